From an optimization exercise on the open Yosys and OpenROAD flow, aimed at small area, a short achievable clock period and few clock cycles; shortcuts taken in it are not production practice. The RTL was checked by simulation tests, not by an equivalence proof against the original design. Order is by start time. A run may have started before the one above it ended, and the first run may already hold edits. Some runs may be left out. An edit can pass the tests and still lose a function that they never use.

===== run.sh =====
#!/bin/bash
# synth_recipe.tcl (not shown) runs the flow's synth.tcl, then flattens the netlist and writes it again
# the make line also repeats each setting of config.mk as NAME=value (left out here)
make -C /OpenROAD-flow-scripts/flow DESIGN_CONFIG=/design/flow/config.mk WORK_HOME=/design/flow/orfs CLKGATE_MAP_FILE= SYNTH_SCRIPT=/design/flow/synth_recipe.tcl finish

===== config.mk =====
export PLATFORM = sky130hd
export DESIGN_NAME = mips
export DESIGN_NICKNAME = mips
export VERILOG_FILES = /design/flow/design.v
export SDC_FILE = /design/flow/constraint.sdc
export NUM_CORES = 4
export LEC_CHECK = 0
export CAP_MARGIN = 20
export CORE_MARGIN = 2
export CORE_UTILIZATION = 40
export SLEW_MARGIN = 20

===== constraint.sdc =====
create_clock -name core_clock -period 9.0 [get_ports {clk}]
set_input_delay 1.8000 -clock core_clock [delete_from_list [all_inputs] [get_ports {clk}]]
set_output_delay 1.8000 -clock core_clock [all_outputs]
set_load 0.01 [all_outputs]

===== design.v =====
`timescale 1ns / 1ps
module ALU(indata1,indata2,aluop,outdata);
	input [31:0] indata1;
	input [31:0] indata2;
	input [1:0] aluop;
	output [31:0] outdata;
	wire [31:0]addu,subu,ori;
	assign addu = indata1+indata2;
	assign subu = indata1-indata2;
	assign ori = indata1|indata2;
	assign outdata = (aluop==2'b00)?addu:
						  (aluop==2'b01)?subu:
						  (aluop==2'b10)?ori:0;
endmodule
`timescale 1ns / 1ps
module EXT(
    input [15:0] inputdata,
    input [1:0] extop,
    output [31:0] outputdata
    );
	 wire [31:0] signdata,highextend,lowextend;
	 assign signdata = {{16{inputdata[15]}},inputdata};
	 assign highextend = {{16{1'b0}},inputdata};
	 assign lowextend = {inputdata,{16{1'b0}}};
	 assign outputdata = (extop==2'b00)?highextend:
								(extop==2'b01)?lowextend:
								(extop==2'b10)?signdata:0;
endmodule
`timescale 1ns / 1ps
module NPC(pc,npc_sel,ra,npc,index,zero,xiao);
	input [31:0] pc;
	input [2:0] npc_sel;
	input zero;
	input xiao;
	input [25:0] index;
	input [31:0] ra;
	output [31:0] npc;
	wire [31:0] npc;
	wire [15:0] offset; 
	assign offset = index[15:0];
	assign npc = ((npc_sel==3'b100)&&xiao)? pc + {{14{offset[15]}},offset,2'b0}:
					 ((npc_sel==3'b100)&&!xiao)? pc + 4:
					 ((npc_sel==3'b001)&&zero)? pc + {{14{offset[15]}},offset,2'b0}:
					 ((npc_sel==3'b001)&&!zero)? pc + 4:
					 (npc_sel==3'b010)?{pc[31:28],index,2'b0}:
					 (npc_sel==3'b011)? ra:pc;
endmodule
`timescale 1ns / 1ps
module M1(A,B,sel,C);
	input [31:0] A;
	input [31:0] B;
	input sel;
	output [31:0] C;
	assign C = (sel==0)?A:B;
endmodule
`timescale 1ns / 1ps
module M2(
    input [31:0] A,
    input [31:0] B,
    input [31:0] C,
    input [1:0] sel,
    output [31:0] D
    );
	 assign D = (sel==0)?A:
					(sel==1)?B:C;
endmodule
`timescale 1ns / 1ps
module M3(
    input [4:0] A,
    input [4:0] B,
    input [4:0] C,
    input [1:0] sel,
    output [4:0] D
    );
	 assign D = (sel==0)?A:
					(sel==1)?B:C;
endmodule
`timescale 1ns / 1ps
module M4(
    input [31:0] A,
    input [31:0] B,
    input [31:0] C,
    input [31:0] D,
    input [1:0] op,
    output [31:0] out
    );
	 assign out = (op==0)?A:
					  (op==1)?B:
					  (op==2)?C:D;
endmodule
`timescale 1ns / 1ps
module MJR(
    input [31:0] A,
    input [31:0] B,
    input [31:0] C,
    input [31:0] D,
    input [31:0] E,
    input [2:0] op,
    output [31:0] out
    );
	 assign out = (op==0)?A:
					  (op==1)?B:
					  (op==2)?C:
					  (op==3)?D:E;
endmodule
`timescale 1ns / 1ps
module PC(clk,reset,inputadd,outputadd,en);
	input clk;
	input reset;
	input en;
	input [31:0]inputadd;
	output reg [31:0]outputadd;
	always @(posedge clk)begin
		if(reset==1)
			outputadd <= 32'h00003000;			
		else
			if(en==1)
				outputadd <= inputadd;
	end
endmodule
`timescale 1ns / 1ps
module add4(
    input [31:0] inputadd,
    output [31:0] outputadd
    );
	 assign outputadd = inputadd + 4;
endmodule
`timescale 1ns / 1ps
module reg1(clk,reset,ird,pc4d,ire,pc4e,pc8d,pc8e,en,pcd,pce);
	input clk;
	input reset;
	input en;
	input [31:0] pcd;
	input [31:0] ird;
	input [31:0] pc4d;
	input [31:0] pc8d;
	output [31:0] pc8e;
	output [31:0] ire;
	output [31:0] pc4e;
	output [31:0] pce;
	reg [31:0] ir;
	reg [31:0] pc4;
	reg [31:0] pc8;
	reg [31:0] pc;
	assign pc4e = pc4;
	assign ire = ir;
	assign pc8e = pc8;
	assign pce = pc;
	always @(posedge clk)begin
		if(reset)begin
			pc4 <= 0;
			ir <= 0;
			pc8 <= 0;
			pc <= 0;
		end
		else begin
			if(en) begin
				pc4 <= pc4d;
				pc8 <= pc8d;
				ir <= ird;
				pc <= pcd;
			end
		end
	end
endmodule
`timescale 1ns / 1ps
module reg2(clk,reset,ire,pc4e,rse,rte,exte,irm,pc4m,rsm,rtm,extm,pc8e,pc8m,pce,pcm);
	input clk,reset;
	input [31:0] ire;
	input [31:0] pce;
	input [31:0] pc4e;
	input [31:0] rse;
	input [31:0] rte;
	input [31:0] exte;
	input [31:0] pc8e;
	output [31:0] pc8m;
	output [31:0] irm;
	output [31:0] pc4m;
	output [31:0] rsm;
	output [31:0] rtm;
	output [31:0] extm;
	output [31:0] pcm;
	reg [31:0] ir,pc4,rs,rt,ext,pc8,pc;
	assign irm = ir;
	assign pc4m = pc4;
	assign pc8m = pc8;
	assign rsm = rs;
	assign rtm = rt;
	assign extm = ext;
	assign pcm = pc;
	always @(posedge clk)begin
		if(reset)begin
			ir <= 0;
			rt <= 0;
			rs <= 0;
			pc4 <= 0;
			pc8 <= 0;
			ext <= 0;
			pc <= 0;
		end
		else begin
			ir <= ire;
			rt <= rte;
			rs <= rse;
			pc4 <= pc4e;
			pc8 <= pc8e;
			ext <= exte;
			pc <= pce;
		end
	end
endmodule
`timescale 1ns / 1ps
module reg3(clk,reset,irm,pc4m,aom,rtm,irw,pc4w,aow,rtw,pc8m,pc8w,pcm,pcw);
	input clk;
	input reset;
	input [31:0] irm,pc4m,aom,rtm,pc8m,pcm;
   output [31:0] irw,pc4w,aow,rtw,pc8w,pcw;
	reg [31:0] ir,pc4,ao,rt,pc8,pc;
	assign irw = ir;
	assign pc4w = pc4;
	assign pc8w = pc8;
	assign aow = ao;
	assign rtw = rt;
	assign pcw = pc;
	always @(posedge clk)begin
		if(reset)begin
			ir <= 0;
			pc4 <= 0;
			ao <= 0;
			rt <= 0;
			pc8 <= 0;
			pc <= 0;
		end
		else begin
			ir <= irm;
			pc4 <= pc4m;
			pc8 <= pc8m;
			ao <= aom;
			pc <= pcm;
			rt <= rtm;
		end
	end
endmodule
`timescale 1ns / 1ps
module reg4(clk,reset,irw,ird,pc4w,pc4d,aow,aod,drw,drd,pc8w,pc8d,pcw,pcd);
	input clk,reset;
	input [31:0] irw,pc4w,aow,drw,pc8w,pcw;
	output [31:0] ird,pc4d,aod,drd,pc8d,pcd;
	reg [31:0] ir,pc4,ao,dr,pc8,pc;
	assign ird = ir;
	assign pc4d = pc4;
	assign pc8d = pc8;
	assign aod = ao;
	assign drd = dr;
	assign pcd = pc;
	always @(posedge clk)begin
		if(reset)begin
			ir <= 0;
			pc4 <= 0;
			pc8 <= 0;
			ao <= 0;
			dr <= 0;
			pc <= 0; 
		end
		else begin
			ir <= irw;
			pc4 <= pc4w;
			pc8 <= pc8w;
			ao <= aow;
			dr <= drw;
			pc <= pcw;
		end
	end
endmodule
`timescale 1ns / 1ps
module control0(op,fun,npc_sel,extop,mu);
	input [5:0] op;
	input [5:0] fun;
	output [2:0] npc_sel;
	output [1:0] extop;
	output mu;
	wire ori,blezals,lw,sw,beq,lui,jal,jr;
	assign blezals = (~op[5])&&op[4]&&op[3]&&(~op[2])&&(~op[1])&&(~op[0]);
	assign ori = (~op[5])&&(~op[4])&&op[3]&&op[2]&&(~op[1])&&op[0];
	assign lw = op[5]&&(~op[4])&&(~op[3])&&(~op[2])&&op[1]&&op[0];
	assign sw = op[5]&&(~op[4])&&op[3]&&(~op[2])&&op[1]&&op[0];
	assign beq = (~op[5])&&(~op[4])&&(~op[3])&&op[2]&&(~op[1])&&(~op[0]);
	assign lui = (~op[5])&&(~op[4])&&op[3]&&op[2]&&op[1]&&op[0];
	assign jal = (~op[5])&&(~op[4])&&(~op[3])&&(~op[2])&&op[1]&&op[0];
	assign j = (~op[5])&&(~op[4])&&(~op[3])&&(~op[2])&&op[1]&&(~op[0]);
	assign jr = (~op[5])&&(~op[4])&&(~op[3])&&(~op[2])&&(~op[1])&&(~op[0])&&(~fun[5])&&(~fun[4])&&fun[3]&&(~fun[2])&&(~fun[1])&&(~fun[0]);
	assign npc_sel = (beq==1)?3'b001:
						  (jal==1||j==1)?3'b010:
						  (jr==1)?3'b011:
						  (blezals==1)?3'b100:3'b000;
	assign extop = (lw||sw)?2'b10:
						(lui)?2'b01:
						(ori)?2'b00:2'b11;
	assign mu = (npc_sel==0)?0:1;
endmodule
`timescale 1ns / 1ps
module control1(
    input [5:0] op,
    input [5:0] fun,
	 output alusrc,
	 output [1:0]aluop
	 );
	 wire addu,subu,ori,lw,sw,lui;
	 assign addu = (~op[5])&&(~op[4])&&(~op[3])&&(~op[2])&&(~op[1])&&(~op[0])&&fun[5]&&(~fun[4])&&(~fun[3])&&(~fun[2])&&(~fun[1])&&fun[0];
	 assign subu = (~op[5])&&(~op[4])&&(~op[3])&&(~op[2])&&(~op[1])&&(~op[0])&&fun[5]&&(~fun[4])&&(~fun[3])&&(~fun[2])&&fun[1]&&fun[0];
	 assign ori = (~op[5])&&(~op[4])&&op[3]&&op[2]&&(~op[1])&&op[0];
	 assign lw = op[5]&&(~op[4])&&(~op[3])&&(~op[2])&&op[1]&&op[0];
	 assign sw = op[5]&&(~op[4])&&op[3]&&(~op[2])&&op[1]&&op[0];
	 assign lui = (~op[5])&&(~op[4])&&op[3]&&op[2]&&op[1]&&op[0];
	 assign alusrc = ori||lw||sw||lui;
	 assign aluop = (subu)?2'b01:
						 (ori)?2'b10:2'b00;
endmodule
`timescale 1ns / 1ps
module control2(
    input [5:0] op,
    input [5:0] fun,
	 output memwrite
	 );
	 wire sw;
	 assign sw = op[5]&&(~op[4])&&op[3]&&(~op[2])&&op[1]&&op[0];
	 assign memwrite = sw;
endmodule
`timescale 1ns / 1ps
module control3(
	input [5:0] op,
   input [5:0] fun,
	output regwrite,
	output [1:0]memtoreg,
	output [1:0]regdst
    );
	wire addu,subu,ori,lw,sw,lui,blezals;
	assign addu = (~op[5])&&(~op[4])&&(~op[3])&&(~op[2])&&(~op[1])&&(~op[0])&&fun[5]&&(~fun[4])&&(~fun[3])&&(~fun[2])&&(~fun[1])&&fun[0];
	assign subu = (~op[5])&&(~op[4])&&(~op[3])&&(~op[2])&&(~op[1])&&(~op[0])&&fun[5]&&(~fun[4])&&(~fun[3])&&(~fun[2])&&fun[1]&&fun[0];
	assign ori = (~op[5])&&(~op[4])&&op[3]&&op[2]&&(~op[1])&&op[0];
	assign lw = op[5]&&(~op[4])&&(~op[3])&&(~op[2])&&op[1]&&op[0];
	assign lui = (~op[5])&&(~op[4])&&op[3]&&op[2]&&op[1]&&op[0];
	assign blezals = (~op[5])&&op[4]&&op[3]&&(~op[2])&&(~op[1])&&(~op[0]);
   assign jal = (~op[5])&&(~op[4])&&(~op[3])&&(~op[2])&&op[1]&&op[0];
	assign regdst = (addu||subu)?2'b01:
						 (jal||blezals)?2'b10:2'b00;
   assign regwrite = addu||subu||ori||lw||lui||jal||blezals;
	assign memtoreg = (lw)?2'b01:
							(jal||blezals)?2'b10:2'b00;
endmodule
`timescale 1ns / 1ps
module GRF(inputadd1,address,inputadd2,outputdata1,outputdata2,regwrite,clk,reset,writeadd,writedata);
	input [4:0] inputadd1;
	input [4:0] inputadd2;
	input clk;
	input reset;
	input regwrite;
	input [4:0] writeadd;
	input [31:0] address;
	input [31:0] writedata;
	output [31:0] outputdata1;
	output [31:0] outputdata2;
	reg [31:0] regfile [31:0];
	integer i;
	always @(posedge clk)begin
		if(reset==1)
			for(i = 0;i<32;i = i+1)
				regfile[i] <= 0;
		else
			if(regwrite==1)begin
				regfile[writeadd] <= writedata;
			end
	end
	assign outputdata1 = (inputadd1==0)?0:
								(inputadd1==writeadd&&regwrite==1)?writedata:regfile[inputadd1];
	assign outputdata2 = (inputadd2==0)?0:
								(inputadd2==writeadd&&regwrite==1)?writedata:regfile[inputadd2];
endmodule
`timescale 1ns / 1ps
module hazard(ird,ire,irm,irw,pcen,irden,ireclr,FORWARDRSD,FORWARDRTD,FORWARDRSE,FORWARDRTE,FORWARDJR,FORWARDRTM,inadd);
	input signed [31:0] ird;
	input [31:0] ire;
	input [31:0] irm;
	input [31:0] irw;
	input [4:0] inadd;
	output pcen;
	output irden;
	output ireclr;
	output [2:0] FORWARDRSD,FORWARDRTD;
	output [1:0] FORWARDRSE,FORWARDRTE;
	output FORWARDRTM;
	output [2:0] FORWARDJR;
	wire [5:0] opd,fund,ope,fune,opm,funm,opw,funw;
	wire calrd,calid,ld,std,beqd,jrd,jald,jd,bld;
	wire calre,calie,le,ste,beqe,jre,jale,je,ble;
	wire calrm,calim,lm,stm,beqm,jrm,jalm,jm,blm;
	wire calrw,caliw,lw,stw,beqw,jrw,jalw,jw,blw;	
	wire stall,stallb,stallcalr,stallcali,stallld,stallsts,stalljr,stallbl;
	wire [1:0] FORWARDRSE,FORWARDRTE;
	wire FORWARDRTM;
	wire [2:0] FORWARDRSD,FORWARDRTD,FORWARDJR;
	assign opd = ird[31:26];
	assign fund = ird[5:0];
	assign ope = ire[31:26];
	assign fune = ire[5:0];
	assign opm = irm[31:26];
	assign funm = irm[5:0];
	assign opw = irw[31:26];
	assign funw = irw[5:0];
	assign calrd = (opd==0&&fund==33)||(opd==0&&fund==35);
	assign calid = (opd==13||opd==15);
	assign ld = opd==35;
 	assign std = opd==43;
	assign beqd = opd==4;
	assign bld = opd==24;
	assign jrd = opd==0&&fund==8;
	assign jald = opd==3;
	assign jd = opd==2;
	assign calre = (ope==0&&fune==33)||(ope==0&&fune==35);
	assign calie = (ope==13||ope==15);
	assign le = ope==35;
	assign ble = ope==24;
 	assign ste = ope==43;
	assign beqe = ope==4;
	assign jre = ope==0&&fune==8;
	assign jale = ope==3;
	assign je = ope==2;
   assign calrm = (opm==0&&funm==33)||(opm==0&&funm==35);
	assign calim = (opm==13||opm==15);
	assign lm = opm==35;
 	assign stm = opm==43;
	assign beqm = opm==4;
	assign blm = opm==24;
	assign jrm = opm==0&&funm==8;
	assign jalm = opm==3;
	assign jm = opm==2;
	assign calrw = (opw==0&&funw==33)||(opw==0&&funw==35);
	assign caliw = (opw==13||opw==15);
	assign lw = opw==35;
 	assign stw = opw==43;
	assign beqw = opw==4;
	assign blw = opw==24;
	assign jrw = opw==0&&funw==8;
	assign jalw = opw==3;
	assign jw = opw==2;
	assign stallb = (beqd&&calre&&((ird[25:21]==ire[15:11]&&ird[25:21]!=0)||(ird[20:16]==ire[15:11]&&ird[20:16]!=0)))||(beqd&&calie&&((ird[25:21]==ire[20:16]&&ird[25:21]!=0)||(ird[20:16]==ire[20:16]&&ird[20:16]!=0)))||(beqd&&le&&((ird[25:21]==ire[20:16]&&ird[25:21]!=0)||(ird[20:16]==ire[20:16]&&ird[20:16]!=0)))||(beqd&&lm&&((ird[25:21]==irm[20:16]&&ird[25:21]!=0)||(ird[20:16]==irm[20:16]&&ird[20:16]!=0)));
	assign stallcalr = calrd&&le&&((ird[25:21]==ire[20:16]&&ird[25:21]!=0)||(ird[20:16]==ire[20:16]&&ird[20:16]!=0));
	assign stallcali = calid&&le&&(ird[25:21]==ire[20:16]&&ird[25:21]!=0);		
	assign stallld = ld&&le&&(ird[25:21]==ire[20:16]&&ird[25:21]!=0);
	assign stallsts = std&&le&&(ird[25:21]==ire[20:16]&&ird[25:21]!=0);
	assign stallbl = (bld&&calre&&((ird[25:21]==ire[15:11]&&ird[25:21]!=0)||(ird[20:16]==ire[15:11]&&ird[20:16]!=0)))||(bld&&calie&&((ird[25:21]==ire[20:16]&&ird[25:21]!=0)||(ird[20:16]==ire[20:16]&&ird[20:16]!=0)))||(bld&&le&&((ird[25:21]==ire[20:16]&&ird[25:21]!=0)||(ird[20:16]==ire[20:16]&&ird[20:16]!=0)))||(bld&&lm&&((ird[25:21]==irm[20:16]&&ird[25:21]!=0)||(ird[20:16]==irm[20:16]&&ird[20:16]!=0)));
	assign stalljr = (jrd&&calre&&((ird[25:21]==ire[15:11]&&ird[25:21]!=0)||(ird[20:16]==ire[15:11]&&ird[20:16]!=0)))||(jrd&&calie&&((ird[25:21]==ire[20:16]&&ird[25:21]!=0)||(ird[20:16]==ire[20:16]&&ird[20:16]!=0)))||(jrd&&le&&((ird[25:21]==ire[20:16]&&ird[25:21]!=0)||(ird[20:16]==ire[20:16]&&ird[20:16]!=0)))||(jrd&&lm&&((ird[25:21]==irm[20:16]&&ird[25:21]!=0)||(ird[20:16]==irm[20:16]&&ird[20:16]!=0)));
	assign stall = stallb||stallcalr||stallcali||stallld||stallsts||stalljr||stallbl;
	assign pcen = ~stall;
	assign irden = ~stall;
	assign ireclr = stall;
	assign FORWARDRSD	= (opd==4||opd==24)&&(jale||ble)&&(ird[25:21]==31)?1:
							  (opd==4||opd==24)&&calrm&&(ird[25:21]==irm[15:11]&&ird[25:21]!=0)?2:
							  (opd==4||opd==24)&&calim&&(ird[25:21]==irm[20:16]&&ird[25:21]!=0)?2:	
							  (opd==4||opd==24)&&(jalm||blm)&&(ird[25:21]==31)?3:	
							  (opd==4||opd==24)&&calrw&&(ird[25:21]==inadd&&ird[25:21]!=0)?4:
							  (opd==4||opd==24)&&caliw&&(ird[25:21]==inadd&&ird[25:21]!=0)?4:
							  (opd==4||opd==24)&&lw&&(ird[25:21]==inadd&&ird[25:21]!=0)?4:
							  (opd==4||opd==24)&&(jalw||blw)&&(ird[25:21]==31)?4:0;
	assign FORWARDJR = jrd&&(jalm||blm)&&(ird[25:21]==31)?0:
							 jrd&&calrm&&(ird[25:21]==irm[15:11]&&ird[25:21]!=0)?1:
							 jrd&&calim&&(ird[25:21]==irm[20:16]&&ird[25:21]!=0)?1:	
							 jrd&&(jalw||blw)&&(ird[25:21]==31)?2:
							 jrd&&calrw&&(ird[25:21]==inadd&&ird[25:21]!=0)?3:
							 jrd&&caliw&&(ird[25:21]==inadd&&ird[25:21]!=0)?3:
							 jrd&&lw&&(ird[25:21]==inadd&&ird[25:21]!=0)?3:4;
	assign FORWARDRTD	= (opd==4)&&(jale||ble)&&(ird[20:16]==31)?1:
							  (opd==4)&&calrm&&(ird[20:16]==irm[15:11]&&ird[20:16]!=0)?2:
							  (opd==4)&&calim&&(ird[20:16]==irm[20:16]&&ird[20:16]!=0)?2:
							  (opd==4)&&(jalm||blm)&&(ird[20:16]==31)?3:	
							  (opd==4)&&calrw&&(ird[20:16]==inadd&&ird[20:16]!=0)?4:
							  (opd==4)&&caliw&&(ird[20:16]==inadd&&ird[20:16]!=0)?4:
							  (opd==4)&&lw&&(ird[20:16]==inadd&&ird[20:16]!=0)?4:
							  (opd==4)&&(jalw||blw)&&(ird[20:16]==31)?4:0;
	assign FORWARDRSE	= ((ope==0&&fune==33)||(ope==0&&fune==35)||(ope==13)||(ope==15)||(ope==35)||(ope==43))&&calrm&&(ire[25:21]==irm[15:11]&&ire[25:21]!=0)?1:
							  ((ope==0&&fune==33)||(ope==0&&fune==35)||(ope==13)||(ope==15)||(ope==35)||(ope==43))&&calim&&(ire[25:21]==irm[20:16]&&ire[25:21]!=0)?1:	
							  ((ope==0&&fune==33)||(ope==0&&fune==35)||(ope==13)||(ope==15)||(ope==35)||(ope==43))&&(jalm||blm)&&(ire[25:21]==31)?3:
							  ((ope==0&&fune==33)||(ope==0&&fune==35)||(ope==13)||(ope==15)||(ope==35)||(ope==43))&&calrw&&(ire[25:21]==irw[15:11]&&ire[25:21]!=0)?2:
							  ((ope==0&&fune==33)||(ope==0&&fune==35)||(ope==13)||(ope==15)||(ope==35)||(ope==43))&&caliw&&(ire[25:21]==irw[20:16]&&ire[25:21]!=0)?2:
							  ((ope==0&&fune==33)||(ope==0&&fune==35)||(ope==13)||(ope==15)||(ope==35)||(ope==43))&&lw&&(ire[25:21]==irw[20:16]&&ire[25:21]!=0)?2:
							  ((ope==0&&fune==33)||(ope==0&&fune==35)||(ope==13)||(ope==15)||(ope==35)||(ope==43))&&(jalw||blw)&&(ire[25:21]==31)?2:0;
	assign FORWARDRTE	= ((ope==0&&fune==33)||(ope==0&&fune==35)||(ope==43))&&calrm&&(ire[20:16]==irm[15:11]&&ire[20:16]!=0)?1:
							  ((ope==0&&fune==33)||(ope==0&&fune==35)||(ope==43))&&calim&&(ire[20:16]==irm[20:16]&&ire[20:16]!=0)?1:
							  ((ope==0&&fune==33)||(ope==0&&fune==35)||(ope==43))&&(jalm||blm)&&(ire[20:16]==31)?3:								  
							  ((ope==0&&fune==33)||(ope==0&&fune==35)||(ope==43))&&calrw&&(ire[20:16]==inadd&&ire[20:16]!=0)?2:
							  ((ope==0&&fune==33)||(ope==0&&fune==35)||(ope==43))&&caliw&&(ire[20:16]==inadd&&ire[20:16]!=0)?2:
							  ((ope==0&&fune==33)||(ope==0&&fune==35)||(ope==43))&&lw&&(ire[20:16]==inadd&&ire[20:16]!=0)?2:
							  ((ope==0&&fune==33)||(ope==0&&fune==35)||(ope==43))&&(jalw||blw)&&(ire[20:16]==31)?2:0;
	assign FORWARDRSM	= ((opm==43)||(ope==35))&&calrw&&(irm[25:21]==inadd&&irm[25:21]!=0)?1:
							  ((opm==43)||(ope==35))&&caliw&&(irm[25:21]==inadd&&irm[25:21]!=0)?1:
							  ((opm==43)||(ope==35))&&lw&&(irm[25:21]==inadd&&irm[25:21]!=0)?1:
							  ((opm==43)||(ope==35))&&(jalw||blw)&&(irm[25:21]==31)?1:0;
	assign FORWARDRTM	= (opm==43)&&calrw&&(irm[20:16]==inadd&&irm[20:16]!=0)?1:
							  (opm==43)&&caliw&&(irm[20:16]==inadd&&irm[20:16]!=0)?1:
							  (opm==43)&&lw&&(irm[20:16]==inadd&&irm[20:16]!=0)?1:
							  (opm==43)&&(jalw||blw)&&(irm[20:16]==31)?1:0;
endmodule
`timescale 1ns / 1ps
module mips(clk,reset,im_addr,im_data,dm_addr,dm_wdata,dm_we,dm_rdata,wb_we,wb_addr,wb_data);
	input clk;
	input reset;
	output [31:0] im_addr;
	input [31:0] im_data;
	output [31:0] dm_addr;
	output [31:0] dm_wdata;
	output dm_we;
	input [31:0] dm_rdata;
	output wb_we;
	output [4:0] wb_addr;
	output [31:0] wb_data;
	wire clk,reset;
	wire [31:0] p1,p2,p3,p4,p5,p6;
	wire d1;
	wire [31:0] r1,r2,r3,r4;
	wire [31:0] re1,re2;
	wire [31:0] se1,se2,se3,se4;
	wire [31:0] t1,t2,t3,t4,t5;
	wire [31:0] ts1;
	wire [4:0] a1;
	wire [31:0] a2;
	wire [31:0] u1,u2,u3,u4,u5;
	wire [31:0] s1,s2,s3,s4;
	wire [31:0] m1,m2,m3,m4;
	wire zero,xiao;
	wire en,en2,clr;
	wire [1:0] h3,h4;
	wire h5;
	wire [2:0] h1,h2,h6,npc_sel;
	wire [31:0] b1,b2,b3,b4,b5,b6;
	wire [1:0]regdst,aluop,extop,memtoreg;
	wire alusrc,regwrite,memwrite;
	assign zero = (b1==b2)?1:0;
	assign xiao = ($signed(b1)<=0)?1:0;
	PC QPC(.clk(clk),.reset(reset),.inputadd(p6),.outputadd(p1),.en(en));
	assign im_addr = p1;
	assign p3 = im_data;
	add4 qadd4(.inputadd(p1),.outputadd(p4));
	add4 qqadd4(.inputadd(p4),.outputadd(p5));
	reg1 qreg1(.clk(clk),.reset(reset),.pcd(p1),.pce(m1),.ird(p3),.pc4d(p4),.ire(r1),.pc4e(r2),.pc8d(p5),.pc8e(r3),.en(en2));
	GRF QGRF(.inputadd1(r1[25:21]),.address(m4),.inputadd2(r1[20:16]),.outputdata1(re1),.outputdata2(re2),.regwrite(regwrite),.clk(clk),.reset(reset),.writeadd(a1),.writedata(a2));
	EXT QEXT(.inputdata(r1[15:0]),.extop(extop),.outputdata(r4));
	NPC QNPC(.pc(r2),.npc_sel(npc_sel),.ra(b6),.npc(p2),.index(r1[25:0]),.zero(zero),.xiao(xiao));
	reg2 qreg2(.clk(clk),.reset(reset||clr),.pce(m1),.pcm(m2),.ire(r1),.pc4e(r2),.rse(re1),.rte(re2),.exte(r4),.irm(s1),.pc4m(s2),.rsm(se1),.rtm(se2),.extm(s4),.pc8e(r3),.pc8m(s3));
	M1 QM1(.A(b4),.B(s4),.sel(alusrc),.C(se3));
	ALU QALU(.indata1(b3),.indata2(se3),.aluop(aluop),.outdata(se4));
	reg3 qreg3(.clk(clk),.reset(reset),.pcm(m2),.pcw(m3),.irm(s1),.pc4m(s2),.aom(se4),.rtm(b4),.irw(t3),.pc4w(t4),.aow(t1),.rtw(t2),.pc8m(s3),.pc8w(t5));
	assign dm_addr = t1;
	assign dm_wdata = b5;
	assign dm_we = memwrite;
	assign ts1 = dm_rdata;
	reg4 qreg4(.clk(clk),.reset(reset),.pcw(m3),.pcd(m4),.irw(t3),.ird(u3),.pc4w(t4),.pc4d(u4),.aow(t1),.aod(u1),.drw(ts1),.drd(u2),.pc8w(t5),.pc8d(u5));
	M2 QM2(.A(u1),.B(u2),.C(u5),.sel(memtoreg),.D(a2));
	M3 QM3(.A(u3[20:16]),.B(u3[15:11]),.C(5'b11111),.sel(regdst),.D(a1));
	hazard qhazard(.ird(r1),.ire(s1),.irm(t3),.irw(u3),.pcen(en),.irden(en2),.ireclr(clr),.FORWARDRSD(h1),.FORWARDRTD(h2),.FORWARDJR(h6),.FORWARDRSE(h3),.FORWARDRTE(h4),.FORWARDRTM(h5),.inadd(a1));
	MJR MRSD(.A(re1),.B(s3),.C(t1),.D(t5),.E(a2),.op(h1),.out(b1));
	MJR MRTD(.A(re2),.B(s3),.C(t1),.D(t5),.E(a2),.op(h2),.out(b2));
	M4 MRSE(.A(se1),.B(t1),.C(a2),.D(t5),.op(h3),.out(b3));
	M4 MRTE(.A(se2),.B(t1),.C(a2),.D(t5),.op(h4),.out(b4));
	MJR MJRE(.A(t5),.B(t1),.C(u5),.E(re1),.D(a2),.op(h6),.out(b6));
	M1 MRTM(.A(t2),.B(a2),.sel(h5),.C(b5));
	M1 pcM1(.A(p4),.B(p2),.sel(d1),.C(p6));
	control0 qcontrol0(.op(r1[31:26]),.fun(r1[5:0]),.npc_sel(npc_sel),.extop(extop),.mu(d1));
	control1 qcontrol1(.op(s1[31:26]),.fun(s1[5:0]),.alusrc(alusrc),.aluop(aluop));
	control2 qcontrol2(.op(t3[31:26]),.fun(t3[5:0]),.memwrite(memwrite));
	control3 qcontrol3(.op(u3[31:26]),.fun(u3[5:0]),.regwrite(regwrite),.memtoreg(memtoreg),.regdst(regdst));
	assign wb_we = regwrite;
	assign wb_addr = a1;
	assign wb_data = a2;
endmodule

==> summary.txt, run 1 <==
Outcome
  – Status: finished clean

Finish
  – Filler cell count: 19.4k
  – Cell area after layout: 0.0958 mm^2
  – Top reg by flops: QGRF.regfile
  – Synthesis-to-layout area growth: 12.9%
  – Max FFs per register: 1024
  – Fraction of layout cells with a size suffix above 1: 17.3%
  – NumNets Final: 7731
  – Final core occ: 45.3%

Critical path
  – Critical Path End Type: register
  – Reg2Reg Depth: 29
  – Worst r2r src: qreg4.ir[30]
  – CP arrival: 8920 ps
  – Req. time, crit path: 9770 ps
  – Internal reg-to-reg setup slack: 850 ps
  – Worst setup SP type: register
  – CP Class: reg2reg
  – Reg2reg end: qreg3.ao[30]
  – CP max stage delay: 730 ps
  – Cell repeated most along the worst path: o21ai_0
  – CP max-delay cell: a2111oi_0
  – Max FO, Critical Path: 38

Floorplanning
  – Initial Util: 40.1%
  – Die area: 0.216 mm^2
  – Die width: 465 um
  – Num rows: 169
  – Core Area: 0.211 mm^2
  – Chip Height: 465 um
  – Boundary pin count: 201

CTS
  – H-tree Lvls: 4
  – Cts repair resizes: 0
  – Clock transition at path regs: 70 ps
  – # Post-CTS Setup Buffers: 0
  – Clk buf depth: 3
  – Worst-Skew Late Latency: 860 ps
  – CTS buffer count: 169
  – Post-CTS Hold Fix Bufs: 0
  – # clock sinks: 1549
  – CTS tree: done
  – Clk root buf: clkbuf_16

Routing
  – WL final: 356000 um
  – DRT Pass-1 Iters: 7
  – Residual DRC: 0
  – Via count: 67.9k
  – Drt via density: 6.47
  – Routed WL per cell: 33.9 um
  – Post-route ant nets: 0
  – DRT iter0 DRCs: 10.0k

Timing
  – Final Hold Viols: 0
  – Max Clock Freq: 123 MHz
  – Fin. max-slew vios: 0
  – Setup WS post-layout: 847 ps
  – Setup_tns: 0 ps
  – Count of final setup violators: 0
  – Fin crit period: 8150 ps
  – Worst Clk Skew: 40.3 ps
  – RSZ-0062 raised after global routing: false
  – Tcrit/Tclk final: 90.6%
  – Worst-Margin Slew: 1350 ps
  – Slew headroom: 9.66%

Logic synthesis
  – Number of synthesized flops with an enable pin: 1024
  – Netlist Area Pre-Place: 0.0849 mm^2
  – YS warnings: 9
  – Commonest register cell after synthesis: edfxtp_1
  – Cells after synthesis: 7632
  – Cell taking the most area after synthesis: edfxtp_1
  – Post-synth ARST share: 0%
  – Synth unique cells: 104
  – Share of the synthesized area in the top cell type: 36.2%
  – Seq/Total Area, Yosys: 48.6%
  – Top cells by area, synth: edfxtp_1 36%, mux4_2 17%, dfxtp_1 12%
  – #FFs+latches synth: 1549
  – Synth Area per Inst: 11.1 um^2

Hold path
  – Hold Path End: qreg2.pc8[31]
  – Cell count of the worst hold path: 1
  – HP Class: reg2reg
  – Hold wc startpoint: qreg1.pc8[31]

Global routing
  – Number of global-route vias before repair: 65.2k
  – Antenna violations before repair: 24
  – First-pass GRT wire length: 497000 um
  – Largest net degree at the start of global routing: 174
  – GRT Overall Usage: 32.2%
  – Global route overflow: 0

Run
  – Max cap viols: 0

Placed design
  – Detailed placer's ending HPWL: 236000 um
  – Final GP Congestion: 1.03
  – I/O Buffers: 200
  – Post-Place Cell Area: 0.0901 mm^2
  – Setup WS pre-CTS: 1110 ps
## logic make-up after synthesis
| family | Yosys count | synth area share (%) |
|---|---|---|
| AO/OA/AOI/OAI | 1285 | 9.80 |
| XOR/XNOR | 233 | 2.43 |
| adder cells (fa/ha/maj) | 129 | 1.93 |
| buffers and inverters | 838 | 3.90 |
| flip-flops | 1549 | 48.6 |
| multiplexers | 795 | 18.9 |
| AND/OR/NAND/NOR | 2803 | 14.5 |
## metal layers
layer,up-vias,routed length (um),track usage [%]
met3,1190,43800,8.61
met2,4948,157000,49.0
met5,-,62,0
li1,27841,-,-
met1,33941,127000,40.8
met4,10,27500,20.4
## layout make-up
class / count / area, um^2 / share of cell area [%]
Clock inverter: 89 / 1120 / 1.17
Sequential cell: 1549 / 41300 / 43.1
Multi-Input combinational cell: 5245 / 40700 / 42.5
Inverter: 127 / 484 / 0.505
Timing Repair Buffer: 444 / 4050 / 4.23
Clock buffer: 214 / 4560 / 4.76
Tap cell: 2821 / 3530 / 3.68
Antenna cell: 6 / 15.0 / 0.0157
## cells in the final DEF (no fill, tap or decap), types with 184 or more instances in the layout
cell and count:
nor2b_1 184, clkdlybuf4s50_1 199, buf_4 227, nor2_1 1576, edfxtp_1 1024, o21ai_0 296
dfxtp_1 515, mux4_2 640, nand2_1 445, a21oi_1 334
## cells in the mapped netlist (118+ instances only)
cell type / instances
nor2_1: 1584
edfxtp_1: 1024
mux4_2: 640
clkbuf_1: 539
dfxtp_1: 525
nand2_1: 498
a21oi_1: 335
o21ai_0: 299
nor2b_1: 184
xnor2_1: 147
mux2i_1: 129
ha_1: 126
inv_1: 123
o211ai_1: 123
a211oi_1: 118
## worst max-delay path by stage
stage	slack, ps	to	cells after the start	start
2_1_floorplan	2830	qreg3.ao[30]	30	qreg4.ir[29]
3_3_place_gp	1070	qreg3.ao[30]	30	qreg4.ir[29]
3_5_place_dp	1110	qreg3.ao[30]	29	qreg4.ir[30]
4_1_cts	1070	qreg3.ao[30]	29	qreg4.ir[30]
5_1_grt	480	qreg3.ao[30]	31	qreg4.ir[29]
6_report	850	qreg3.ao[30]	29	qreg4.ir[30]
## stage by stage
step                std cells  hold WS (ps)
finish                  10495           472
global route            10489           486
CTS                     10487           474
detailed placement      10184           458
global placement        10182           463
floorplan                7632           429
## worst max-delay path: cells and delay by family, from the launching register on
kind	cells	cell delay, ps
AND/OR/NAND/NOR	7	1950
flip-flops	1	360
buffers and inverters	2	590
AO/OA/AOI/OAI	16	4180
XOR/XNOR	2	310
adder cells (fa/ha/maj)	2	710
Testbench counts, summed over its fixed seeds: cycles 61,699.
Power of run 1 is not shown: the default activity estimate is doubtful for this run.
==> run 2, diff against run 1 <==
==> design.v (replaced) <==
module mips(clk,reset,im_addr,im_data,dm_addr,dm_wdata,dm_we,dm_rdata,wb_we,wb_addr,wb_data);
	input clk;
	input reset;
	output [31:0] im_addr;
	input [31:0] im_data;
	output [31:0] dm_addr;
	output [31:0] dm_wdata;
	output dm_we;
	input [31:0] dm_rdata;
	output wb_we;
	output [4:0] wb_addr;
	output [31:0] wb_data;
	reg [31:2] pc_f;
	wire [31:2] pc_f4 = pc_f + 30'd1;
	assign im_addr = {pc_f, 2'b00};
	reg [31:0] ir_d;
	reg [31:0] a_e, b_e, sd_e;
	reg        sub_e, or_e, wr_e, ld_e, st_e;
	reg [4:0]  dst_e;
	reg [31:0] r_m, sd_m;
	reg        wr_m, ld_m, st_m;
	reg [4:0]  dst_m;
	reg [31:0] d_w;
	reg        wr_w;
	reg [4:0]  a_w;
	wire [5:0] op = ir_d[31:26];
	wire [5:0] fn = ir_d[5:0];
	wire [4:0] rs = ir_d[25:21];
	wire [4:0] rt = ir_d[20:16];
	wire [4:0] rd = ir_d[15:11];
	wire [15:0] imm = ir_d[15:0];
	wire is_r    = (op == 6'd0);
	wire is_alur = is_r & fn[5];
	wire is_sub  = fn[1];
	wire is_jr   = is_r & fn[3];
	wire is_ori  = (op == 6'd13);
	wire is_lui  = (op == 6'd15);
	wire is_lw   = (op == 6'd35);
	wire is_sw   = (op == 6'd43);
	wire is_beq  = (op == 6'd4);
	wire is_bl   = (op == 6'd24);
	wire is_j    = (op == 6'd2);
	wire is_jal  = (op == 6'd3);
	wire is_link = is_jal | is_bl;
	wire use_rs = is_alur | is_ori | is_lw | is_sw | is_beq | is_bl | is_jr;
	wire use_rt = is_alur | is_sw | is_beq;
	wire br_rs  = is_beq | is_bl | is_jr;
	wire br_rt  = is_beq;
	wire [4:0] dst = is_alur ? rd : is_link ? 5'd31 : rt;
	wire writes = (is_alur | is_ori | is_lui | is_lw | is_link) & (dst != 5'd0);
	reg [31:0] rf [1:31];
	reg [31:1] rv;
	wire [31:0] val_m = ld_m ? dm_rdata : r_m;
	always @(posedge clk) begin
		if (reset) rv <= 31'd0;
		else if (wr_m) rv[dst_m] <= 1'b1;
	end
	always @(posedge clk) begin
		if (wr_m) rf[dst_m] <= val_m;
	end
	reg [31:1] ohs_d, oht_d;
	wire [31:1] ss = ohs_d & rv;
	wire [31:1] st = oht_d & rv;
	reg [31:0] rf_rs, rf_rt;
	integer i;
	always @* begin
		rf_rs = 32'd0;
		rf_rt = 32'd0;
		for (i = 1; i < 32; i = i + 1) begin
			rf_rs = rf_rs | ({32{ss[i]}} & rf[i]);
			rf_rt = rf_rt | ({32{st[i]}} & rf[i]);
		end
	end
	wire e_rs = wr_e & (dst_e == rs);
	wire e_rt = wr_e & (dst_e == rt);
	wire m_rs = wr_m & (dst_m == rs);
	wire m_rt = wr_m & (dst_m == rt);
	wire [31:0] res_e;
	wire [31:0] rs_mr = m_rs ? val_m : rf_rs;
	wire [31:0] rt_mr = m_rt ? val_m : rf_rt;
	wire [31:0] rs_v = e_rs ? res_e : rs_mr;
	wire [31:0] rt_v = e_rt ? res_e : rt_mr;
	wire [31:0] rs_b = e_rs ? res_e : m_rs ? r_m : rf_rs;
	wire [31:0] rt_b = e_rt ? res_e : m_rt ? r_m : rf_rt;
	wire stall = (ld_e & ((use_rs & e_rs) | (use_rt & e_rt))) |
	             (ld_e & ((br_rs & e_rs) | (br_rt & e_rt))) |
	             (ld_m & ((br_rs & m_rs) | (br_rt & m_rt)));
	wire eq = (rs_b == rt_b);
	wire le = rs_b[31] | (rs_b == 32'd0);
	wire taken = (is_beq & eq) | (is_bl & le);
	wire [31:2] br_tgt = pc_f + {{14{imm[15]}}, imm};
	wire [31:2] pc_next = taken ? br_tgt :
	                      (is_j | is_jal) ? {pc_f[31:28], ir_d[25:0]} :
	                      is_jr ? rs_b[31:2] : pc_f4;
	always @(posedge clk) begin
		if (reset) begin
			pc_f <= 30'h00000c00;
			ir_d <= 32'd0;
		end else if (!stall) begin
			pc_f <= pc_next;
			ir_d <= im_data;
		end
	end
	always @(posedge clk) begin
		if (!stall) begin
			ohs_d <= 31'd1 << (im_data[25:21] - 5'd1);
			oht_d <= 31'd1 << (im_data[20:16] - 5'd1);
		end
	end
	wire [31:0] imm_x = is_lui ? {imm, 16'd0} :
	                    is_ori ? {16'd0, imm} :
	                    is_link ? 32'd0 : {{16{imm[15]}}, imm};
	wire [31:0] a_n = is_link ? {pc_f4, 2'b00} : is_lui ? 32'd0 : rs_v;
	wire [31:0] b_n = is_alur ? rt_v : imm_x;
	always @(posedge clk) begin
		a_e <= a_n;
		b_e <= b_n;
		sd_e <= rt_v;
		sub_e <= is_alur & is_sub;
		or_e <= is_ori;
		dst_e <= dst;
	end
	always @(posedge clk) begin
		if (reset || stall) begin
			wr_e <= 1'b0;
			ld_e <= 1'b0;
			st_e <= 1'b0;
		end else begin
			wr_e <= writes;
			ld_e <= is_lw;
			st_e <= is_sw;
		end
	end
	wire [31:0] sum = a_e + (sub_e ? ~b_e : b_e) + {31'd0, sub_e};
	assign res_e = or_e ? (a_e | b_e) : sum;
	always @(posedge clk) begin
		r_m <= res_e;
		sd_m <= sd_e;
		dst_m <= dst_e;
	end
	always @(posedge clk) begin
		if (reset) begin
			wr_m <= 1'b0;
			ld_m <= 1'b0;
			st_m <= 1'b0;
		end else begin
			wr_m <= wr_e;
			ld_m <= ld_e;
			st_m <= st_e;
		end
	end
	assign dm_addr = r_m;
	assign dm_wdata = sd_m;
	assign dm_we = st_m;
	always @(posedge clk) begin
		d_w <= val_m;
		a_w <= dst_m;
	end
	always @(posedge clk) begin
		if (reset) wr_w <= 1'b0;
		else wr_w <= wr_m;
	end
	assign wb_we = wr_w;
	assign wb_addr = a_w;
	assign wb_data = d_w;
endmodule
--- a/config.mk
+++ b/config.mk
@@ -10,2 +10,3 @@
 export CORE_UTILIZATION = 40
+export SETUP_SLACK_MARGIN = 5
 export SLEW_MARGIN = 20
==> summary.txt, run 2 <==
Outcome
  – Status: finished clean

Finish
  – Fraction of layout cells with a size suffix above 1: 16.7%
  – Fin cells: 7869
  – NumNets Final: 5825
  – Commonest non-fill, non-tap cell in the layout: edfxtp_1
  – Max FFs per register: 992
  – Most frequent cells in the layout: 1054 x edfxtp_1, 610 x a22oi_1, 411 x nand3_1
  – Top reg by flops: rf
  – Multi-input logic area: 0.0247 mm^2
  – Filler cell count: 13.7k
  – Register area: 0.0379 mm^2
  – Synthesis-to-layout area growth: 20.8%

CTS
  – CTS buffer count: 146
  – Post-CTS Hold Fix Bufs: 0
  – Clk buf depth: 3
  – Clock transition at path regs: 60 ps
  – H-tree Lvls: 4
  – Worst-Skew Late Latency: 850 ps
  – Clk root buf: clkbuf_16
  – CTS tree: done
  – # clock sinks: 1363

Timing
  – Setup_tns: 0 ps
  – Fin crit period: 5600 ps
  – Max Clock Freq: 179 MHz
  – Fin. max-slew vios: 0
  – Tcrit/Tclk final: 62.2%
  – Fin Hold WS: 324 ps
  – RSZ-0062 raised after global routing: true
  – Worst-Margin Slew: 1260 ps
  – Worst Clk Skew: 44.2 ps
  – Final Hold Viols: 0
  – Count of final setup violators: 0
  – Slew headroom: 15.6%
  – Setup WS post-layout: 3400 ps

Placed design
  – I/O Buffers: 198
  – Final GP Congestion: 1.07
  – Setup WS pre-CTS: 1400 ps
  – Dpl cells: 7418
  – Detailed placer's ending HPWL: 204000 um

Logic synthesis
  – Cell taking the most area after synthesis: edfxtp_1
  – Synth Area per Inst: 11.6 um^2
  – Cells after synthesis: 5369
  – #FFs+latches synth: 1363
  – Post-synth ARST share: 0%
  – Share of the synthesized area in the top cell type: 50.8%
  – Netlist Area Pre-Place: 0.0623 mm^2
  – Seq/Total Area, Yosys: 60.7%
  – Number of synthesized flops with an enable pin: 1054
  – Synth cell count leaders: 1054 x edfxtp_1, 617 x a22oi_1, 416 x nand3_1
  – YS warnings: 1
  – Top-count cell post-synth: edfxtp_1
  – Top cells by area, synth: edfxtp_1 51%, dfxtp_1 9.9%, a22oi_1 7.4%
  – Commonest register cell after synthesis: edfxtp_1
  – Synth unique cells: 92

Floorplanning
  – Die area: 0.159 mm^2
  – Initial Util: 40.3%
  – Chip Height: 399 um
  – Core Area: 0.154 mm^2
  – Die width: 399 um
  – Num rows: 144
  – Boundary pin count: 201

Global routing
  – Largest net degree at the start of global routing: 85
  – Global route overflow: 0
  – Number of global-route vias before repair: 53.7k
  – First-pass GRT wire length: 452000 um
  – GRT Overall Usage: 41.5%
  – Antenna violations before repair: 30

Critical path
  – Req. time, crit path: 9710 ps
  – Max FO, Critical Path: 14
  – CP Class: reg2reg
  – Critical Path End Type: register
  – Worst setup SP type: register
  – CP arrival: 6310 ps

Run
  – Max cap viols: 0

Routing
  – DRT Pass-1 Iters: 12
  – Post-route ant nets: 0
  – Via count: 58.7k
  – Routed WL per cell: 43.2 um
  – WL final: 340000 um
  – Residual DRC: 0
  – DRT iter0 DRCs: 13.4k
  – Drt via density: 7.47

Hold path
  – HP Class: reg2reg
[run 2: worst max-delay path, stage by stage (launching register included)]
cell and delay, ps:
edfxtp_1 520, and2_4 390, a221o_1 390, nor4_1 600
buf_4 280, a31oi_1 150, xnor2_1 190, o211a_1 300
a2111oi_2 350, nand4_1 230, or4_4 580, or4_4 650
o21ai_4 220, buf_12 150, nor2_4 70, a2111oi_4 370
[run 2: repair_timing]
action                                  in CTS  in global routing
pin swaps                                   37                 46
endpoints found under the setup margin     188                126
gates resized for setup                    250                121
gates cloned                                 7                  0
buffers inserted                           110                 45
[run 2: path summary, 6_finish.rpt]
kind,startpoint,to,slack [ps],cells after the start
max,oht_d[13],pc_f[4],3400,15
min,sd_e[6],sd_m[6],320,0
max reg2reg,oht_d[13],pc_f[4],3400,15
min reg2reg,sd_e[6],sd_m[6],320,0
[run 2: per-layer routing]
layer | vias up | wire (um) | global-route usage (%)
met1 | 27980 | 111000 | 48.8
met2 | 6701 | 135000 | 58.2
met3 | 2052 | 58600 | 20.2
met5 | - | 612 | 1.42
met4 | 36 | 34700 | 30.8
li1 | 21977 | - | -
[run 2: layout make-up]
cell class                 instances  share of cell area (%)
sequential                      1363                    50.3
multi-input combinational       3573                    32.8
timing repair buffer             548                    6.61
clock buffer                     188                    5.36
tap                             2044                    3.40
clock inverter                    84                    1.21
inverter                          53                   0.268
antenna                           16                  0.0532
[run 2: metrics by stage]
stage | cell area (um^2) | utilization, %
2_1_floorplan | 62600 | -
3_3_place_gp | 67400 | 43.6
3_5_place_dp | 67400 | 43.6
4_1_cts | 74300 | 48.1
5_1_grt | 75200 | 48.7
6_report | 75300 | 48.7
[run 2: cells by family (layout without fill, tap and decap cells)]
group | count (synthesis) | count (layout) | synth area share (%)
adder cells (fa/ha/maj) | 74 | 74 | 1.51
XOR/XNOR | 142 | 142 | 2.00
other | 1 | 18 | 0.00602
flip-flops | 1363 | 1363 | 60.7
buffers and inverters | 440 | 873 | 2.75
multiplexers | 45 | 45 | 0.781
AND/OR/NAND/NOR | 1727 | 1729 | 14.1
AO/OA/AOI/OAI | 1577 | 1581 | 18.2
Testbench counts for the RTL of run 2, summed over its fixed seeds: cycles 58,287.
Power of run 2 is not shown: the default activity estimate is doubtful for this run.
==> run 3, diff against run 2 <==
==> design.v (replaced) <==
module mips(clk,reset,im_addr,im_data,dm_addr,dm_wdata,dm_we,dm_rdata,wb_we,wb_addr,wb_data);
	input clk;
	input reset;
	output [31:0] im_addr;
	input [31:0] im_data;
	output [31:0] dm_addr;
	output [31:0] dm_wdata;
	output dm_we;
	input [31:0] dm_rdata;
	output wb_we;
	output [4:0] wb_addr;
	output [31:0] wb_data;
	reg [31:2] pc_f;
	reg [25:0] ir_d;
	reg        d_alur, d_sub, d_jr, d_ori, d_lui, d_lw, d_sw, d_beq, d_bl, d_j, d_link, d_writes;
	reg        d_urs, d_urt, d_same;
	reg [4:0]  d_dst;
	reg [31:0] raw_rs, raw_rt;             
	reg        fe_rs, fm_rs, fw_rs, fr_rs, fe_rt, fm_rt, fw_rt, fr_rt;
	reg [31:0] a_e, b_e, sd_e;
	reg        sub_e, or_e, wr_e, ld_e, st_e;
	reg [4:0]  dst_e;
	reg [31:0] r_m, sd_m;
	reg        wr_m, ld_m, st_m;
	reg [4:0]  dst_m;
	reg [31:0] d_w;
	reg        wr_w;
	reg [4:0]  a_w;
	wire [4:0] rs = ir_d[25:21];
	wire [4:0] rt = ir_d[20:16];
	wire [15:0] imm = ir_d[15:0];
	assign im_addr = {pc_f, 2'b00};
	wire [5:0] f_op = im_data[31:26];
	wire [5:0] f_fn = im_data[5:0];
	wire f_r    = (f_op == 6'd0);
	wire f_alur = f_r & f_fn[5];
	wire f_jr   = f_r & f_fn[3];
	wire f_ori  = (f_op == 6'd13);
	wire f_lui  = (f_op == 6'd15);
	wire f_lw   = (f_op == 6'd35);
	wire f_sw   = (f_op == 6'd43);
	wire f_beq  = (f_op == 6'd4);
	wire f_bl   = (f_op == 6'd24);
	wire f_j    = (f_op == 6'd2) | (f_op == 6'd3);
	wire f_link = (f_op == 6'd3) | f_bl;
	wire [4:0] f_dst = f_alur ? im_data[15:11] : f_link ? 5'd31 : im_data[20:16];
	reg [31:0] rf [1:31];
	wire [31:0] val_m = ld_m ? dm_rdata : r_m;
	wire [31:0] rf_wd = val_m & {32{~reset}};
	wire [31:1] rf_we = ({30'd0, wr_m} << (dst_m - 5'd1)) | {31{reset}};
	genvar gi;
	generate
		for (gi = 1; gi < 32; gi = gi + 1) begin : g_rf
			always @(posedge clk) begin
				if (rf_we[gi]) rf[gi] <= rf_wd;
			end
		end
	endgenerate
	wire stall = (ld_e & ((d_urs & fe_rs) | (d_urt & fe_rt))) |
	             (ld_m & (((d_beq | d_bl | d_jr) & fm_rs) | (d_beq & fm_rt))) |
	             (d_beq & ~d_same & (fe_rs | fe_rt)) |
	             (d_jr & fe_rs);
	wire [4:0] n_rs = stall ? rs : im_data[25:21];
	wire [4:0] n_rt = stall ? rt : im_data[20:16];
	wire [31:1] sel_rs = 31'd1 << (n_rs - 5'd1);
	wire [31:1] sel_rt = 31'd1 << (n_rt - 5'd1);
	reg [31:0] rd_rs, rd_rt;
	integer i;
	always @* begin
		rd_rs = 32'd0;
		rd_rt = 32'd0;
		for (i = 1; i < 32; i = i + 1) begin
			rd_rs = rd_rs | ({32{sel_rs[i]}} & rf[i]);
			rd_rt = rd_rt | ({32{sel_rt[i]}} & rf[i]);
		end
	end
	wire d_wrnz = d_writes & (d_dst != 5'd0);
	wire n_fe_rs = ~stall & d_wrnz & (d_dst == n_rs);
	wire n_fe_rt = ~stall & d_wrnz & (d_dst == n_rt);
	wire n_fm_rs = ~n_fe_rs & wr_e & (dst_e == n_rs);
	wire n_fm_rt = ~n_fe_rt & wr_e & (dst_e == n_rt);
	wire n_fw_rs = ~n_fe_rs & ~n_fm_rs & wr_m & (dst_m == n_rs);
	wire n_fw_rt = ~n_fe_rt & ~n_fm_rt & wr_m & (dst_m == n_rt);
	always @(posedge clk) begin
		raw_rs <= rd_rs;
		raw_rt <= rd_rt;
		fe_rs <= n_fe_rs;
		fm_rs <= n_fm_rs;
		fw_rs <= n_fw_rs;
		fr_rs <= ~(n_fe_rs | n_fm_rs | n_fw_rs);
		fe_rt <= n_fe_rt;
		fm_rt <= n_fm_rt;
		fw_rt <= n_fw_rt;
		fr_rt <= ~(n_fe_rt | n_fm_rt | n_fw_rt);
	end
	wire [31:0] res_e;
	wire [31:0] rs_x = ({32{fr_rs}} & raw_rs) | ({32{fm_rs}} & r_m) | ({32{fw_rs}} & d_w);
	wire [31:0] rt_x = ({32{fr_rt}} & raw_rt) | ({32{fm_rt}} & r_m) | ({32{fw_rt}} & d_w);
	wire [31:0] rs_v = ({32{fr_rs}} & raw_rs) | ({32{fm_rs}} & val_m) | ({32{fw_rs}} & d_w) | ({32{fe_rs}} & res_e);
	wire [31:0] rt_v = ({32{fr_rt}} & raw_rt) | ({32{fm_rt}} & val_m) | ({32{fw_rt}} & d_w) | ({32{fe_rt}} & res_e);
	wire [31:0] sum;
	add32 u_add(.a(a_e), .b(b_e), .ci(sub_e), .s(sum));
	wire [31:0] orv = a_e | b_e;
	assign res_e = or_e ? orv : sum;
	wire [31:0] pe = a_e ^ b_e;
	wire [31:0] oe = a_e | b_e;
	wire [31:0] ge = a_e & b_e;
	wire zero_e = or_e ? ~|orv : ~|(pe ^ {oe[30:0], sub_e});
	wire c31;
	carry31 u_c31(.g(ge[30:0]), .o(oe[30:0]), .ci(sub_e), .co(c31));
	wire sign_e = or_e ? orv[31] : pe[31] ^ c31;
	wire le_e = sign_e | zero_e;
	wire eq = d_same | (rs_x == rt_x);
	wire le = fe_rs ? le_e : rs_x[31] | (rs_x == 32'd0);
	wire taken = ~stall & ((d_beq & eq) | (d_bl & le));
	wire [31:2] seq = pc_f + 30'd1;
	wire [31:2] brt = pc_f + {{14{imm[15]}}, imm};
	wire [31:2] alt = stall ? pc_f :
	                  d_j ? {pc_f[31:28], ir_d[25:0]} :
	                  d_jr ? rs_x[31:2] : seq;
	always @(posedge clk) begin
		if (reset) pc_f <= 30'h00000c00;
		else pc_f <= taken ? brt : alt;
	end
	always @(posedge clk) begin
		if (reset) begin
			d_jr <= 1'b0;
			d_lw <= 1'b0;
			d_sw <= 1'b0;
			d_beq <= 1'b0;
			d_bl <= 1'b0;
			d_j <= 1'b0;
			d_writes <= 1'b0;
			d_urs <= 1'b0;
			d_urt <= 1'b0;
		end else if (!stall) begin
			d_jr <= f_jr;
			d_lw <= f_lw;
			d_sw <= f_sw;
			d_beq <= f_beq;
			d_bl <= f_bl;
			d_j <= f_j;
			d_writes <= f_alur | f_ori | f_lui | f_lw | f_link;
			d_urs <= f_alur | f_ori | f_lw | f_sw | f_beq | f_bl | f_jr;
			d_urt <= f_alur | f_sw | f_beq;
		end
	end
	always @(posedge clk) begin
		if (!stall) begin
			ir_d <= im_data[25:0];
			d_alur <= f_alur;
			d_sub <= f_fn[1];
			d_ori <= f_ori;
			d_lui <= f_lui;
			d_link <= f_link;
			d_dst <= f_dst;
			d_same <= (im_data[25:21] == im_data[20:16]);
		end
	end
	wire [31:0] imm_x = d_lui ? {imm, 16'd0} :
	                    d_ori ? {16'd0, imm} :
	                    d_link ? 32'd0 : {{16{imm[15]}}, imm};
	always @(posedge clk) begin
		a_e <= d_link ? {seq, 2'b00} : rs_v;
		b_e <= (d_alur ? rt_v : imm_x) ^ {32{d_alur & d_sub}};
		sd_e <= rt_v;
		sub_e <= d_alur & d_sub;
		or_e <= d_ori;
		dst_e <= d_dst;
	end
	always @(posedge clk) begin
		if (reset || stall) begin
			wr_e <= 1'b0;
			ld_e <= 1'b0;
			st_e <= 1'b0;
		end else begin
			wr_e <= d_wrnz;
			ld_e <= d_lw;
			st_e <= d_sw;
		end
	end
	always @(posedge clk) begin
		r_m <= res_e;
		sd_m <= sd_e;
		dst_m <= dst_e;
	end
	always @(posedge clk) begin
		if (reset) begin
			wr_m <= 1'b0;
			ld_m <= 1'b0;
			st_m <= 1'b0;
		end else begin
			wr_m <= wr_e;
			ld_m <= ld_e;
			st_m <= st_e;
		end
	end
	assign dm_addr = r_m;
	assign dm_wdata = sd_m;
	assign dm_we = st_m;
	always @(posedge clk) begin
		d_w <= val_m;
		a_w <= dst_m;
	end
	always @(posedge clk) begin
		if (reset) wr_w <= 1'b0;
		else wr_w <= wr_m;
	end
	assign wb_we = wr_w;
	assign wb_addr = a_w;
	assign wb_data = d_w;
endmodule
module add32(a, b, ci, s);
	input [31:0] a, b;
	input ci;
	output [31:0] s;
	wire [31:0] p = a ^ b;
	wire [31:0] g0 = a & b;
	wire [31:0] g1, p1, g2, p2, g3, p3, g4, p4, g5, p5;
	genvar k;
	generate
		for (k = 0; k < 32; k = k + 1) begin : lv
			if ((k & 1) != 0) begin
				assign g1[k] = g0[k] | (p[k] & g0[k-1]);
				assign p1[k] = p[k] & p[k-1];
			end else begin
				assign g1[k] = g0[k];
				assign p1[k] = p[k];
			end
			if ((k & 2) != 0) begin
				assign g2[k] = g1[k] | (p1[k] & g1[(k & ~1) - 1]);
				assign p2[k] = p1[k] & p1[(k & ~1) - 1];
			end else begin
				assign g2[k] = g1[k];
				assign p2[k] = p1[k];
			end
			if ((k & 4) != 0) begin
				assign g3[k] = g2[k] | (p2[k] & g2[(k & ~3) - 1]);
				assign p3[k] = p2[k] & p2[(k & ~3) - 1];
			end else begin
				assign g3[k] = g2[k];
				assign p3[k] = p2[k];
			end
			if ((k & 8) != 0) begin
				assign g4[k] = g3[k] | (p3[k] & g3[(k & ~7) - 1]);
				assign p4[k] = p3[k] & p3[(k & ~7) - 1];
			end else begin
				assign g4[k] = g3[k];
				assign p4[k] = p3[k];
			end
			if ((k & 16) != 0) begin
				assign g5[k] = g4[k] | (p4[k] & g4[(k & ~15) - 1]);
				assign p5[k] = p4[k] & p4[(k & ~15) - 1];
			end else begin
				assign g5[k] = g4[k];
				assign p5[k] = p4[k];
			end
		end
	endgenerate
	wire [32:0] c = {g5 | (p5 & {32{ci}}), ci};
	assign s = p ^ c[31:0];
endmodule
module carry31(g, o, ci, co);
	input [30:0] g, o;
	input ci;
	output co;
	wire [31:0] g0 = {g, ci};
	wire [31:0] o0 = {o, 1'b0};
	wire [15:0] g1, o1;
	wire [7:0] g2, o2;
	wire [3:0] g3, o3;
	wire [1:0] g4, o4;
	genvar k;
	generate
		for (k = 0; k < 16; k = k + 1) begin : l1
			assign g1[k] = g0[2*k+1] | (o0[2*k+1] & g0[2*k]);
			assign o1[k] = o0[2*k+1] & o0[2*k];
		end
		for (k = 0; k < 8; k = k + 1) begin : l2
			assign g2[k] = g1[2*k+1] | (o1[2*k+1] & g1[2*k]);
			assign o2[k] = o1[2*k+1] & o1[2*k];
		end
		for (k = 0; k < 4; k = k + 1) begin : l3
			assign g3[k] = g2[2*k+1] | (o2[2*k+1] & g2[2*k]);
			assign o3[k] = o2[2*k+1] & o2[2*k];
		end
		for (k = 0; k < 2; k = k + 1) begin : l4
			assign g4[k] = g3[2*k+1] | (o3[2*k+1] & g3[2*k]);
			assign o4[k] = o3[2*k+1] & o3[2*k];
		end
	endgenerate
	assign co = g4[1] | (o4[1] & g4[0]);
endmodule
--- a/config.mk
+++ b/config.mk
@@ -9,3 +9,3 @@
 export CORE_MARGIN = 2
-export CORE_UTILIZATION = 40
+export CORE_UTILIZATION = 50
 export SETUP_SLACK_MARGIN = 5
==> summary.txt, run 3 <==
Floorplanning
  – Boundary pin count: 201
  – Core Area: 0.122 mm^2
  – Die area: 0.125 mm^2
  – Initial Util: 50.4%
  – Die width: 354 um
  – Chip Height: 354 um
  – Num rows: 128

Timing
  – Worst-Margin Slew: 1200 ps
  – Setup_tns: 0 ps
  – Fin Hold WS: 323 ps
  – Fin crit period: 4080 ps
  – Slew headroom: 20.0%
  – Fin. max-slew vios: 0
  – Worst Clk Skew: 34.8 ps
  – Max Clock Freq: 245 MHz
  – Count of final setup violators: 0
  – RSZ-0062 raised after global routing: true
  – Final Hold Viols: 0
  – Tcrit/Tclk final: 45.3%

Routing
  – Routed WL per cell: 43.2 um
  – Via count: 53.5k
  – Drt via density: 7.79
  – Residual DRC: 0
  – DRT Pass-1 Iters: 14
  – Post-route ant nets: 0
  – WL final: 297000 um
  – DRT iter0 DRCs: 12.3k

Critical path
  – Cell Chain, Critical Path: buf_8, a22oi_1, o21ai_2, a211o_4, inv_16, buf_16, nand3_1, nand2_2, buf_4, a22oi_1, nand4_1, nor3_1, nand4_1
  – CP max-delay cell: nand4_1
  – Worst path bufs/invs: 4
  – Worst setup SP type: register
  – Max FO, Critical Path: 58
  – Req. time, crit path: 9450 ps
  – CP arrival: 4530 ps
  – Crit path max-delay family: simple AND/OR/NAND/NOR gates
  – CP max stage delay: 510 ps
  – Critical Path End Type: register
  – CP Class: reg2reg

Global routing
  – First-pass GRT wire length: 397000 um
  – Global route overflow: 0
  – Antenna violations before repair: 19
  – Largest net degree at the start of global routing: 68
  – Number of global-route vias before repair: 48.9k
  – GRT Overall Usage: 45.7%

CTS
  – Clk buf depth: 3
  – H-tree Lvls: 4
  – Clk root buf: clkbuf_16
  – CTS tree: done
  – # clock sinks: 1355
  – Worst-Skew Late Latency: 800 ps
  – Clock transition at path regs: 70 ps
  – CTS buffer count: 143

Logic synthesis
  – Share of the synthesized area in the top cell type: 50.4%
  – Netlist Area Pre-Place: 0.0613 mm^2
  – Synth unique cells: 89
  – Synth cell count leaders: 1028 x edfxtp_1, 390 x a22oi_1, 329 x nand2_1
  – Number of synthesized flops with an enable pin: 1028
  – Synth Area per Inst: 12.5 um^2
  – Cells after synthesis: 4903
  – Commonest register cell after synthesis: edfxtp_1
  – #FFs+latches synth: 1355
  – Seq/Total Area, Yosys: 61.0%
  – Cell taking the most area after synthesis: edfxtp_1
  – Top-count cell post-synth: edfxtp_1
  – Top cells by area, synth: edfxtp_1 50%, dfxtp_1 11%, a22oi_1 4.8%
  – YS warnings: 2
  – Post-synth ARST share: 0%

Run
  – Max cap viols: 0

Finish
  – NumNets Final: 5256
  – Most frequent cells in the layout: 1028 x edfxtp_1, 389 x a22oi_1, 319 x dfxtp_1
  – Synthesis-to-layout area growth: 17.1%
  – Max FFs per register: 992
  – Fraction of layout cells with a size suffix above 1: 12.5%
  – Top reg by flops: rf
  – Commonest non-fill, non-tap cell in the layout: edfxtp_1
  – Filler cell count: 9740
  – Final core occ: 59.0%
  – Cell area after layout: 0.0718 mm^2

Placed design
  – Final GP Congestion: 1.03
  – I/O Buffers: 198
  – Post-Place Cell Area: 0.0657 mm^2
  – Detailed placer's ending HPWL: 172000 um

Outcome
  – Status: finished clean

Hold path
  – HP Class: reg2reg
run 3: changes by cell type after synthesis, moves of 100 or more:
cell and change:
a22oi_1 -227, nand3_1 -273, a221oi_1 +112, mux2i_1 +100, a222oi_1 +156, nor2_1 -149
run 3: worst reg2reg max path, cell delays in order (launching register included):
cell and delay (ps):
dfxtp_1 340, buf_8 280, a22oi_1 140, o21ai_2 220, a211o_4 300, inv_16 160, buf_16 280, nand3_1 100
nand2_2 270, buf_4 420, a22oi_1 330, nand4_1 120, nor3_1 270, nand4_1 510
run 3: final timing paths:
check	start	to	slack, ps	cells after the start
worst max register to register	fe_rs	raw_rt[14]	4920	13
worst min-delay path	sd_e[9]	sd_m[9]	320	0
worst min register to register	sd_e[9]	sd_m[9]	320	0
worst max-delay path	fe_rs	raw_rt[14]	4920	13
run 3: stage by stage:
stage          worst slack (ps)  instances
4_1_cts                    4930       6825
2_1_floorplan              5050       4904
3_3_place_gp               2920       6529
6_report                   4920       6870
3_5_place_dp               2910       6530
5_1_grt                    4960       6841
run 3: metal layers:
layer  share of wire, %  GRT usage (%)
met1                 33           54.9
met2                 41           65.3
met3                 17           20.4
met4                9.2           32.7
met5              0.029          0.340
run 3: timing repair:
action	CTS	global route
resized for setup	95	32
hold buffers	0	0
cloned	2	4
setup endpoints to repair	85	45
buffers inserted	29	9
pin swaps	12	5
endpoints found under the hold margin	0	0
run 3: cells by family after synthesis:
| kind of cell | share of synthesized area (%) |
|---|---|
| compound gates | 19.4 |
| xor+xnor | 2.87 |
| fa+ha+maj | 1.98 |
| buf+inv | 3.09 |
| flops | 61.0 |
| mux | 2.67 |
| other cells | 0.00612 |
| simple gates | 8.93 |
run 3: area by class of cell:
type | count | area [um^2] | area share (%)
inverter | 133 | 518 | 0.722
antenna | 32 | 80.1 | 0.112
clock buffer | 192 | 4000 | 5.57
timing repair buffer | 387 | 3700 | 5.16
multi-input combinational | 3074 | 23100 | 32.1
clock inverter | 72 | 940 | 1.31
sequential | 1355 | 37400 | 52.2
tap | 1625 | 2030 | 2.83
Testbench counts for the RTL of run 3, summed over its fixed seeds: cycles 58,753.
Power of run 3 is not shown: the default activity estimate is doubtful for this run.
==> run 4, diff against run 3 <==
--- a/design.v
+++ b/design.v
@@ -49,3 +49,2 @@
 	wire [31:0] rf_wd = val_m & {32{~reset}};
-	wire [31:1] rf_we = ({30'd0, wr_m} << (dst_m - 5'd1)) | {31{reset}};
 	genvar gi;
@@ -54,3 +53,3 @@
 			always @(posedge clk) begin
-				if (rf_we[gi]) rf[gi] <= rf_wd;
+				if ((wr_m && dst_m == gi) || reset) rf[gi] <= rf_wd;
 			end
@@ -62,6 +61,4 @@
 	             (d_jr & fe_rs);
-	wire [4:0] n_rs = stall ? rs : im_data[25:21];
-	wire [4:0] n_rt = stall ? rt : im_data[20:16];
-	wire [31:1] sel_rs = 31'd1 << (n_rs - 5'd1);
-	wire [31:1] sel_rt = 31'd1 << (n_rt - 5'd1);
+	wire [4:0] f_rs = im_data[25:21];
+	wire [4:0] f_rt = im_data[20:16];
 	reg [31:0] rd_rs, rd_rt;
@@ -72,4 +69,4 @@
 		for (i = 1; i < 32; i = i + 1) begin
-			rd_rs = rd_rs | ({32{sel_rs[i]}} & rf[i]);
-			rd_rt = rd_rt | ({32{sel_rt[i]}} & rf[i]);
+			rd_rs = rd_rs | ({32{f_rs == i}} & rf[i]);
+			rd_rt = rd_rt | ({32{f_rt == i}} & rf[i]);
 		end
@@ -77,19 +74,36 @@
 	wire d_wrnz = d_writes & (d_dst != 5'd0);
-	wire n_fe_rs = ~stall & d_wrnz & (d_dst == n_rs);
-	wire n_fe_rt = ~stall & d_wrnz & (d_dst == n_rt);
-	wire n_fm_rs = ~n_fe_rs & wr_e & (dst_e == n_rs);
-	wire n_fm_rt = ~n_fe_rt & wr_e & (dst_e == n_rt);
-	wire n_fw_rs = ~n_fe_rs & ~n_fm_rs & wr_m & (dst_m == n_rs);
-	wire n_fw_rt = ~n_fe_rt & ~n_fm_rt & wr_m & (dst_m == n_rt);
+	wire f_fe_rs = d_wrnz & (d_dst == f_rs);
+	wire f_fe_rt = d_wrnz & (d_dst == f_rt);
+	wire f_fm_rs = ~f_fe_rs & wr_e & (dst_e == f_rs);
+	wire f_fm_rt = ~f_fe_rt & wr_e & (dst_e == f_rt);
+	wire f_fw_rs = ~f_fe_rs & ~f_fm_rs & wr_m & (dst_m == f_rs);
+	wire f_fw_rt = ~f_fe_rt & ~f_fm_rt & wr_m & (dst_m == f_rt);
+	wire s_fm_rs = wr_e & (dst_e == rs);
+	wire s_fm_rt = wr_e & (dst_e == rt);
+	wire s_fw_rs = ~s_fm_rs & wr_m & (dst_m == rs);
+	wire s_fw_rt = ~s_fm_rt & wr_m & (dst_m == rt);
 	always @(posedge clk) begin
-		raw_rs <= rd_rs;
-		raw_rt <= rd_rt;
-		fe_rs <= n_fe_rs;
-		fm_rs <= n_fm_rs;
-		fw_rs <= n_fw_rs;
-		fr_rs <= ~(n_fe_rs | n_fm_rs | n_fw_rs);
-		fe_rt <= n_fe_rt;
-		fm_rt <= n_fm_rt;
-		fw_rt <= n_fw_rt;
-		fr_rt <= ~(n_fe_rt | n_fm_rt | n_fw_rt);
+		if (stall) begin
+			raw_rs <= fw_rs ? d_w : raw_rs;
+			raw_rt <= fw_rt ? d_w : raw_rt;
+			fe_rs <= 1'b0;
+			fm_rs <= s_fm_rs;
+			fw_rs <= s_fw_rs;
+			fr_rs <= ~(s_fm_rs | s_fw_rs);
+			fe_rt <= 1'b0;
+			fm_rt <= s_fm_rt;
+			fw_rt <= s_fw_rt;
+			fr_rt <= ~(s_fm_rt | s_fw_rt);
+		end else begin
+			raw_rs <= rd_rs;
+			raw_rt <= rd_rt;
+			fe_rs <= f_fe_rs;
+			fm_rs <= f_fm_rs;
+			fw_rs <= f_fw_rs;
+			fr_rs <= ~(f_fe_rs | f_fm_rs | f_fw_rs);
+			fe_rt <= f_fe_rt;
+			fm_rt <= f_fm_rt;
+			fw_rt <= f_fw_rt;
+			fr_rt <= ~(f_fe_rt | f_fm_rt | f_fw_rt);
+		end
 	end
@@ -156,3 +170,3 @@
 			d_dst <= f_dst;
-			d_same <= (im_data[25:21] == im_data[20:16]);
+			d_same <= (f_rs == f_rt);
 		end
--- a/config.mk
+++ b/config.mk
@@ -10,2 +10,5 @@
 export CORE_UTILIZATION = 50
+export CTS_BUF_LIST = sky130_fd_sc_hd__clkbuf_16
+export CTS_CLUSTER_DIAMETER = 80
+export CTS_CLUSTER_SIZE = 25
 export SETUP_SLACK_MARGIN = 5
==> summary.txt, run 4 <==
Logic synthesis
  – Share of the synthesized area in the top cell type: 53.3%
  – YS warnings: 2
  – Cells after synthesis: 4750
  – Synth cell count leaders: 1092 x edfxtp_1, 344 x a22o_1, 328 x a221oi_1
  – Number of synthesized flops with an enable pin: 1092
  – Seq/Total Area, Yosys: 61.8%
  – Post-synth ARST share: 0%
  – Synth unique cells: 88
  – #FFs+latches synth: 1355
  – Synth Area per Inst: 13.0 um^2
  – Top cells by area, synth: edfxtp_1 53%, dfxtp_1 8.6%, a22o_1 4.9%
  – Cell taking the most area after synthesis: edfxtp_1
  – Netlist Area Pre-Place: 0.0616 mm^2
  – Commonest register cell after synthesis: edfxtp_1
  – Top-count cell post-synth: edfxtp_1

Critical path
  – Crit path max-delay family: flip-flops
  – Req. time, crit path: 7200 ps
  – Max FO, Critical Path: 5
  – Cell Chain, Critical Path: clkdlybuf4s50_1
  – CP max stage delay: 810 ps
  – CP arrival: 2180 ps
  – CP Class: reg2out
  – Worst path bufs/invs: 1
  – Worst setup SP type: register
  – CP max-delay cell: dfxtp_1
  – Critical Path End Type: output port

Finish
  – NumNets Final: 5024
  – Max FFs per register: 992
  – Commonest non-fill, non-tap cell in the layout: edfxtp_1
  – Final core occ: 56.9%
  – Most frequent cells in the layout: 1092 x edfxtp_1, 344 x a22o_1, 328 x a221oi_1
  – Fraction of layout cells with a size suffix above 1: 10.7%
  – Synthesis-to-layout area growth: 12.7%
  – Top reg by flops: rf

Timing
  – Fin. max-slew vios: 0
  – Fin crit period: 3980 ps
  – Max Clock Freq: 251 MHz
  – Count of final setup violators: 0
  – Slew headroom: 20.6%
  – RSZ-0062 raised after global routing: true
  – Worst Clk Skew: 33.2 ps
  – Setup_tns: 0 ps
  – Worst-Margin Slew: 1190 ps
  – Fin Hold WS: 331 ps
  – Tcrit/Tclk final: 44.3%
  – Setup WS post-layout: 5020 ps
  – Final Hold Viols: 0

CTS
  – Clock transition at path regs: 100 ps
  – Clk buf depth: 3
  – # clock sinks: 1355
  – CTS tree: done
  – Clk root buf: clkbuf_16
  – H-tree Lvls: 3
  – Worst-Skew Late Latency: 720 ps
  – Post-CTS Hold Fix Bufs: 0
  – CTS buffer count: 73

Floorplanning
  – Core Area: 0.122 mm^2
  – Initial Util: 50.5%
  – Boundary pin count: 201
  – Die width: 355 um
  – Chip Height: 355 um
  – Die area: 0.126 mm^2
  – Num rows: 128

Routing
  – DRT iter0 DRCs: 12.3k
  – Via count: 53.2k
  – WL final: 309000 um
  – Drt via density: 8.11
  – Residual DRC: 0
  – DRT Pass-1 Iters: 17
  – Routed WL per cell: 47.2 um
  – Post-route ant nets: 0

Global routing
  – Largest net degree at the start of global routing: 93
  – First-pass GRT wire length: 411000 um
  – Antenna violations before repair: 16
  – Number of global-route vias before repair: 48.5k
  – Global route overflow: 0
  – GRT Overall Usage: 47.8%

Placed design
  – I/O Buffers: 198
  – Detailed placer's ending HPWL: 171000 um
  – Final GP Congestion: 1.05
  – Setup WS pre-CTS: 3480 ps

Hold path
  – HP Class: reg2reg

Outcome
  – Status: finished clean

Run
  – Max cap viols: 0
==> run 4: cell count changes in the layout (fill, tap and decap cells not counted), sizes merged, moves of 77 or more <==
cell / delta
clkbuf: -115
a22oi: -90
a222oi: -101
mux2i: -77
a221oi: +152
nand2: -148
a22o: +173
==> run 4: layout make-up <==
type | count | area, um^2
fillers | 9941 | 52600
diodes | 18 | 45.0
flip-flops and latches | 1355 | 38100
clock buffers | 77 | 1930
clock inverters | 50 | 478
repair buffers | 383 | 3670
well taps | 1625 | 2030
inverters | 111 | 432
multi-input cells | 2939 | 22700
==> run 4: cell families (layout without fill, tap and decap cells) <==
family / count (synthesis) / after routing / share of synthesized area [%]
compound gates: 1663 / 1663 / 21.7
xor+xnor: 200 / 200 / 2.85
fa+ha+maj: 95 / 95 / 1.95
buf+inv: 458 / 621 / 2.87
flops: 1355 / 1355 / 61.8
mux: 81 / 81 / 1.41
other cells: 1 / 20 / 0.00609
simple gates: 897 / 898 / 7.39
==> run 4: through the flow <==
stage / instance area [um^2] / cells
6_report: 69400 / 6558
5_1_grt: 69300 / 6541
4_1_cts: 69200 / 6533
3_5_place_dp: 66000 / 6364
3_3_place_gp: 66000 / 6363
2_1_floorplan: 61600 / 4751
==> run 4: timing repair <==
item	CTS	global route
hold endpoints to repair	0	0
pin swaps	25	4
cloned	1	0
endpoints found under the setup margin	1393	650
gates resized for setup	92	41
buffers inserted	41	7
==> run 4: worst paths after layout <==
path                 start          end  slack (ps)  cells past startpoint
hold / removal    sd_e[11]     sd_m[11]         330                      0
hold reg to reg   sd_e[11]     sd_m[11]         330                      0
setup / recovery   d_w[15]  wb_data[15]        5020                      1
setup reg to reg     fw_rs     pc_f[13]        5060                      9
==> run 4: routing by layer <==
metal  GRT usage [%]  up-vias  share of wire (%)
li1                -    19814                  -
met1            57.1    25524                 33
met2            67.1     5973                 40
met3            21.8     1864                 17
met4            36.2        6                 11
met5            1.02        -              0.045
Testbench counts for the RTL of run 4, summed over its fixed seeds: cycles 58,753.
Power of run 4 is not shown: the default activity estimate is doubtful for this run.
==> run 5, diff against run 4 <==
==> flow/run.sh (new file) <==
#!/bin/bash
set -euo pipefail
cd "$(dirname "$0")/.."
bash standard.sh SETUP_SLACK_MARGIN=5.6 finish > flow_make.log 2>&1
==> standard.sh (new file) <==
#!/bin/bash
# synth_recipe.tcl (not shown) runs the flow's synth.tcl, then flattens the netlist and writes it again
# the make line also repeats each setting of config.mk as NAME=value (left out here)
make -C /OpenROAD-flow-scripts/flow DESIGN_CONFIG=/design/flow/config.mk WORK_HOME=/design/flow/orfs CLKGATE_MAP_FILE= SYNTH_SCRIPT=/design/flow/synth_recipe.tcl "${@:-finish}"
--- a/config.mk
+++ b/config.mk
@@ -13,3 +13,2 @@
 export CTS_CLUSTER_SIZE = 25
-export SETUP_SLACK_MARGIN = 5
 export SLEW_MARGIN = 20
removed: run.sh
==> summary.txt, run 5 <==
Routing
  – Residual DRC: 0
  – Via count: 54.4k
  – Routed WL per cell: 48.8 um
  – Drt via density: 8.15
  – WL final: 326000 um
  – Post-route ant nets: 0
  – DRT iter0 DRCs: 12.1k
  – DRT Pass-1 Iters: 17

Logic synthesis
  – Synth Area in Compound Gates: 21.7%
  – Share of the synthesized area in the top cell type: 53.3%
  – Top cells by area, synth: edfxtp_1 53%, dfxtp_1 8.6%, a22o_1 4.9%
  – Post-synth ARST share: 0%
  – Post-synthesis xor/xnor area fraction: 2.85%
  – Multiplexer area fraction after synthesis: 1.41%
  – Synth unique cells: 88
  – Netlist Area Pre-Place: 0.0616 mm^2
  – Post-Synth Adder-Cell Area: 1.95%
  – Cells after synthesis: 4750
  – Synth cell count leaders: 1092 x edfxtp_1, 344 x a22o_1, 328 x a221oi_1
  – Cell taking the most area after synthesis: edfxtp_1
  – #FFs+latches synth: 1355
  – YS warnings: 2
  – Largest family of logic cells by synthesized area: compound AO/OA/AOI/OAI gates
  – Simple-gate area share of the yosys netlist: 7.39%
  – Commonest register cell after synthesis: edfxtp_1
  – Synth Area per Inst: 13.0 um^2
  – Number of synthesized flops with an enable pin: 1092
  – Seq/Total Area, Yosys: 61.8%
  – Top-count cell post-synth: edfxtp_1

Finish
  – Filler cell count: 9625
  – Fraction of layout cells with a size suffix above 1: 20.9%
  – Register area: 0.0384 mm^2
  – Top reg by flops: rf
  – NumNets Final: 5154
  – Synthesis-to-layout area growth: 19.3%
  – Commonest non-fill, non-tap cell in the layout: edfxtp_1
  – Multi-input logic area: 0.0247 mm^2
  – Most frequent cells in the layout: 1092 x edfxtp_1, 344 x a22o_1, 284 x a22oi_1
  – Max FFs per register: 992

Floorplanning
  – Boundary pin count: 201
  – Initial Util: 50.5%
  – Num rows: 128
  – Chip Height: 355 um
  – Die width: 355 um
  – Core Area: 0.122 mm^2
  – Die area: 0.126 mm^2

Placed design
  – Final GP Congestion: 1.03
  – I/O Buffers: 198
  – Detailed placer's ending HPWL: 182000 um

CTS
  – Clk buf depth: 3
  – # clock sinks: 1355
  – Clk root buf: clkbuf_16
  – Post-CTS Hold Fix Bufs: 0
  – Worst-Skew Late Latency: 750 ps
  – CTS buffer count: 73
  – CTS tree: done
  – H-tree Lvls: 3
  – Clock transition at path regs: 100 ps

Timing
  – Final Hold Viols: 0
  – Fin crit period: 3620 ps
  – Worst Clk Skew: 62.2 ps
  – RSZ-0062 raised after global routing: true
  – Setup_tns: 0 ps
  – Count of final setup violators: 0
  – Tcrit/Tclk final: 40.3%
  – Worst-Margin Slew: 1320 ps
  – Slew headroom: 11.6%
  – Max Clock Freq: 276 MHz
  – Fin. max-slew vios: 0

Hold path
  – HP Class: reg2reg

Critical path
  – CP max-delay cell: a222oi_1
  – Critical Path End Type: register
  – Cell repeated most along the worst path: buf_12
  – CP max stage delay: 680 ps
  – Max FO, Critical Path: 53
  – Cell Chain, Critical Path: buf_12, a222oi_1, xnor2_1, nand4_1, nor4_4, a41o_1, and2_4, nor2_2, buf_12, a221o_1
  – CP Class: reg2reg
  – Worst setup SP type: register
  – CP arrival: 4230 ps
  – Req. time, crit path: 9610 ps

Global routing
  – Largest net degree at the start of global routing: 65
  – Global route overflow: 0
  – GRT Overall Usage: 50.0%
  – Antenna violations before repair: 22
  – Number of global-route vias before repair: 49.6k
  – First-pass GRT wire length: 427000 um

Run
  – Max cap viols: 0

Outcome
  – Status: finished clean
==> run 5: cell types whose count changed in the layout (fill, tap and decap cells not counted), moves of 18 or more <==
| cell | change |
|---|---|
| clkdlybuf4s50_1 | -102 |
| dlygate4sd2_1 | +90 |
| buf_6 | +33 |
| dfxtp_4 | +65 |
| dfxtp_1 | -104 |
| dfxtp_2 | +39 |
| buf_4 | +43 |
| ha_1 | -18 |
| buf_12 | +21 |
| buf_8 | +27 |
| a221oi_1 | -206 |
| a221oi_2 | +204 |
==> run 5: metrics by stage <==
step                      setup slack [ps]  cell area, um^2  instances  util (%)  hold slack [ps]
after global placement                3510            67400       6369      55.2              310
after floorplan                       4870            64600       4751         -              310
after detailed placement              3470            67400       6371      55.2              312
after global routing                  5370            73400       6660      60.2              336
final                                 5380            73500       6678      60.2              332
after CTS                             5330            72300       6606      59.3              329
==> run 5: path summary, 6_finish.rpt <==
check / from / endpoint / slack, ps / cells after the start
max: fm_rs / pc_f[30] / 5380 / 10
min: sd_e[21] / sd_m[21] / 330 / 0
max reg2reg: fm_rs / pc_f[30] / 5380 / 10
min reg2reg: sd_e[21] / sd_m[21] / 330 / 0
==> run 5: cell families (layout without fill, tap and decap cells) <==
| kind of cell | count (synthesis) | count (layout) |
|---|---|---|
| adders and majority gates | 95 | 95 |
| buffers and inverters | 458 | 741 |
| AOI/OAI and AO/OA | 1663 | 1664 |
| muxes | 81 | 81 |
| and+or+nand+nor | 897 | 897 |
| xor gates and xnor gates | 200 | 200 |
| other | 1 | 20 |
| DFF | 1355 | 1355 |
==> run 5: timing repair <==
item                       in CTS  in global routing
pin swaps                      57                 36
cloned                          8                  2
setup endpoints to repair    2161                316
setup buffers                 110                 51
resized for setup             549                160
==> run 5: final cells by class <==
| cell class | instances | share of cell area, % |
|---|---|---|
| timing repair inverter | 1 | 0.0119 |
| inverter | 111 | 0.616 |
| clock buffer | 77 | 2.62 |
| clock inverter | 40 | 0.637 |
| timing repair buffer | 512 | 7.48 |
| sequential | 1355 | 52.2 |
| multi-input combinational | 2939 | 33.6 |
| tap | 1625 | 2.77 |
| antenna | 18 | 0.0613 |
==> run 5: routing by layer <==
layer	vias to the layer above	global-route usage, %	routed length, um
met5	-	1.43	401
met4	22	38.1	34200
met3	1816	21.2	53700
met2	6110	70.4	131000
met1	26330	60.5	106000
li1	20122	-	-
==> run 5: critical path: cells and delay by family, from the launching register on <==
kind / cells / cell delay [ps]
AOI/OAI and AO/OA: 3 / 1330
and+or+nand+nor: 4 / 940
DFF: 1 / 440
buffers and inverters: 2 / 390
xor gates and xnor gates: 1 / 330
Power of run 5 is not shown: the default activity estimate is doubtful for this run.
==> run 6, diff against run 5 <==
--- a/config.mk
+++ b/config.mk
@@ -9,3 +9,3 @@
 export CORE_MARGIN = 2
-export CORE_UTILIZATION = 50
+export CORE_UTILIZATION = 58
 export CTS_BUF_LIST = sky130_fd_sc_hd__clkbuf_16
==> summary.txt, run 6 <==
Global routing
  – Antenna violations before repair: 25
  – Global route overflow: 0
  – Largest net degree at the start of global routing: 81
  – GRT Overall Usage: 53.8%
  – First-pass GRT wire length: 400000 um
  – Number of global-route vias before repair: 49.8k

Run
  – Max cap viols: 0

CTS
  – Clk root buf: clkbuf_16
  – # clock sinks: 1355
  – Clock transition at path regs: 100 ps
  – CTS buffer count: 68
  – CTS tree: done
  – H-tree Lvls: 3
  – Worst-Skew Late Latency: 730 ps
  – Clk buf depth: 3

Floorplanning
  – Initial Util: 58.5%
  – Core Area: 0.105 mm^2
  – Die width: 330 um
  – Boundary pin count: 201
  – Chip Height: 330 um
  – Die area: 0.109 mm^2
  – Num rows: 119

Logic synthesis
  – Synth unique cells: 88
  – Synth Area per Inst: 13.0 um^2
  – Share of the synthesized area in the top cell type: 53.3%
  – YS warnings: 2
  – Top cells by area, synth: edfxtp_1 53%, dfxtp_1 8.6%, a22o_1 4.9%
  – Cells after synthesis: 4750
  – Cell taking the most area after synthesis: edfxtp_1
  – Top-count cell post-synth: edfxtp_1
  – Number of synthesized flops with an enable pin: 1092
  – #FFs+latches synth: 1355
  – Seq/Total Area, Yosys: 61.8%
  – Commonest register cell after synthesis: edfxtp_1
  – Synth cell count leaders: 1092 x edfxtp_1, 344 x a22o_1, 328 x a221oi_1
  – Post-synth ARST share: 0%
  – Netlist Area Pre-Place: 0.0616 mm^2

Routing
  – WL met2: 118000 um
  – Residual DRC: 0
  – DRT iter0 DRCs: 13.9k
  – Via count: 54.6k
  – WL final: 301000 um
  – Met1 Wirelength: 93900 um
  – Routed wl met3: 55400 um
  – Top Layer Used: met5
  – Drt via density: 8.51
  – Routed WL per cell: 47.0 um
  – Post-route ant nets: 0
  – DRT Pass-1 Iters: 17

Timing
  – Max Clock Freq: 282 MHz
  – Tcrit/Tclk final: 39.5%
  – RSZ-0062 raised after global routing: true
  – Fin. max-slew vios: 0
  – Final Hold Viols: 0
  – Slew headroom: 21.0%
  – Fin crit period: 3550 ps
  – Worst-Margin Slew: 1180 ps
  – Count of final setup violators: 0
  – Worst Clk Skew: 52.7 ps
  – Setup_tns: 0 ps
  – Fin Hold WS: 328 ps

Finish
  – Top reg by flops: rf
  – Max FFs per register: 992
  – Synthesis-to-layout area growth: 17.7%
  – Fraction of layout cells with a size suffix above 1: 20.3%
  – Most frequent cells in the layout: 1092 x edfxtp_1, 344 x a22o_1, 282 x a22oi_1
  – Commonest non-fill, non-tap cell in the layout: edfxtp_1
  – NumNets Final: 5139
  – Filler cell count: 7340
  – Cell area after layout: 0.0725 mm^2

Placed design
  – Post-Place Cell Area: 0.0670 mm^2
  – Final GP Congestion: 1.02
  – Detailed placer's ending HPWL: 167000 um
  – I/O Buffers: 198

Critical path
  – CP Class: in2reg
  – Max FO, Critical Path: 22
  – CP arrival: 4130 ps
  – Critical Path End Type: register
  – Worst setup SP type: primary input
  – Req. time, crit path: 9580 ps

Outcome
  – Status: finished clean

Hold path
  – HP Class: reg2reg
run 6: worst paths after layout:
kind	depth (start not counted)	endpoint	slack [ps]	from
hold / removal	0	sd_m[25]	330	sd_e[25]
hold reg to reg	0	sd_m[25]	330	sd_e[25]
setup / recovery	8	raw_rs[4]	5450	im_data[23]
setup reg to reg	12	pc_f[9]	5470	raw_rs[25]
run 6: logic make-up (layout without fill, tap and decap cells):
kind of cell    count (synthesis)  in the layout  synth area share [%]
buf+inv                       458            708                  2.87
simple gates                  897            900                  7.39
flops                        1355           1355                  61.8
mux                            81             81                  1.41
compound gates               1663           1663                  21.7
xor+xnor                      200            200                  2.85
fa+ha+maj                      95             95                  1.95
other cells                     1             24               0.00609
run 6: cell type report:
cell class / instances / area, um^2 / share of cell area (%)
Timing Repair Buffer: 500 / 5220 / 7.19
Tap cell: 1391 / 1740 / 2.40
Timing Repair inverter: 1 / 8.76 / 0.0121
Antenna cell: 22 / 55.1 / 0.0759
Clock buffer: 69 / 1730 / 2.38
Multi-Input combinational cell: 2941 / 24700 / 34.1
Clock inverter: 27 / 243 / 0.335
Sequential cell: 1355 / 38300 / 52.9
Inverter: 111 / 440 / 0.608
run 6: routing by layer:
layer  track usage, %  vias to the layer above
met5             3.52                        -
met4             43.7                       28
met3             27.5                     2150
met2             73.2                     6613
met1             63.2                    25758
li1                 -                    20071
run 6: worst max-delay path, cell delays in order:
cell and delay (ps):
clkbuf_4 240, nand3_2 270, nor2_4 620, buf_6 500, a22o_1 250, a221oi_1 60, nand4_1 140, o32a_1 180
run 6: through the flow:
step	instances	worst slack, ps	utilization, %
floorplan	4751	4870	-
global placement	6125	3660	63.6
CTS	6334	5410	67.7
finish	6417	5450	68.9
detailed placement	6126	3640	63.7
global route	6403	5450	68.8
run 6: timing repair:
item | CTS | global route
resized for setup | 548 | 150
endpoints found under the setup margin | 1863 | 964
pin swaps | 49 | 48
buffers inserted | 109 | 54
hold buffers | 0 | 0
cloned | 3 | 7
Power of run 6 is not shown: the default activity estimate is doubtful for this run.
==> run 7, diff against run 6 <==
==> flow/run.sh (replaced) <==
#!/bin/bash
set -euo pipefail
cd "$(dirname "$0")/.."
bash standard.sh SETUP_SLACK_MARGIN=5.45 finish > flow_make.log 2>&1
--- a/config.mk
+++ b/config.mk
@@ -9,3 +9,3 @@
 export CORE_MARGIN = 2
-export CORE_UTILIZATION = 58
+export CORE_UTILIZATION = 50
 export CTS_BUF_LIST = sky130_fd_sc_hd__clkbuf_16
==> summary.txt, run 7 <==
Logic synthesis
  – Synth cell count leaders: 1092 x edfxtp_1, 344 x a22o_1, 328 x a221oi_1
  – #FFs+latches synth: 1355
  – Post-synthesis xor/xnor area fraction: 2.85%
  – YS warnings: 2
  – Commonest register cell after synthesis: edfxtp_1
  – Synth Area per Inst: 13.0 um^2
  – Synth Area in Compound Gates: 21.7%
  – Top cells by area, synth: edfxtp_1 53%, dfxtp_1 8.6%, a22o_1 4.9%
  – Largest family of logic cells by synthesized area: compound AO/OA/AOI/OAI gates
  – Cell taking the most area after synthesis: edfxtp_1
  – Multiplexer area fraction after synthesis: 1.41%
  – Number of synthesized flops with an enable pin: 1092
  – Post-synth ARST share: 0%
  – Seq/Total Area, Yosys: 61.8%
  – Netlist Area Pre-Place: 0.0616 mm^2
  – Share of the synthesized area in the top cell type: 53.3%
  – Post-Synth Adder-Cell Area: 1.95%
  – Cells after synthesis: 4750
  – Synth unique cells: 88
  – Simple-gate area share of the yosys netlist: 7.39%
  – Top-count cell post-synth: edfxtp_1

Timing
  – Count of final setup violators: 0
  – Fin crit period: 3620 ps
  – Final Hold Viols: 0
  – Slew headroom: 21.9%
  – RSZ-0062 raised after global routing: true
  – Tcrit/Tclk final: 40.3%
  – Fin. max-slew vios: 0
  – Worst Clk Skew: 38.0 ps
  – Max Clock Freq: 276 MHz
  – Worst-Margin Slew: 1160 ps
  – Setup_tns: 0 ps

Floorplanning
  – Initial Util: 50.5%
  – Die area: 0.126 mm^2
  – Die width: 355 um
  – Boundary pin count: 201
  – Core Area: 0.122 mm^2
  – Chip Height: 355 um
  – Num rows: 128

Critical path
  – Internal reg-to-reg setup slack: 5410 ps
  – Critical Path End Type: register
  – Reg2Reg Depth: 11
  – CP arrival: 4080 ps
  – Worst setup SP type: primary input
  – Req. time, crit path: 9450 ps
  – CP endpoint: raw_rs[13]
  – CP Class: in2reg
  – Reg2reg end: pc_f[30]
  – Max FO, Critical Path: 18
  – Worst r2r src: fr_rs
  – Critical Path Source: im_data[25]

CTS
  – Clock transition at path regs: 90 ps
  – # clock sinks: 1355
  – CTS buffer count: 73
  – H-tree Lvls: 3
  – Clk root buf: clkbuf_16
  – CTS tree: done
  – Worst-Skew Late Latency: 720 ps
  – Clk buf depth: 3
  – Post-CTS Hold Fix Bufs: 0

Routing
  – DRT Pass-1 Iters: 15
  – Routed WL per cell: 46.2 um
  – Post-route ant nets: 0
  – DRT iter0 DRCs: 12.6k
  – WL final: 306000 um
  – Drt via density: 8.05
  – Via count: 53.4k
  – Residual DRC: 0

Finish
  – Top reg by flops: rf
  – Most frequent cells in the layout: 1092 x edfxtp_1, 344 x a22o_1, 309 x a221oi_1
  – Register area: 0.0383 mm^2
  – Synthesis-to-layout area growth: 15.0%
  – Commonest non-fill, non-tap cell in the layout: edfxtp_1
  – Filler cell count: 9848
  – Fraction of layout cells with a size suffix above 1: 15.4%
  – NumNets Final: 5103
  – Multi-input logic area: 0.0232 mm^2
  – Max FFs per register: 992

Placed design
  – Detailed placer's ending HPWL: 171000 um
  – Final GP Congestion: 1.03
  – I/O Buffers: 198

Global routing
  – GRT Overall Usage: 47.2%
  – Largest net degree at the start of global routing: 83
  – First-pass GRT wire length: 408000 um
  – Antenna violations before repair: 15
  – Number of global-route vias before repair: 48.7k
  – Global route overflow: 0

Outcome
  – Status: finished clean

Hold path
  – HP Class: reg2reg

Run
  – Max cap viols: 0
-- run 7: cell counts after synthesis --
No cell type changed its count.
-- run 7: cells by family after synthesis --
group           Yosys count
flops                  1355
xor+xnor                200
buf+inv                 458
mux                      81
other cells               1
simple gates            897
compound gates         1663
fa+ha+maj                95
-- run 7: what timing repair did --
| action | in CTS | in global routing |
|---|---|---|
| buffers inserted | 81 | 39 |
| resized for setup | 302 | 104 |
| gates cloned | 3 | 0 |
| setup endpoints to repair | 939 | 478 |
| pin swaps | 38 | 13 |
-- run 7: worst min-delay path by stage --
stage / start / end / slack, ps / cells past startpoint
floorplan: sd_e[0] / sd_m[0] / 310 / 0
global placement: sd_e[24] / sd_m[24] / 310 / 0
detailed placement: sd_e[14] / sd_m[14] / 310 / 0
CTS: sd_e[14] / sd_m[14] / 330 / 0
global route: sd_e[10] / sd_m[10] / 340 / 0
finish: sd_e[15] / sd_m[15] / 330 / 0
-- run 7: through the flow --
stage	utilization [%]	instances	setup slack [ps]	hold slack [ps]	cell area, um^2
floorplan	-	4751	4870	310	62000
global placement	54.2	6368	3640	311	66200
detailed placement	54.2	6369	3610	312	66200
CTS	57.4	6576	5340	334	70100
global route	58.0	6617	5410	337	70700
finish	58.0	6631	5380	331	70800
-- run 7: per-layer routing --
metal	wire [um]	share of wire, %	global-route usage, %	vias to the layer above
met2	123000	40	66.4	5941
met4	30700	10	34.6	12
met1	101000	33	57.0	25706
met3	51600	17	21.3	1763
met5	246	0.080	0.151	-
li1	-	-	-	19986
-- run 7: critical path, cell delays in order --
cell	delay [ps]
buf_2	200
or3b_4	330
nor2_4	50
buf_4	260
buf_8	280
a22o_1	270
a221oi_1	250
nand4_1	170
o32a_1	410
-- run 7: area by class of cell --
type,instances,area share (%)
sequential,1355,54.1
multi-input combinational,2940,32.8
timing repair buffer,461,6.25
tap,1625,2.87
clock buffer,76,2.69
inverter,111,0.635
clock inverter,47,0.628
antenna,16,0.0566
Power of run 7 is not shown: the default activity estimate is doubtful for this run.

## separate check: timing with driven ports
The flow's constraints put no driver on any port. The routed layouts listed below were extracted and timed again, unchanged, in two steps.
Step 1 (the two cells are an assumption about what drives the block):
set clk [get_ports {clk}]
set_driving_cell -lib_cell sky130_fd_sc_hd__clkbuf_16 $clk
set_driving_cell -lib_cell sky130_fd_sc_hd__buf_2 [delete_from_list [all_inputs] $clk]
Step 2 adds t to the input delays and takes it off the output delays; t is the mean of the earliest and latest rising clock arrival at the registers after step 1. Input paths then give back, and output paths get back, about the clock's delay inside the block.
a / b / c = ideal / step 1 / step 2; a / b = the first two.
| run | t (ns) | setup WS [ns] | worst setup path after step 2 | worst data-port slew with drivers (ns) |
|---|---|---|---|---|
| run 1 | 0.931 | 0.847 / 0.847 / 0.847 | register to register | 0.06 |
| run 2 | 0.919 | 3.401 / 3.401 / 3.401 | register to register | 0.07 |
| run 3 | 0.861 | 4.921 / 4.921 / 4.169 | input to register | 0.09 |
| run 4 | 0.786 | 5.015 / 4.934 / 4.289 | input to register | 0.06 |
| run 5 | 0.794 | 5.376 / 5.376 / 4.762 | input to register | 0.06 |
| run 6 | 0.771 | 5.449 / 5.468 / 4.718 | input to register | 0.05 |
| run 7 | 0.778 | 5.377 / 5.369 / 4.654 | input to register | 0.05 |
After both steps every run listed still meets setup and hold. For run 3, which loses most, drivers alone change the setup slack by 0.000 ns; drivers and shift together by -0.752 ns.
